From an optimization exercise on the open Yosys and OpenROAD flow, aimed at small area; shortcuts taken in it are not production practice. Where RTL was checked, it was by simulation tests only, not by an equivalence proof against the original. Runs are listed by start time; runs that overlapped did not see each other's results, and the first one shown may already differ from the original design. The series may have gaps, and a smaller design here may also do less where the tests do not look. Only the layout flow was run in run 2; the RTL was not checked for function there. No activity file was given, so power comes from the tool's default toggle rates.

### flow/config.mk
export PLATFORM = sky130hd
export DESIGN_NAME = CPU
export DESIGN_NICKNAME = CPU
export VERILOG_FILES = /design/flow/design.v
export SDC_FILE = /design/flow/constraint.sdc
export NUM_CORES = 8
export LEC_CHECK = 0
export CAP_MARGIN = 20
export CORE_MARGIN = 2
export CORE_UTILIZATION = 25
export PLACE_DENSITY = 0.3
export SETUP_SLACK_MARGIN = 0.3
export SLEW_MARGIN = 20
### flow/constraint.sdc
create_clock -name core_clock -period 15.0 [get_ports {clk_i}]
set_input_delay 3.0000 -clock core_clock [delete_from_list [all_inputs] [get_ports {clk_i}]]
set_output_delay 3.0000 -clock core_clock [all_outputs]
set_load 0.01 [all_outputs]
### flow/run.sh
#!/bin/bash
# synth_recipe.tcl (not shown) runs the flow's synth.tcl, then flattens the netlist and writes it again
# the make line also repeats each setting of config.mk as NAME=value (left out here)
make -C /OpenROAD-flow-scripts/flow DESIGN_CONFIG=/design/flow/config.mk WORK_HOME=/design/flow/orfs CLKGATE_MAP_FILE= SYNTH_SCRIPT=/design/flow/synth_recipe.tcl finish
### flow/design.v
module MUX32(
    data1_i    ,
    data2_i    ,
    select_i   ,
    data_o     
);
input [31:0] data1_i,data2_i;
input select_i;
output[31:0] data_o;
assign data_o = (select_i)? data2_i : data1_i ;
endmodule
module PC
(
    clk_i,
    start_i,
    pc_i,
    hazardpc_i,
    pc_o
);
input               clk_i;
input               start_i, hazardpc_i;
input   [31:0]      pc_i;
output  [31:0]      pc_o;
reg     [31:0]      pc_o;
reg     flag,flag_next;
always@(*)begin
    if(pc_i == 32'd248)flag_next = 1;
    else flag_next = flag;
end
always@(posedge clk_i or negedge start_i) begin
    if(~start_i) begin
        pc_o <= 32'b0;
        flag <= 0;
    end
    else begin
        flag <= flag_next;
        if(start_i & (!hazardpc_i))
            pc_o <= (flag)? 32'd248 : pc_i ;
        else
            pc_o <= pc_o;
    end
end
endmodule
module Adder
(
    data1_in,
    data2_in,
    data_o
);
input [31:0] data1_in,data2_in;
output [31:0] data_o;
assign data_o = data1_in + data2_in ;
endmodule
module Instruction_Memory
(
    clk,
    reset,
    addr_i, 
    instr_i,
    instr_o
);
integer i;
input               clk;
input               reset;
input   [31:0]      addr_i;
input   [7:0]       instr_i;
output  [31:0]      instr_o;
reg     [31:0]     memory  [0:63];    
reg     [1:0]      quad,quad_d1;
reg     [7:0]      instr_read;
reg     [5:0]      address_read;
reg                flag,flag_next;
reg     [1:0]      counter,counter_next;
reg     [5:0]      instr_wr_address,instr_wr_address_next;  
assign  instr_o = memory[addr_i[7:2]];  
always@(*)begin
    if(instr_i == 8'b1111_1110)flag_next = 1;
    else if (instr_i == 8'b1111_1111)flag_next = 0;
    else flag_next = flag;
    if(flag)counter_next = counter + 2'd1;
    else counter_next = counter;
    if(counter == 2'b11)instr_wr_address_next = instr_wr_address + 6'd1;
    else instr_wr_address_next = instr_wr_address;
end
always@(posedge clk or posedge reset)begin
    if(reset)begin
        for(i=0;i<64;i=i+1)begin
            memory[i] <= 0;
        end
        counter         <= 0;
        quad            <= 0;
        instr_read      <= 0;
        flag            <= 0;
        address_read    <= 0;
        instr_wr_address<=0;
    end
    else begin
        flag             <= flag_next;
        counter          <= counter_next;
        quad             <= (2'b11-counter);
        quad_d1          <= quad;
        instr_wr_address <= instr_wr_address_next;
        address_read     <= instr_wr_address;
        instr_read       <= instr_i;
        if(flag)begin
            case(quad)
            2'b00: memory[address_read][7:0]   <= (instr_read == 8'b1111_1111)?0:instr_read;
            2'b01: memory[address_read][15:8]  <= (instr_read == 8'b1111_1111)?0:instr_read;
            2'b10: memory[address_read][23:16] <= (instr_read == 8'b1111_1111)?0:instr_read;
            2'b11: memory[address_read][31:24] <= (instr_read == 8'b1111_1111)?0:instr_read;
            default: memory[address_read][7:0] <= (instr_read == 8'b1111_1111)?0:instr_read;
            endcase
        end
    end
end
endmodule
module ALU (data1_i, data2_i, ALUCtrl_i, data_o,Zero_o);
input [31:0] data1_i, data2_i;
input [2:0] ALUCtrl_i;
output reg[31:0] data_o;
output reg Zero_o;
parameter SUM = 3'b001;
parameter SUB = 3'b010;
parameter AND = 3'b011;
parameter OR  = 3'b100;
parameter XOR = 3'b101;
parameter MUL = 3'b110;
always@(*)begin
  Zero_o   = (data1_i - data2_i)?0:1;
case(ALUCtrl_i)
  SUM : begin
    data_o = data1_i + data2_i;
  end
  SUB : begin
    data_o = data1_i - data2_i;
  end
  AND : begin
    data_o = data1_i & data2_i;
  end
  OR : begin
    data_o = data1_i | data2_i;
  end
  XOR : begin
    data_o = data1_i ^ data2_i;
  end
  MUL : begin
    data_o = data1_i * data2_i;
  end
  default : begin
    data_o = data1_i;
  end
endcase
end
endmodule
module shift2 (
  input [31:0] data_i,
  output [31:0] data_o
);
assign data_o = {data_i[29:0],2'b00};
endmodule
module Sign_Extend(
    select_i,
    data0_i,
    data1_i,
    data_o     
);
input [11:0] data0_i,data1_i;
input select_i;
output[31:0] data_o;
assign data_o = (select_i)? {{20{data1_i[11]}},data1_i} : {{20{data0_i[11]}},data0_i} ; 
endmodule
module IF_ID(
	clk_i,
	start_i,
	pc_i,
	inst_i,
	hazard_i,
	flush_i,
	pcIm_i,
	pcIm_o,
	pc_o,
	inst_o
);
input	clk_i, hazard_i, flush_i, start_i;
input	[31:0]	inst_i, pc_i;
input 	[11:0]	pcIm_i;
output 	[11:0]	pcIm_o;
output	[31:0]	pc_o, inst_o;
reg [31:0]	pc_o, inst_o;
reg [11:0] 	pcIm_o;
always@(posedge clk_i) begin
	if(~start_i) begin
		pc_o <= 32'b0;
		inst_o <= 32'b0;
		pcIm_o <= 12'b0;
	end
	else if(flush_i) begin
		pc_o <= pc_i;
		inst_o <= 32'b0;   
		pcIm_o <= 12'b0;
	end
	else if(hazard_i) begin
		pc_o <= pc_i;
		inst_o <= inst_o;
		pcIm_o <= pcIm_i;
	end
	else begin
		pc_o <= pc_i;
		inst_o <= inst_i;
		pcIm_o <= pcIm_i;
	end
end
endmodule
module Control(
    Op_i       ,
    ALUOp_o    ,
    ALUSrc_o   ,
    RegWrite_o ,
    MemRd_o,
    MemWr_o,
    MemToReg_o,
    Branch_o,
    immSelect_o,
    Flush_o  
);
input [6:0]     Op_i;
output reg[1:0]     ALUOp_o;   
output  reg      ALUSrc_o, immSelect_o;
output  reg    RegWrite_o, MemRd_o, MemWr_o, MemToReg_o, Branch_o, Flush_o;
always@(*)begin
  case(Op_i)
  7'b0010011 : begin  
    ALUOp_o = 2'b11;
    ALUSrc_o = 1'b1;
    RegWrite_o = 1'b1;    
    MemRd_o = 1'b0;      
    MemWr_o = 1'b0;      
    MemToReg_o = 1'b0;       
    Branch_o = 1'b0;
    immSelect_o = 1'b0;
    Flush_o = 1'b0;
  end
  7'b0110011 : begin  
    ALUOp_o = 2'b10;
    ALUSrc_o = 1'b0;
    RegWrite_o = 1'b1;
    MemRd_o = 1'b0;
    MemWr_o = 1'b0;
    MemToReg_o = 1'b0;
    Branch_o = 1'b0;
    immSelect_o = 1'b0;
    Flush_o = 1'b0;
  end
  7'b1100011 : begin  
    ALUOp_o = 2'b01;
    ALUSrc_o = 1'b1;
    RegWrite_o = 1'b0;
    MemRd_o = 1'b0;
    MemWr_o = 1'b0;
    MemToReg_o = 1'b0;
    Branch_o = 1'b1;
    immSelect_o = 1'b0;
    Flush_o = 1'b1;
  end
  7'b0000011 : begin  
    ALUOp_o = 2'b00;
    ALUSrc_o = 1'b1;
    MemRd_o = 1'b1;
    MemToReg_o = 1'b1;
    RegWrite_o = 1'b1;
    MemWr_o = 1'b0;
    Branch_o = 1'b0;
    immSelect_o = 1'b0;
    Flush_o = 1'b0;
  end
  7'b0100011 : begin  
    ALUOp_o = 2'b00;
    ALUSrc_o = 1'b1;
    MemWr_o = 1'b1;
    RegWrite_o = 1'b0;
    MemRd_o = 1'b0;
    MemToReg_o = 1'b0;
    Branch_o = 1'b0;
    immSelect_o = 1'b1;
    Flush_o = 1'b0;
  end
  7'b1010111: begin  
    ALUOp_o = 2'b00;  
    ALUSrc_o = 1'b0;
    RegWrite_o = 1'b1;
    MemRd_o = 1'b0;
    MemWr_o = 1'b0;
    MemToReg_o = 1'b0;
    Branch_o = 1'b0;
    immSelect_o = 1'b0;
    Flush_o = 1'b0;
  end
  default : begin
    ALUOp_o = 2'b11;
    ALUSrc_o = 1'b1;
    RegWrite_o = 1'b0;
    MemRd_o = 1'b0;
    MemWr_o = 1'b0;
    MemToReg_o = 1'b0;
    Branch_o = 1'b0;
    immSelect_o = 1'b0;
    Flush_o = 1'b0;
  end
  endcase
end
endmodule
module Registers
(
    clk_i,
    reset,
    op_address,
    RSaddr_i,
    RTaddr_i,
    RDaddr_i, 
    RDdata_i,
    RegWrite_i,
    is_pos_i, 
    RSdata_o, 
    RTdata_o,
    reg_o,
    pos_o
);
integer i;
input               clk_i;
input               reset;
input   [4:0]       op_address;
input   [4:0]       RSaddr_i;
input   [4:0]       RTaddr_i;
input   [4:0]       RDaddr_i;
input   [31:0]      RDdata_i;
input               RegWrite_i;
input   [3:0]       is_pos_i;
output  [31:0]      RSdata_o; 
output  [31:0]      RTdata_o;
output  [31:0]      reg_o;
output  [3:0]       pos_o;
reg     [31:0]      register        [0:31];
reg     [3:0]       pos             [0:31];
assign  RSdata_o = register[RSaddr_i];
assign  RTdata_o = register[RTaddr_i];
assign  reg_o    = register[op_address];    
assign  pos_o    = pos[op_address];         
always@(negedge clk_i or posedge reset)begin
    if(reset) begin
        for(i=0;i<32;i=i+1) register[i] <= 0;
        for(i=0;i<32;i=i+1) pos[i]      <= 0;
    end  
    else  begin
        if(RegWrite_i)begin
            register[RDaddr_i] <= RDdata_i;
            pos[RDaddr_i]      <= is_pos_i;
        end
    end      
end
endmodule 
module ID_EX(
	clk_i,
	start_i,
	inst_i,
	pc_i,
	RDData0_i,
	RDData1_i,
	SignExtended_i,
	RegDst_i,
	ALUOp_i,
	ALUSrc_i,
	RegWrite_i,
	MemToReg_i,
	MemRead_i,
	MemWrite_i,
	inst_o,
	PC_branch_select_i,
	RSaddr_i,     
    RTaddr_i,
	pc_o,
	RDData0_o,
	RDData1_o,
	SignExtended_o,
	RegDst_o,
	ALUOp_o,
	ALUSrc_o,
	RegWrite_o,
	MemToReg_o,
	MemRead_o,
	MemWrite_o,
	PC_branch_select_o,
	RSaddr_o,
	RTaddr_o
);
input	clk_i, ALUSrc_i, RegWrite_i, MemToReg_i, MemRead_i, MemWrite_i, start_i; 
input	[31:0]	inst_i, pc_i, RDData0_i, RDData1_i, SignExtended_i;
input	[1:0]	ALUOp_i;
input 	[4:0]	RegDst_i,RSaddr_i,RTaddr_i;
input   PC_branch_select_i;
output	reg ALUSrc_o, RegWrite_o, MemToReg_o, MemRead_o, MemWrite_o;  
output	reg [31:0]	inst_o, pc_o, RDData0_o, RDData1_o, SignExtended_o;
output	reg [1:0]	ALUOp_o;
output 	reg [4:0]	RegDst_o, RSaddr_o, RTaddr_o;
output reg PC_branch_select_o;
always@(posedge clk_i or negedge start_i) begin
	if(~start_i) begin
		inst_o <= 0;
		pc_o <= 0 ;
		RDData0_o <= 0;
		RDData1_o <= 0;
		SignExtended_o <= 0;
		RegDst_o <= 0;
		ALUOp_o <= 0;
		ALUSrc_o <= 0;
		RegWrite_o <= 0;
		MemToReg_o <= 0;
		MemRead_o <= 0;
		MemWrite_o <= 0;
		PC_branch_select_o <=0;
		RSaddr_o <= 0;
		RTaddr_o <= 0;
	end
	else begin
		inst_o <= inst_i;
		pc_o <= pc_i ;
		RDData0_o <= RDData0_i;
		RDData1_o <= RDData1_i;
		SignExtended_o <= SignExtended_i;
		RegDst_o <= RegDst_i;
		ALUOp_o <= ALUOp_i;
		ALUSrc_o <= ALUSrc_i;
		RegWrite_o <= RegWrite_i;
		MemToReg_o <= MemToReg_i;
		MemRead_o <= MemRead_i;
		MemWrite_o <= MemWrite_i;
		PC_branch_select_o <= PC_branch_select_i;
		RSaddr_o <= RSaddr_i;
		RTaddr_o <= RTaddr_i;
	end
end
endmodule
module ALU_Control(
    funct_i    ,
    ALUOp_i    ,
    ALUCtrl_o 
);
input [9:0] funct_i; 
input [1:0] ALUOp_i; 
output reg[2:0] ALUCtrl_o;
always@(*)begin
  case(ALUOp_i)
    2'b11 : begin
        ALUCtrl_o = 3'b001; 
    end
    2'b10 : begin
        case(funct_i)
            10'b0000000000 : begin
                ALUCtrl_o = 3'b001; 
            end
            10'b0100000000 : begin
                ALUCtrl_o = 3'b010; 
            end
            10'b0000001000 : begin
                ALUCtrl_o = 3'b110; 
            end
            10'b0000000110 : begin
                ALUCtrl_o = 3'b100; 
            end
            10'b0000000111 : begin
                ALUCtrl_o = 3'b011; 
            end
            default : begin
                ALUCtrl_o = 3'b001;
            end
        endcase
    end
    2'b01 : begin  
    ALUCtrl_o = 3'b010; 
    end
    default : begin
        ALUCtrl_o = 3'b001;
    end
endcase
end
endmodule
module HazardDetect(
    IF_IDrs1_i,
    IF_IDrs2_i,
    ID_EXrd_i,
    ID_EX_MemRead_i,
    Hazard_o
);
input ID_EX_MemRead_i;
input [4:0] IF_IDrs1_i, IF_IDrs2_i, ID_EXrd_i;
output Hazard_o;
assign Hazard_o = ((ID_EX_MemRead_i && (ID_EXrd_i == IF_IDrs1_i || ID_EXrd_i == IF_IDrs2_i))? 1'b1 : 1'b0);
endmodule
module MUX_Control(
    Hazard_i, 
    RegDst_i,  
    ALUOp_i, 
    ALUSrc_i,  
    RegWrite_i, 
    MemToReg_i, 
    MemRead_i,
    MemWrite_i,
    Branch_i,
    RegDst_o,  
    ALUOp_o, 
    ALUSrc_o,  
    RegWrite_o, 
    MemToReg_o, 
    MemRead_o,
    MemWrite_o,  
    Branch_o 
);
input	[1:0]	ALUOp_i;
input 	[4:0]	RegDst_i;
input	Hazard_i, ALUSrc_i, RegWrite_i, MemToReg_i, MemRead_i, MemWrite_i, Branch_i; 
output	reg [1:0]	ALUOp_o;
output 	reg [4:0]	RegDst_o;
output	reg ALUSrc_o, RegWrite_o, MemToReg_o, MemRead_o, MemWrite_o, Branch_o; 
always@(*)begin
    case(Hazard_i)
    1'b1 : begin
        RegDst_o <= 4'b0000;  
        ALUOp_o <= 2'b00;
        ALUSrc_o <= 1'b0; 
        RegWrite_o <= 1'b0;
        MemToReg_o <= 1'b0;
        MemRead_o <= 1'b0;
        MemWrite_o <= 1'b0;
        Branch_o <= 1'b0;
    end
    1'b0 : begin
        RegDst_o <= RegDst_i;  
        ALUOp_o <= ALUOp_i;
        ALUSrc_o <= ALUSrc_i; 
        RegWrite_o <= RegWrite_i;
        MemToReg_o <= MemToReg_i;
        MemRead_o <= MemRead_i;
        MemWrite_o <= MemWrite_i;
        Branch_o <= Branch_i;
    end
    default : begin
        RegDst_o <= RegDst_i;  
        ALUOp_o <= ALUOp_i;
        ALUSrc_o <= ALUSrc_i; 
        RegWrite_o <= RegWrite_i;
        MemToReg_o <= MemToReg_i;
        MemRead_o <= MemRead_i;
        MemWrite_o <= MemWrite_i;
        Branch_o <= 1'b0;
    end
    endcase
end
endmodule
module ForwardingUnit (   
    EX_MEM_RegWrite_i,
    EX_MEM_RD_i,
    ID_EX_RS_i,
    ID_EX_RT_i,
    MEM_WB_RegWrite_i,
    MEM_WB_RD_i,
    ForwardA_o, 
    ForwardB_o
);
input			    EX_MEM_RegWrite_i, MEM_WB_RegWrite_i;
input	    [4:0]	ID_EX_RS_i, ID_EX_RT_i, EX_MEM_RD_i, MEM_WB_RD_i;
output reg	[1:0]	ForwardA_o, ForwardB_o;
always@(*)begin
    ForwardA_o = 2'b00;
    if(EX_MEM_RegWrite_i && (EX_MEM_RD_i != 5'b00000) && (EX_MEM_RD_i == ID_EX_RS_i))
        ForwardA_o = 2'b10;
    else if(MEM_WB_RegWrite_i && (MEM_WB_RD_i != 5'b00000) && MEM_WB_RD_i == ID_EX_RS_i)
        ForwardA_o = 2'b01;
    ForwardB_o = 2'b00;
    if(EX_MEM_RegWrite_i && (EX_MEM_RD_i != 5'b00000) && (EX_MEM_RD_i == ID_EX_RT_i)) 
        ForwardB_o = 2'b10;
    else if(MEM_WB_RegWrite_i && (MEM_WB_RD_i != 5'b00000) && MEM_WB_RD_i == ID_EX_RT_i)  
        ForwardB_o = 2'b01;
end
endmodule
module ForwardingMUX(
    select_i,
    data_i,
    EX_MEM_i,
    MEM_WB_i,
    data_o
);
input	[1:0]		select_i;
input	[31:0]		data_i, EX_MEM_i, MEM_WB_i;
output reg[31:0]	data_o;
always @(*) begin
	case(select_i)
        2'b00: data_o = data_i;
        2'b01: data_o = MEM_WB_i;
		2'b10: data_o = EX_MEM_i;	
        default : data_o = data_i;
	endcase
end
endmodule
module EX_MEM(
	clk_i,
	start_i,
	pc_i,
	zero_i,
	ALUResult_i,
    VALUResult_i,  
	RDData_i,
	RDaddr_i,
	RegWrite_i,
	MemToReg_i,
	MemRead_i,
	MemWrite_i,
	Branch_i,
	instr_i,
	instr_o,
	pc_o,
	zero_o,
	ALUResult_o,
    VALUResult_o,  
	RDData_o,
	RDaddr_o,
	RegWrite_o,
	MemToReg_o,
	MemRead_o,
	MemWrite_o,
	Branch_o  
);
input	clk_i, zero_i, RegWrite_i, MemToReg_i, MemRead_i, MemWrite_i, Branch_i, start_i;
input	[31:0]	pc_i, ALUResult_i, RDData_i, VALUResult_i;  
input	[4:0] RDaddr_i;
input 	[31:0] instr_i;
output reg [31:0] instr_o;
output reg 	zero_o, RegWrite_o, MemToReg_o, MemRead_o, MemWrite_o, Branch_o;
output reg [31:0]	pc_o, ALUResult_o, RDData_o, VALUResult_o;  
output reg[4:0] RDaddr_o;
always@(posedge clk_i or negedge start_i) begin
	if(~start_i) begin
		pc_o <= 0;
		zero_o <= 0;
		ALUResult_o <= 0;
        VALUResult_o <= 0;  
		RDData_o <= 0;
		RDaddr_o <= 0;
		RegWrite_o <= 0;
		MemToReg_o <= 0;
		MemRead_o <= 0;
		MemWrite_o <= 0;
		Branch_o <= 0;
		instr_o	<= 0;
	end
	else begin
		pc_o <= pc_i;
		zero_o <= zero_i;
		ALUResult_o <= ALUResult_i;
        VALUResult_o <= VALUResult_i;  
		RDData_o <= RDData_i;
		RDaddr_o <= RDaddr_i;
		RegWrite_o <= RegWrite_i;
		MemToReg_o <= MemToReg_i;
		MemRead_o <= MemRead_i;
		MemWrite_o <= MemWrite_i;
		Branch_o <= Branch_i;
		instr_o    <= instr_i;
	end
end
endmodule
module DataMemory(   
    input clk_i,
    input reset,
    input [4:0] op_addr,
    input [31:0] addr_i,
    input [31:0]  data_i,
    input MemWrite_i, 
    input MemRead_i,
    output [31:0] data_o,
    output [31:0] data_mem_o
);
integer i;
reg [7:0] memory [0:31];    
wire [31:0] op;
wire [4:0] a0, a1, a2, a3;
wire [4:0] o0, o1, o2, o3;
assign a0 = addr_i[4:0];
assign a1 = addr_i[4:0] + 5'd1;
assign a2 = addr_i[4:0] + 5'd2;
assign a3 = addr_i[4:0] + 5'd3;
assign o0 = op_addr;
assign o1 = op_addr + 5'd1;
assign o2 = op_addr + 5'd2;
assign o3 = op_addr + 5'd3;
assign op = {memory[a3], memory[a2], memory[a1], memory[a0]};
assign data_mem_o = { memory[o3], memory[o2],
                        memory[o1], memory[o0]};
assign data_o = (MemRead_i) ? op : 32'd0;
always @(posedge clk_i or posedge reset) begin
    if(reset)
        for(i=0;i<32;i=i+1) memory[i] <= 0;
    else if(MemWrite_i) begin
            memory[a3] <= data_i[31:24];
            memory[a2] <= data_i[23:16];
            memory[a1] <= data_i[15:8];
            memory[a0] <= data_i[7:0];
        end
end
endmodule
module MEM_WB(
	clk_i,
	start_i,
	ALUResult_i,
	RDData_i,
	RDaddr_i,
	RegWrite_i,
	MemToReg_i,
	DataMemReadData_i,
	ALUResult_o,
	RDData_o,
	RDaddr_o,
	RegWrite_o,
	MemToReg_o,
	DataMemReadData_o
);
input	clk_i, RegWrite_i, MemToReg_i, start_i;
input	[31:0]	ALUResult_i, RDData_i, DataMemReadData_i;
input	[4:0]	RDaddr_i;
output	 RegWrite_o, MemToReg_o;
output	[31:0]	ALUResult_o, RDData_o, DataMemReadData_o;
reg	 RegWrite_o, MemToReg_o;
reg	[31:0]	ALUResult_o, RDData_o, DataMemReadData_o;
output reg	[4:0]	RDaddr_o;
always@(posedge clk_i or negedge start_i) begin
	if(~start_i) begin
		ALUResult_o <= 0;
		RDData_o <= 0;
		RDaddr_o <= 0;
		RegWrite_o <= 0;
		MemToReg_o <= 0;
		DataMemReadData_o<=0;
	end
	else begin
		ALUResult_o <= ALUResult_i;
		RDData_o <= RDData_i;
		RDaddr_o <= RDaddr_i;
		RegWrite_o <= RegWrite_i;
		MemToReg_o <= MemToReg_i;
		DataMemReadData_o <= DataMemReadData_i;
	end
end
endmodule
module VALU (v1_i, v2_i, VALUCtrl_i, v_o, over);
    input signed[31:0] v1_i, v2_i; 
    input [2:0] VALUCtrl_i;  
    output reg [31:0] v_o;  
    output reg [3:0]  over; 
    reg signed[7:0] e1, e2, e3, e4;
    reg signed[7:0] b1,b2,b3,b4,b5,b6,b7,b8;
    wire [15:0]  a1,a2,a3,a4,a5,a6,a7,a8;
    reg signed[15:0]   s1,s2,s3,s4;
    assign a1 = {{8{v1_i[7]}} ,v1_i[7:0]};
    assign a2 = {{8{v2_i[7]}} ,v2_i[7:0]};
    assign a3 = {{8{v1_i[15]}},v1_i[15:8]};
    assign a4 = {{8{v2_i[15]}},v2_i[15:8]};
    assign a5 = {{8{v1_i[23]}},v1_i[23:16]};
    assign a6 = {{8{v2_i[23]}},v2_i[23:16]};
    assign a7 = {{8{v1_i[31]}},v1_i[31:24]};
    assign a8 = {{8{v2_i[31]}},v2_i[31:24]};
    parameter VSUM  = 3'b010;  
    parameter VSUB  = 3'b110;  
    parameter VDP   = 3'b001;  
    always @(*) begin
        over[0] = 0;
        over[1] = 0;
        over[2] = 0;
        over[3] = 0;
        b1 = v1_i[7:0];
        b2 = v2_i[7:0];
        b3 = v1_i[15:8];
        b4 = v2_i[15:8];
        b5 = v1_i[23:16];
        b6 = v2_i[23:16];
        b7 = v1_i[31:24];
        b8 = v2_i[31:24];
        e1 = 0; e2 = 0; e3 = 0; e4 = 0;
        s1 = 0; s2 = 0; s3 = 0; s4 = 0;
        case (VALUCtrl_i)
            VSUM: begin
                e1 = b1 + b2;
                e2 = b3 + b4;
                e3 = b5 + b6;
                e4 = b7 + b8;
                v_o = {e4,e3,e2,e1};
                if( ~v1_i[7]  & ~v2_i[7] )over[0] = 1;
                else over[0] = 0;
                if( ~v1_i[15] & ~v2_i[15] )over[1] = 1;
                else over[1] = 0;
                if( ~v1_i[23] & ~v2_i[23] )over[2] = 1;
                else over[2] = 0;
                if( ~v1_i[31] & ~v2_i[31] )over[3] = 1;
                else over[3] = 0;
            end
            VSUB: begin
                e1 = b1 - b2;
                e2 = b3 - b4;
                e3 = b5 - b6;
                e4 = b7 - b8;
                v_o = {e4,e3,e2,e1};
                if( ~v1_i[7]  & (v2_i[7]) )     over[0] = 1;
                else over[0] = 0;
                if( ~v1_i[15] & (v2_i[15]) )    over[1] = 1;
                else over[1] = 0;
                if( ~v1_i[23] & (v2_i[23]) )    over[2] = 1;
                else over[2] = 0;
                if( ~v1_i[31] & (v2_i[31]) )    over[3] = 1;
                else over[3] = 0;
            end
            VDP: begin
                s1  = a1 * a2 ;
                s2  = a3 * a4 ;
                s3  = a5 * a6 ;
                s4  = a7 * a8 ; 
                v_o = (s1+s2+s3+s4);
            end
            default: begin
                over[0] = 0;
                over[1] = 0;
                over[2] = 0;
                over[3] = 0;
                v_o = v1_i;
            end
        endcase
    end
endmodule
module VALU_ctrl(vfunct_i, VALUCtrl_o);
    input [9:0] vfunct_i;  
    output reg [2:0] VALUCtrl_o;
    always @(*) begin
        case (vfunct_i)
            10'b000000_1_001: begin
                VALUCtrl_o = 3'b010;  
            end 
            10'b010000_1_000: begin
                VALUCtrl_o = 3'b110;  
            end
            10'b000000_1_111: begin
                VALUCtrl_o = 3'b000;  
            end
            10'b000000_1_110: begin
                VALUCtrl_o = 3'b001;  
            end
            default: begin
                VALUCtrl_o = 3'b000;
            end
        endcase
    end
endmodule
module Branch(
    input [31:0] data1_i,
    input [31:0] data2_i,
    input [2:0] funct_i,      
    input isBranch_i,
    output isBranch_o  
);
    reg branch_select;
    always@(*)begin
        if(isBranch_i) begin
            case(funct_i)
                3'b000: begin
                    if(data1_i == data2_i)branch_select = 1;
                    else branch_select = 0;
                end
                3'b001: begin
                    if(data1_i != data2_i)branch_select = 1;
                    else branch_select = 0;
                end
                3'b100: begin
                    if(data1_i < data2_i)branch_select = 1;
                    else branch_select = 0;
                end
                3'b101: begin
                    if(data1_i >= data2_i)branch_select = 1;
                    else branch_select = 0;
                end
                3'b110: begin
                    if(data1_i < data2_i)branch_select = 1;
                    else branch_select = 0;
                end
                3'b111: begin
                    if(data1_i >= data2_i)branch_select = 1;
                    else branch_select = 0;
                end
                default: branch_select = 0;
            endcase
        end else begin
            branch_select = 0;
        end
    end
    assign isBranch_o = branch_select;
endmodule
module CPU(
    input           clk_i,
    input           DataOrReg,       
    input [4:0]     address,
    input [7:0]     instr_i,
    input           reset,
    input [1:0]     vout_addr,   
    output reg[7:0] value_o,
    output          is_positive,
    output reg[2:0] easter_egg
);
wire [3:0]  vector_signed_bits;
wire [31:0] op_selection;
wire [31:0] inst_addr,inst,aluData,RSD,RTD,signExData,MUXop;
wire [9:0]  ALUfunct_in;
wire [2:0]  alu_ctrl_wire;
wire [11:0] swIm;
wire        rst;
    wire [31:0] pcSelect_data_o;
    wire [31:0] addPC;               
    wire [31:0] AddSum_data_o;         
    reg         start_i;
    wire [11:0] pcIm;
    wire [31:0] IF_ID_pc_o;
    wire [11:0] IF_ID_pcIm_o;
    wire [31:0] IF_ID_inst_o;
    wire        HazardDetect_Hazard_o;
    wire [31:0] shiftLeft_data_o;
    wire [31:0] Registers_RSdata_o;
    wire [31:0] Registers_RTdata_o;
    wire [31:0] reg_o;
     wire [3:0] is_positive_line;
    wire isBranch;
    wire [4:0]  MEM_WB_RDaddr_o;
    wire [31:0] memToReg_data_o;
    wire        MEM_WB_RegWrite_o;
    wire [31:0] Sign_Extend_data_o;
    wire [31:0] PCImmExtend_data_o;
    wire [4:0]  MUX_Control_RegDst_o;
    wire [1:0]  MUX_Control_ALUOp_o;
    wire        MUX_Control_ALUSrc_o;
    wire        MUX_Control_RegWrite_o;
    wire        MUX_Control_MemToReg_o;
    wire        MUX_Control_MemRead_o;
    wire        MUX_Control_MemWrite_o;
    wire        MUX_Control_Branch_o;
    wire [1:0]  Control_ALUOp_o;
    wire        Control_ALUSrc_o;
    wire        Control_RegWrite_o;
    wire        Control_MemRd_o;
    wire        Control_MemWr_o;
    wire        Control_MemToReg_o;
    wire        Control_Branch_o;
    wire        Control_immSelect_o;
    wire        Control_Flush_o;
    wire [1:0]  ForwardingUnit_ForwardA_o;
    wire [1:0]  ForwardingUnit_ForwardB_o;
    wire [31:0] ForwardToData1_data_o;
    wire [31:0] ForwardToData2_data_o;
    wire [31:0] ID_EX_pc_o;
    wire [31:0] ID_EX_inst_o;
    wire [31:0] ID_EX_RDData0_o;
    wire [31:0] ID_EX_RDData1_o;
    wire [31:0] ID_EX_SignExtended_o;
    wire [4:0]  ID_EX_RegDst_o;
    wire        ID_EX_ALUSrc_o;
    wire [1:0]  ID_EX_ALUOp_o;
    wire        ID_EX_RegWrite_o;
    wire        ID_EX_MemToReg_o;
    wire        ID_EX_MemRead_o;
    wire        ID_EX_MemWrite_o;
    wire        ID_EX_PC_Branch_Select_o; 
    wire [4:0]  ID_EX_RSaddr_o;
    wire [4:0]  ID_EX_RTaddr_o;
    wire [31:0] Data_Memory_data_o;
    wire [31:0] data_mem_o;
    wire [31:0] MUX_ALUSrc_data_o;
    wire [2:0]  ALU_Control_ALUCtrl_o;
    wire        ALU_Zero_o;
    wire [31:0] ALU_data_o;
    wire [31:0] EX_MEM_instr_o;
    wire [31:0] EX_MEM_ALUResult_o;
    wire        EX_MEM_RegWrite_o;
    wire [4:0]  EX_MEM_RDaddr_o;
    wire [31:0] EX_MEM_RDData_o;
    wire        EX_MEM_MemWrite_o;
    wire        EX_MEM_MemRead_o;
    wire        EX_MEM_MemToReg_o;
    wire [31:0] MEM_WB_ALUResult_o;
    wire [31:0] MEM_WB_DataMemReadData_o;
    wire        MEM_WB_MemToReg_o;
    wire        PC_Branch_Select;
    wire [31:0] VALU_v_o, EX_MEM_VALUResult_o, aluToDM_data_o;  
    wire        toDataMemory;  
    wire [2:0]  VALU_Control_VALUCtrl_o;
reg         flag;
reg [3:0]   vector_signed [0:2];
reg         easter_flag, easter_flag_next;
reg [7:0]   egg1, egg2, egg3;
reg [2:0]   easter_counter, easter_counter_next;
assign ALUfunct_in      = {ID_EX_inst_o[31:25],ID_EX_inst_o[14:12]};
assign pcIm             = {inst[31],inst[7],inst[30:25],inst[11:8]};  
assign swIm             = {inst[31:25],inst[11:7]};   
assign rst              = reset;
assign toDataMemory     = (EX_MEM_instr_o[6:0] == 7'b1010111)? 1 : 0;  
assign is_positive      = is_positive_line[vout_addr];
always@(posedge clk_i or posedge reset )begin
    if(reset)begin
        flag             <= 0;
        start_i          <= 0;
        vector_signed[0] <= 0;
        vector_signed[1] <= 0;
        egg1             <= 8'b0000_1101; 
        egg2             <= 8'b0011_0110; 
        egg3             <= 8'b1001_1010; 
    end
    else begin
        vector_signed[0] <= vector_signed_bits;
        vector_signed[1] <= vector_signed[0];
        egg1             <= 8'b0000_1101; 
        egg2             <= 8'b0011_0110; 
        egg3             <= 8'b1001_1010; 
        if(flag)begin
            if(instr_i == 8'b1111_1111)begin
                flag    <= 0;
                start_i <= 1;
            end
            else begin
                flag    <= flag;
                start_i <= start_i;
            end
        end
        else begin
            if(instr_i == 8'b1111_1110)flag <= 1; 
            else begin 
                flag <= flag;
                start_i   <= start_i;
            end
        end
    end
end
always@(posedge clk_i or posedge reset )begin
    if(reset)begin
        easter_flag    <= 0;
        easter_counter <= 0;
    end
    else begin
        easter_flag    <= easter_flag_next;
        easter_counter <= easter_counter_next;
        if(easter_flag)begin
            easter_egg[0] <= egg1[(3'd7 - easter_counter)];
            easter_egg[1] <= egg2[(3'd7 - easter_counter)];
            easter_egg[2] <= egg3[(3'd7 - easter_counter)];
        end
        else begin
            easter_egg[0] <= 0;
            easter_egg[1] <= 0;
            easter_egg[2] <= 0;
        end
    end
end
always@(*)begin
    if(instr_i == 8'b1010_1010)     easter_flag_next <= 1;
    else if(easter_counter == 3'd7) easter_flag_next <= 0;
    else                            easter_flag_next <= easter_flag;
    if(easter_flag)easter_counter_next = easter_counter + 3'd1;
    else easter_counter_next = easter_counter;
end
always@(*)begin
    case(vout_addr)
        2'b00:value_o   = (DataOrReg)? reg_o[7:0]   : data_mem_o[7:0];
        2'b01:value_o   = (DataOrReg)? reg_o[15:8]  : data_mem_o[15:8];
        2'b10:value_o   = (DataOrReg)? reg_o[23:16] : data_mem_o[23:16];
        2'b11:value_o   = (DataOrReg)? reg_o[31:24] : data_mem_o[31:24];
    endcase
end
MUX32 u_pcSelect(
    .data1_i    (addPC),
    .data2_i    (AddSum_data_o),             
    .select_i   (PC_Branch_Select),          
    .data_o     (pcSelect_data_o)
);
PC u_PC(
    .clk_i      (clk_i),
    .start_i    (start_i),
    .pc_i       (pcSelect_data_o),
    .hazardpc_i (HazardDetect_Hazard_o),
    .pc_o       (inst_addr)
);
Adder u_Add_PC(
    .data1_in   (inst_addr),
    .data2_in   (32'd4),
    .data_o     (addPC)               
);
Instruction_Memory u_Instruction_Memory(
    .clk        (clk_i),
    .reset      (rst),
    .addr_i     (inst_addr), 
    .instr_i    (instr_i),         
    .instr_o    (inst)           
);
ALU u_AddSum(
    .data1_i    (IF_ID_pc_o),
    .data2_i    (shiftLeft_data_o),
    .ALUCtrl_i  (3'b001),
    .data_o     (AddSum_data_o),         
    .Zero_o     ()
);
shift2 u_shiftLeft(
    .data_i (PCImmExtend_data_o),
    .data_o(shiftLeft_data_o)
);
Sign_Extend u_PCImmExtend(      
    .select_i   (1'b0),
    .data0_i    (IF_ID_pcIm_o),
    .data1_i    (12'b0),
    .data_o     (PCImmExtend_data_o)   
);
IF_ID u_IF_ID(
    .clk_i      (clk_i),
    .start_i    (start_i),
    .pc_i       (inst_addr),
    .inst_i     (inst), 
    .hazard_i   (HazardDetect_Hazard_o),
    .flush_i    (Control_Flush_o),          
    .pcIm_i     (pcIm),
    .pcIm_o     (IF_ID_pcIm_o),      
    .pc_o       (IF_ID_pc_o),        
    .inst_o     (IF_ID_inst_o)       
);
Control u_Control(
    .Op_i       (IF_ID_inst_o[6:0]),
    .ALUOp_o    (Control_ALUOp_o),                
    .ALUSrc_o   (Control_ALUSrc_o),               
    .RegWrite_o (Control_RegWrite_o),             
    .MemRd_o    (Control_MemRd_o),                
    .MemWr_o    (Control_MemWr_o),                
    .MemToReg_o (Control_MemToReg_o),           
    .Branch_o   (Control_Branch_o),             
    .immSelect_o(Control_immSelect_o),           
    .Flush_o    (Control_Flush_o)                 
);
Registers u_Registers(
    .clk_i      (clk_i),
    .reset      (rst),
    .op_address (address),                       
    .RSaddr_i   (IF_ID_inst_o[19:15]),     
    .RTaddr_i   (IF_ID_inst_o[24:20]),     
    .RDaddr_i   (MEM_WB_RDaddr_o), 
    .RDdata_i   (memToReg_data_o),
    .RegWrite_i (MEM_WB_RegWrite_o), 
    .is_pos_i   (vector_signed[1]),
    .RSdata_o   (Registers_RSdata_o),                   
    .RTdata_o   (Registers_RTdata_o),                   
    .reg_o      (reg_o),
    .pos_o      (is_positive_line)
);
Branch u_Branch(
    .data1_i    (Registers_RSdata_o),
    .data2_i    (Registers_RTdata_o),
    .funct_i    (ALUfunct_in[2:0]),
    .isBranch_i (ID_EX_PC_Branch_Select_o),          
    .isBranch_o (isBranch)         
);
Sign_Extend u_Sign_Extend(
    .select_i   (Control_immSelect_o),  
    .data0_i    (IF_ID_inst_o[31:20]),
    .data1_i    ({IF_ID_inst_o[31:25], IF_ID_inst_o[11:7]}),
    .data_o     (Sign_Extend_data_o)    
);
ID_EX u_ID_EX(
    .clk_i              (clk_i),
    .start_i            (start_i),
    .inst_i             (IF_ID_inst_o),
    .pc_i               (IF_ID_pc_o),
    .RDData0_i          (Registers_RSdata_o),
    .RDData1_i          (Registers_RTdata_o),
    .SignExtended_i     (Sign_Extend_data_o),
    .RegDst_i           (MUX_Control_RegDst_o),
    .ALUOp_i            (MUX_Control_ALUOp_o),
    .ALUSrc_i           (MUX_Control_ALUSrc_o),
    .RegWrite_i         (MUX_Control_RegWrite_o),
    .MemToReg_i         (MUX_Control_MemToReg_o),
    .MemRead_i          (MUX_Control_MemRead_o),
    .MemWrite_i         (MUX_Control_MemWrite_o),
    .PC_branch_select_i (MUX_Control_Branch_o),
    .RSaddr_i           (IF_ID_inst_o[19:15]),     
    .RTaddr_i           (IF_ID_inst_o[24:20]),
    .inst_o             (ID_EX_inst_o),     
    .pc_o               (ID_EX_pc_o),              
    .RDData0_o          (ID_EX_RDData0_o),          
    .RDData1_o          (ID_EX_RDData1_o),          
    .SignExtended_o     (ID_EX_SignExtended_o),      
    .RegDst_o           (ID_EX_RegDst_o),          
    .ALUOp_o            (ID_EX_ALUOp_o),          
    .ALUSrc_o           (ID_EX_ALUSrc_o),          
    .RegWrite_o         (ID_EX_RegWrite_o),          
    .MemToReg_o         (ID_EX_MemToReg_o),          
    .MemRead_o          (ID_EX_MemRead_o),          
    .MemWrite_o         (ID_EX_MemWrite_o),          
    .PC_branch_select_o (ID_EX_PC_Branch_Select_o),          
    .RSaddr_o           (ID_EX_RSaddr_o),
    .RTaddr_o           (ID_EX_RTaddr_o)
);
MUX32 MUX_ALUSrc(
    .data1_i    (ForwardToData2_data_o),
    .data2_i    (ID_EX_SignExtended_o),
    .select_i   (ID_EX_ALUSrc_o),
    .data_o     (MUX_ALUSrc_data_o)
);
ALU_Control ALU_Control(
    .funct_i    (ALUfunct_in),
    .ALUOp_i    (ID_EX_ALUOp_o),
    .ALUCtrl_o  (ALU_Control_ALUCtrl_o)
);
ALU ALU(
    .data1_i    (ForwardToData1_data_o),
    .data2_i    (MUX_ALUSrc_data_o),
    .ALUCtrl_i  (ALU_Control_ALUCtrl_o),
    .data_o     (ALU_data_o),          
    .Zero_o     (ALU_Zero_o)           
);
HazardDetect u_HazardDetect(
    .IF_IDrs1_i         (IF_ID_inst_o[24:20]),
    .IF_IDrs2_i         (IF_ID_inst_o[19:15]),
    .ID_EXrd_i          (IF_ID_inst_o[19:15]),
    .ID_EX_MemRead_i    (ID_EX_MemRead_o),
    .Hazard_o           (HazardDetect_Hazard_o)
);
MUX_Control u_MUX_Control(
    .Hazard_i   (HazardDetect_Hazard_o), 
    .RegDst_i   (IF_ID_inst_o[11:7]),            
    .ALUOp_i    (Control_ALUOp_o), 
    .ALUSrc_i   (Control_ALUSrc_o),  
    .RegWrite_i (Control_RegWrite_o), 
    .MemToReg_i (Control_MemToReg_o), 
    .MemRead_i  (Control_MemRd_o),
    .MemWrite_i (Control_MemWr_o),
    .Branch_i   (Control_Branch_o),
    .RegDst_o   (MUX_Control_RegDst_o),  
    .ALUOp_o    (MUX_Control_ALUOp_o), 
    .ALUSrc_o   (MUX_Control_ALUSrc_o),  
    .RegWrite_o (MUX_Control_RegWrite_o), 
    .MemToReg_o (MUX_Control_MemToReg_o),  
    .MemRead_o  (MUX_Control_MemRead_o),
    .MemWrite_o (MUX_Control_MemWrite_o),
    .Branch_o   (MUX_Control_Branch_o)         
);
ForwardingUnit ForwardingUnit(
    .EX_MEM_RegWrite_i (EX_MEM_RegWrite_o),
    .EX_MEM_RD_i       (EX_MEM_RDaddr_o),
    .ID_EX_RS_i        (ID_EX_RSaddr_o),
    .ID_EX_RT_i        (ID_EX_RTaddr_o),
    .MEM_WB_RegWrite_i (MEM_WB_RegWrite_o),
    .MEM_WB_RD_i       (MEM_WB_RDaddr_o),
    .ForwardA_o        (ForwardingUnit_ForwardA_o),
    .ForwardB_o        (ForwardingUnit_ForwardB_o)
);
ForwardingMUX ForwardToData1(
    .select_i (ForwardingUnit_ForwardA_o),
    .data_i   (ID_EX_RDData0_o),
    .EX_MEM_i (EX_MEM_ALUResult_o),
    .MEM_WB_i (memToReg_data_o),
    .data_o   (ForwardToData1_data_o)
);
ForwardingMUX ForwardToData2(
    .select_i (ForwardingUnit_ForwardB_o),
    .data_i   (ID_EX_RDData1_o),
    .EX_MEM_i (EX_MEM_ALUResult_o),
    .MEM_WB_i (memToReg_data_o),
    .data_o   (ForwardToData2_data_o)
);
EX_MEM u_EX_MEM(
    .clk_i  (clk_i),
    .start_i    (start_i),
    .pc_i   (ID_EX_pc_o),
    .zero_i (ALU_Zero_o),
    .ALUResult_i    (ALU_data_o),
    .VALUResult_i (VALU_v_o),  
    .RDData_i   (ForwardToData2_data_o),         
    .RDaddr_i   (ID_EX_RegDst_o),                
    .RegWrite_i (ID_EX_RegWrite_o),
    .MemToReg_i (ID_EX_MemToReg_o),
    .MemRead_i  (ID_EX_MemRead_o),
    .MemWrite_i (ID_EX_MemWrite_o),
    .Branch_i  (isBranch),                       
    .instr_i(ID_EX_inst_o),
    .instr_o(EX_MEM_instr_o),
    .pc_o   (),
    .zero_o (),
    .ALUResult_o    (EX_MEM_ALUResult_o),
    .VALUResult_o (EX_MEM_VALUResult_o),  
    .RDData_o   (EX_MEM_RDData_o),              
    .RDaddr_o   (EX_MEM_RDaddr_o),              
    .RegWrite_o (EX_MEM_RegWrite_o),              
    .MemToReg_o (EX_MEM_MemToReg_o),              
    .MemRead_o  (EX_MEM_MemRead_o),              
    .MemWrite_o (EX_MEM_MemWrite_o),               
    .Branch_o  (PC_Branch_Select)              
);
DataMemory u_DataMemory(
    .clk_i      (clk_i),
    .reset      (rst),
    .op_addr    (address),
    .addr_i     (aluToDM_data_o),
    .data_i     (EX_MEM_RDData_o),
    .MemWrite_i (EX_MEM_MemWrite_o),
    .MemRead_i  (EX_MEM_MemRead_o),
    .data_o     (Data_Memory_data_o),
    .data_mem_o (data_mem_o)
);
MEM_WB u_MEM_WB(
    .clk_i  (clk_i),
    .start_i    (start_i),
    .ALUResult_i    (aluToDM_data_o),
    .RDData_i   (EX_MEM_RDData_o),
    .RDaddr_i   (EX_MEM_RDaddr_o),
    .RegWrite_i (EX_MEM_RegWrite_o),
    .MemToReg_i (EX_MEM_MemToReg_o),
    .DataMemReadData_i(Data_Memory_data_o),
    .ALUResult_o    (MEM_WB_ALUResult_o),
    .RDData_o   (),          
    .RDaddr_o   (MEM_WB_RDaddr_o),         
    .RegWrite_o (MEM_WB_RegWrite_o),          
    .MemToReg_o (MEM_WB_MemToReg_o),           
    .DataMemReadData_o(MEM_WB_DataMemReadData_o)
);
MUX32 memToReg(
    .data1_i    (MEM_WB_ALUResult_o),
    .data2_i    (MEM_WB_DataMemReadData_o),
    .select_i   (MEM_WB_MemToReg_o), 
    .data_o     (memToReg_data_o)
);
MUX32 aluToDM(  
    .data1_i(EX_MEM_ALUResult_o),
    .data2_i(EX_MEM_VALUResult_o),
    .select_i(toDataMemory),  
    .data_o(aluToDM_data_o)  
);
VALU VALU(  
    .v1_i(ForwardToData1_data_o),
    .v2_i(MUX_ALUSrc_data_o),
    .VALUCtrl_i(VALU_Control_VALUCtrl_o),
    .v_o(VALU_v_o),
    .over(vector_signed_bits)
);
VALU_ctrl VALU_Control(  
    .vfunct_i(ALUfunct_in),
    .VALUCtrl_o(VALU_Control_VALUCtrl_o)
);
endmodule
==> out/qor.txt, run 1 <==
run status -> finished clean
clock network power share -> 44.0%
CORE AREA -> 902000 um2
wire per inst -> 46.6 um
Die Ht -> 955 um
Seq cells post-synth -> 3898
synth top area cells -> dfrtp_1 30%, dfrtn_1 13%, fa_1 6.5%, o21ai_0 6.5%, nand2_1 6.5%
GRT Util Overall -> 37.1%
vias in the first global route -> 215000
sequential power share -> 37.0%
commonest non-fill, non-tap cells in the layout -> 3844 x nand2_1, 2892 x o21ai_0, 2653 x dfrtp_1, 1730 x nor2_1, 1469 x a22oi_1
detailed-route DRC error count -> 0
WP buf/inv -> 1
routability cong. -> 1.03
# setup viols final -> 0
Worst Path Required -> 12.00 ns
most common cell after layout, fill and taps aside -> nand2_1
Worst path slowest cell -> mux4_2
Remaining Overflow, GRT -> 0
via count -> 225000
# H-tree levels -> 6
slew margin rel. -> 12.1%
top cell type's share of synthesized area -> 29.5%
Crit. End Element -> primary output
antenna violations before repair -> 202
row cnt -> 349
share of cells above drive strength 1 -> 12.0%
Mapped Cells -> 25100
WL final -> 1740000 um
CTS Buf Count -> 560
Post-Syn Area -> 226000 um2
vias per inst -> 6.01
CP delay by family, top -> compound AO/OA/AOI/OAI gates
leak pwr -> 114 nW
multi-input logic area -> 119000 um2
Post-Route Skew -> 0.128 ns
Synth Area in Adders -> 9.10%
nets -> 26100
CP peak stage delay -> 0.64 ns
CTS tree -> built
DRT iter0 DRCs -> 31400
Layout fillers -> 95600
area share of xor/xnor cells in the synthesized design -> 1.30%
Final Max Tran Viols -> 0
actual slew at the worst max-slew pin -> 1.31 ns
Synth warnings -> 24
1st-pass router iterations -> 9
storage element area -> 97200 um2
Final Hold Violating Endpoints -> 0
area grow syn2layout -> 17.7%
Syn Nets -> 26300
post-synthesis cell type count -> 102
Boundary Pins -> 30
maximum vdd drop -> 158 uV
DIE AREA -> 911000 um2
synthesized area per cell -> 9.00 um2
CP Class -> reg -> out
Max FO, Critical Path -> 4
RSZ-0062 raised after global routing -> yes
mux share of post-synthesis cell area -> 3.12%
combinational power share -> 19.0%
port bufs -> 29
Hold-fix buffers, CTS -> 0
internal power -> 20.2 mW
first-pass GRT wire length -> 2260000 um
pin count of the biggest net entering global routing -> 151
arrival time worst endpoint -> 11.70 ns
Die Wd -> 955 um
Synth Flop Type -> dfrtp_1
Worst Setup Start Kind -> flip-flop
setup TNS -> 0 ns
CTS Root Cell -> clkbuf_16
post-synthesis simple-gate area fraction -> 13.4%
clk buf depth -> 5
worst-skew pair later-pin latency -> 1.13 ns
PwrDens -> 114 nW/um2
Starting Density -> 25.1%
switching fraction of total power -> 33.5%
clk sinks -> 3898
total power -> 30.4 mW
Synth area leader -> dfrtp_1
Final ANT Viol Nets -> 0
hpwl dp -> 1170000 um
chain of cells forming the critical path -> a221oi_1 -> o21ai_0 -> a221oi_1 -> nand4_1 -> o221ai_4 -> o21ai_0 -> mux4_2 -> dlygate4sd2_1
Post-synth ARST share -> 98.0%
main combinational cell family by area after synthesis -> compound AO/OA/AOI/OAI gates
post-synthesis compound-gate area fraction -> 24.4%
Reg clk slew, reported paths -> 0.06 ns
Sw Pwr -> 10.2 mW
worst min path class -> reg -> reg
number of flops mapped to enable cells by yosys -> 3
sequential area share after synthesis -> 43.0%
max-cap viol count -> 0
-- layer usage --
metal / vias up / track usage (%) / part of all wire [%]
li1: 89500 / - / -
met1: 117000 / 48.0 / 42
met2: 13800 / 56.2 / 43
met3: 4484 / 9.20 / 8.1
met4: 62 / 21.3 / 6.9
met5: - / 0.388 / 0.048
-- cell type report --
class                           count  area share [%]
Clock inverter                     88           0.371
Timing Repair Buffer             1474            4.64
Antenna cell                      166           0.156
Multi-Input combinational cell  17800            44.9
Sequential cell                  3898            36.6
Tap cell                        11900            5.62
Clock buffer                      847            6.25
Inverter                         1104            1.56
-- sequential cells by signal (all words and copies together), names as in the netlist, 23 cells and up --
| name | count |
|---|---|
| u_EX_MEM.VALUResult_o | 32 |
| u_MEM_WB.DataMemReadData_o | 32 |
| u_ID_EX.inst_o | 23 |
| u_DataMemory.memory | 256 |
| u_Registers.register | 1024 |
| u_ID_EX.RDData0_o | 32 |
| u_MEM_WB.ALUResult_o | 32 |
| u_Instruction_Memory.memory | 2048 |
| u_IF_ID.inst_o | 32 |
| u_IF_ID.pc_o | 32 |
| u_PC.pc_o | 32 |
| u_ID_EX.RDData1_o | 32 |
| u_EX_MEM.RDData_o | 32 |
| u_Registers.pos | 128 |
| u_EX_MEM.ALUResult_o | 32 |
-- worst register-to-register path, delay by kind of cell, from the launching register on --
family	cells	cell delay, ns
adders and majority gates	14	6.29
DFF	1	0.53
buffers and inverters	8	0.73
and+or+nand+nor	5	0.71
muxes	1	0.53
AOI/OAI and AO/OA	20	4.67
xor gates and xnor gates	1	0.38
-- kinds of logic after synthesis --
kind of cell    count (synthesis)
compound gates               8449
xor+xnor                      320
fa+ha+maj                    1204
buf+inv                      3369
flops                        3898
mux                           640
simple gates                 7226
-- worst paths after layout --
path | from | cells past startpoint | slack [ns] | end
worst max-delay path | u_Registers.register[15][20]$_DFFE_NP0P_ | 8 | 0.30 | value_o[4]
worst min-delay path | u_ID_EX.RegDst_o[4]$_DFF_PN0_ | 0 | 0.32 | u_EX_MEM.RDaddr_o[4]$_DFF_PN0_
worst max register to register | u_MEM_WB.RDaddr_o[1]$_DFF_PN0_ | 49 | 1.04 | u_EX_MEM.VALUResult_o[31]$_DFF_PN0_
worst min register to register | u_ID_EX.RegDst_o[4]$_DFF_PN0_ | 0 | 0.32 | u_EX_MEM.RDaddr_o[4]$_DFF_PN0_
max in group asynchronous | reset | 4 | 3.22 | u_Registers.pos[17][0]$_DFFE_NP0P_
min in group asynchronous | start_i$_DFFE_PP0P_ | 1 | 0.73 | u_EX_MEM.VALUResult_o[16]$_DFF_PN0_
-- cells in the mapped netlist, drive strengths merged, types with 131 or more instances --
library cell / instances
mux2i: 426
inv: 1089
o21ai: 2955
mux2: 181
a22o: 717
dfrtp: 2667
a221oi: 867
fa: 733
a21oi: 1465
a211oi: 284
a22oi: 1469
nand4: 461
nor2: 1963
dfrtn: 1152
nand3: 341
xnor2: 222
clkbuf: 1981
nand2: 3888
buf: 284
nor3: 131
ha: 471
-- power groups by stage --
stage	Clock [mW]	Combinational (mW)	Sequential, mW
6_report	13.4	5.78	11.2
4_1_cts	13.7	5.65	11.2
5_1_grt	14.0	5.96	11.3
2_1_floorplan	0	2.61	11.4
3_3_place_gp	0	5.64	11.4
3_5_place_dp	0	5.63	11.4
-- metrics by stage --
step                      instances  instance area [um2]  hold WS (ns)  worst slack, ns  util [%]
final                         37400               266000         0.316            0.302      29.5
after global routing          37200               266000         0.340            0.211      29.5
after CTS                     37200               265000         0.319            0.187      29.4
after detailed placement      36200               248000         0.335            0.725      27.5
after global placement        36200               247000         0.332            0.720      27.4
after floorplan               25100               226000         0.331           -46.69         -
-- timing repair --
| item | 4_1_cts | 5_1_grt |
|---|---|---|
| resized for setup | 15 | 9 |
| pin swaps | 1 | 4 |
| setup buffers | 0 | 1 |
| setup endpoints to repair | 5 | 11 |
==> inputs of run 2 (changes only) <==
==> flow/design.v (replaced) <==
module CPU(
    input           clk_i,
    input           DataOrReg,
    input [4:0]     address,
    input [7:0]     instr_i,
    input           reset,
    input [1:0]     vout_addr,
    output reg[7:0] value_o,
    output          is_positive,
    output reg[2:0] easter_egg
);
localparam C_OTH = 3'd0, C_ADDI = 3'd1, C_R = 3'd2, C_BR = 3'd3,
           C_LW  = 3'd4, C_SW   = 3'd5, C_VEC = 3'd6;
reg        flag;
reg        start_i;
reg [1:0]  ld_cnt;
reg [5:0]  ld_wa;
reg [1:0]  ld_quad;
reg [5:0]  ld_ar;
reg [7:0]  ld_byte;
always @(posedge clk_i or posedge reset) begin
    if (reset) begin
        flag    <= 1'b0;
        start_i <= 1'b0;
        ld_cnt  <= 2'd0;
        ld_wa   <= 6'd0;
    end else begin
        flag   <= (instr_i == 8'hFE) | (flag & (instr_i != 8'hFF));
        if (flag & (instr_i == 8'hFF)) start_i <= 1'b1;
        ld_cnt <= ld_cnt + {1'b0, flag};
        if (ld_cnt == 2'd3) ld_wa <= ld_wa + 6'd1;
    end
end
always @(posedge clk_i) begin
    ld_quad <= ~ld_cnt;
    ld_ar   <= ld_wa;
    ld_byte <= instr_i;
end
localparam [7:0] EGG1 = 8'b0000_1101, EGG2 = 8'b0011_0110, EGG3 = 8'b1001_1010;
reg       e_flag;
reg [2:0] e_cnt;
always @(posedge clk_i or posedge reset) begin
    if (reset) begin
        e_flag <= 1'b0;
        e_cnt  <= 3'd0;
    end else begin
        e_flag <= (instr_i == 8'hAA) | (e_flag & (e_cnt != 3'd7));
        if (e_flag) e_cnt <= e_cnt + 3'd1;
    end
end
always @(posedge clk_i) begin
    easter_egg <= e_flag ? {EGG3[~e_cnt], EGG2[~e_cnt], EGG1[~e_cnt]} : 3'b000;
end
function [2:0] op_class(input [6:0] op);
    case (op)
        7'b0010011: op_class = C_ADDI;
        7'b0110011: op_class = C_R;
        7'b1100011: op_class = C_BR;
        7'b0000011: op_class = C_LW;
        7'b0100011: op_class = C_SW;
        7'b1010111: op_class = C_VEC;
        default:    op_class = C_OTH;
    endcase
endfunction
reg  [27:0] im   [0:63];
reg  [63:0] im_v;
wire [3:0]  ld_lane = 4'b0001 << ld_quad;
wire [27:0] im_wd = { ld_lane[3] ? ld_byte : 8'd0,
                      ld_lane[2] ? ld_byte : 8'd0,
                      ld_lane[1] ? ld_byte : 8'd0,
                      ld_lane[0] ? {ld_byte[7], op_class(ld_byte[6:0])} : 4'd0 };
genvar gw;
generate
for (gw = 0; gw < 64; gw = gw + 1) begin : g_im
    wire sel = flag & (ld_ar == gw);
    always @(posedge clk_i) begin
        if (sel & (ld_lane[3] | ~im_v[gw])) im[gw][27:20] <= im_wd[27:20];
        if (sel & (ld_lane[2] | ~im_v[gw])) im[gw][19:12] <= im_wd[19:12];
        if (sel & (ld_lane[1] | ~im_v[gw])) im[gw][11:4]  <= im_wd[11:4];
        if (sel & (ld_lane[0] | ~im_v[gw])) im[gw][3:0]   <= im_wd[3:0];
    end
    always @(posedge clk_i or posedge reset) begin
        if (reset)    im_v[gw] <= 1'b0;
        else if (sel) im_v[gw] <= 1'b1;
    end
end
endgenerate
reg  [31:2] pc;
reg         pc_flag;
reg  [27:0] id_inst;
reg  [31:2] id_pc;
reg  [11:0] id_pcim;
reg         ex_regwrite, ex_memread, ex_memwrite, ex_branch;
reg  [31:0] ex_a, ex_b;
reg  [11:0] ex_imm;
reg  [4:0]  ex_rd;
reg         ex_alusrc;
reg         ex_sub, ex_mul, ex_or, ex_and;
reg  [1:0]  ex_vc;           
reg         ex_vec;
reg  [1:0]  ex_fa, ex_fb;    
reg         mem_regwrite, mem_memread, mem_memwrite, mem_branch;
reg  [31:0] mem_alu, mem_res, mem_sd;
reg  [4:0]  mem_rd;
reg         wb_regwrite;
reg  [31:0] wb_data;
reg  [4:0]  wb_rd;
reg  [3:0]  vs0, vs1;
wire        hazard = ex_memread;
wire [5:0]  f_idx  = pc[7:2];
wire [27:0] f_inst = im_v[f_idx] ? im[f_idx] : 28'd0;
wire [11:0] f_pcim = {f_inst[27], f_inst[3], f_inst[26:21], f_inst[7:4]};
wire [31:2] pc_target = id_pc + {{18{id_pcim[11]}}, id_pcim};
wire [31:2] pc_next   = mem_branch ? pc_target : (pc + 30'd1);
always @(posedge clk_i or negedge start_i) begin
    if (~start_i) begin
        pc      <= 30'd0;
        pc_flag <= 1'b0;
    end else begin
        pc_flag <= pc_flag | (pc_next == 30'd62);
        if (~hazard) pc <= pc_flag ? 30'd62 : pc_next;
    end
end
wire [2:0] id_cls = id_inst[2:0];
wire       flush  = (id_cls == C_BR);
always @(posedge clk_i) begin
    if (~start_i | flush) id_inst <= 28'd0;
    else if (~hazard)     id_inst <= f_inst;
    id_pc   <= pc;
    id_pcim <= f_pcim;
end
wire [4:0] id_rs1  = id_inst[15:11];
wire [4:0] id_rs2  = id_inst[20:16];
wire [4:0] id_rdn  = {id_inst[7:4], id_inst[3]};
wire [2:0] id_f3   = id_inst[10:8];
wire [6:0] id_f7   = id_inst[27:21];
wire [9:0] id_fn   = {id_f7, id_f3};
wire c_addi = (id_cls == C_ADDI);
wire c_r    = (id_cls == C_R);
wire c_lw   = (id_cls == C_LW);
wire c_sw   = (id_cls == C_SW);
wire c_vec  = (id_cls == C_VEC);
wire id_regwrite = c_addi | c_r | c_lw | c_vec;
wire id_brtaken  = flush & ((id_f3 == 3'b000) | (id_f3 == 3'b101) | (id_f3 == 3'b111));
wire [11:0] id_imm = c_sw ? {id_inst[27:21], id_rdn} : id_inst[27:16];
reg  [31:0] rf [0:31];
reg  [3:0]  pf [0:31];
reg  [31:0] rf_v;
wire [31:0] id_a = rf_v[id_rs1] ? rf[id_rs1] : 32'd0;
wire [31:0] id_b = rf_v[id_rs2] ? rf[id_rs2] : 32'd0;
wire fa_mem = ex_regwrite  & (ex_rd  != 5'd0) & (ex_rd  == id_rs1);
wire fa_wb  = mem_regwrite & (mem_rd != 5'd0) & (mem_rd == id_rs1);
wire fb_mem = ex_regwrite  & (ex_rd  != 5'd0) & (ex_rd  == id_rs2);
wire fb_wb  = mem_regwrite & (mem_rd != 5'd0) & (mem_rd == id_rs2);
always @(posedge clk_i or negedge start_i) begin
    if (~start_i) begin
        ex_regwrite <= 1'b0;
        ex_memread  <= 1'b0;
        ex_memwrite <= 1'b0;
        ex_branch   <= 1'b0;
    end else begin
        ex_regwrite <= ~hazard & id_regwrite;
        ex_memread  <= ~hazard & c_lw;
        ex_memwrite <= ~hazard & c_sw;
        ex_branch   <= ~hazard & id_brtaken;
    end
end
always @(posedge clk_i) begin
    ex_a      <= id_a;
    ex_b      <= id_b;
    ex_imm    <= id_imm;
    ex_rd     <= id_rdn;
    ex_alusrc <= ~(c_r | c_vec);
    ex_sub    <= c_r & (id_fn == 10'b0100000_000);
    ex_mul    <= c_r & (id_fn == 10'b0000001_000);
    ex_or     <= c_r & (id_fn == 10'b0000000_110);
    ex_and    <= c_r & (id_fn == 10'b0000000_111);
    ex_vc     <= (id_fn == 10'b0000001_001) ? 2'd1 :
                 (id_fn == 10'b0100001_000) ? 2'd2 :
                 (id_fn == 10'b0000001_110) ? 2'd3 : 2'd0;
    ex_vec    <= c_vec;
    ex_fa     <= fa_mem ? 2'd2 : fa_wb ? 2'd1 : 2'd0;
    ex_fb     <= fb_mem ? 2'd2 : fb_wb ? 2'd1 : 2'd0;
end
wire [31:0] fwd_a = ex_fa[1] ? mem_alu : ex_fa[0] ? wb_data : ex_a;
wire [31:0] fwd_b = ex_fb[1] ? mem_alu : ex_fb[0] ? wb_data : ex_b;
wire [31:0] opb   = ex_alusrc ? {{20{ex_imm[11]}}, ex_imm} : fwd_b;
wire [31:0] alu_sum = ex_sub ? (fwd_a - opb) : (fwd_a + opb);
wire [31:0] alu_mul = fwd_a * opb;
wire [31:0] alu_out = ex_mul ? alu_mul :
                      ex_or  ? (fwd_a | opb) :
                      ex_and ? (fwd_a & opb) : alu_sum;
wire signed [7:0]  sa0 = fwd_a[7:0],   sa1 = fwd_a[15:8],  sa2 = fwd_a[23:16], sa3 = fwd_a[31:24];
wire signed [7:0]  sb0 = opb[7:0],     sb1 = opb[15:8],    sb2 = opb[23:16],   sb3 = opb[31:24];
wire signed [15:0] dp0 = sa0 * sb0;
wire signed [15:0] dp1 = sa1 * sb1;
wire signed [15:0] dp2 = sa2 * sb2;
wire signed [15:0] dp3 = sa3 * sb3;
wire signed [31:0] vdp = dp0 + dp1 + dp2 + dp3;
reg  [31:0] valu;
reg  [3:0]  over;
always @(*) begin
    over = 4'd0;
    case (ex_vc)
        2'd1: begin
            valu = {fwd_a[31:24] + opb[31:24], fwd_a[23:16] + opb[23:16],
                    fwd_a[15:8]  + opb[15:8],  fwd_a[7:0]   + opb[7:0]};
            over = ~{fwd_a[31], fwd_a[23], fwd_a[15], fwd_a[7]} &
                   ~{opb[31],   opb[23],   opb[15],   opb[7]};
        end
        2'd2: begin
            valu = {fwd_a[31:24] - opb[31:24], fwd_a[23:16] - opb[23:16],
                    fwd_a[15:8]  - opb[15:8],  fwd_a[7:0]   - opb[7:0]};
            over = ~{fwd_a[31], fwd_a[23], fwd_a[15], fwd_a[7]} &
                    {opb[31],   opb[23],   opb[15],   opb[7]};
        end
        2'd3:    valu = vdp;
        default: valu = fwd_a;
    endcase
end
always @(posedge clk_i) begin
    vs0 <= over;
    vs1 <= vs0;
end
always @(posedge clk_i or negedge start_i) begin
    if (~start_i) begin
        mem_regwrite <= 1'b0;
        mem_memread  <= 1'b0;
        mem_memwrite <= 1'b0;
        mem_branch   <= 1'b0;
    end else begin
        mem_regwrite <= ex_regwrite;
        mem_memread  <= ex_memread;
        mem_memwrite <= ex_memwrite;
        mem_branch   <= ex_branch;
    end
end
always @(posedge clk_i) begin
    mem_alu <= alu_out;
    mem_res <= ex_vec ? valu : alu_out;
    mem_sd  <= fwd_b;
    mem_rd  <= ex_rd;
end
reg  [7:0] dm [0:31];
wire [4:0] da  = mem_res[4:0];
wire [1:0] dr  = da[1:0];
wire [2:0] dw  = da[4:2];
wire [2:0] dw1 = dw + 3'd1;
wire [31:0] sd_rot = (dr == 2'd0) ? mem_sd :
                     (dr == 2'd1) ? {mem_sd[23:0], mem_sd[31:24]} :
                     (dr == 2'd2) ? {mem_sd[15:0], mem_sd[31:16]} :
                                    {mem_sd[7:0],  mem_sd[31:8]};
genvar gb;
generate
for (gb = 0; gb < 32; gb = gb + 1) begin : g_dm
    localparam [1:0] LJ = gb % 4;
    localparam [2:0] WJ = gb / 4;
    wire we = mem_memwrite & ((LJ >= dr) ? (dw == WJ) : (dw1 == WJ));
    always @(posedge clk_i or posedge reset) begin
        if (reset)   dm[gb] <= 8'd0;
        else if (we) dm[gb] <= sd_rot[8*LJ +: 8];
    end
end
endgenerate
wire [7:0] ln0 = dm[{(2'd0 < dr) ? dw1 : dw, 2'd0}];
wire [7:0] ln1 = dm[{(2'd1 < dr) ? dw1 : dw, 2'd1}];
wire [7:0] ln2 = dm[{(2'd2 < dr) ? dw1 : dw, 2'd2}];
wire [7:0] ln3 = dm[{dw, 2'd3}];
wire [31:0] lanes = {ln3, ln2, ln1, ln0};
wire [31:0] ld_data = (dr == 2'd0) ? lanes :
                      (dr == 2'd1) ? {lanes[7:0],  lanes[31:8]} :
                      (dr == 2'd2) ? {lanes[15:0], lanes[31:16]} :
                                     {lanes[23:0], lanes[31:24]};
always @(posedge clk_i or negedge start_i) begin
    if (~start_i) wb_regwrite <= 1'b0;
    else          wb_regwrite <= mem_regwrite;
end
always @(posedge clk_i) begin
    wb_data <= mem_memread ? ld_data : mem_res;
    wb_rd   <= mem_rd;
end
genvar gr;
generate
for (gr = 0; gr < 32; gr = gr + 1) begin : g_rf
    wire we = wb_regwrite & (wb_rd == gr);
    always @(negedge clk_i) begin
        if (we) begin
            rf[gr] <= wb_data;
            pf[gr] <= vs1;
        end
    end
    always @(negedge clk_i or posedge reset) begin
        if (reset)   rf_v[gr] <= 1'b0;
        else if (we) rf_v[gr] <= 1'b1;
    end
end
endgenerate
wire [31:0] ro_reg  = rf[address];
wire [7:0]  ro_rb   = rf_v[address] ? ro_reg[8*vout_addr +: 8] : 8'd0;
wire [3:0]  ro_pf   = pf[address];
assign is_positive  = rf_v[address] & ro_pf[vout_addr];
wire [4:0]  ro_da   = address + {3'd0, vout_addr};
wire [7:0]  ro_db   = dm[ro_da];
always @(*) begin
    value_o = DataOrReg ? ro_rb : ro_db;
end
endmodule
==> run 2 against run 1 <==
Effect of this change: core utilization grew 0.82 points; setup slack lost 0.036 ns; synthesized cell count decreased by 43%; die area is 19% lower; area after synthesis decreased by 19%; highest routed layer unchanged; largest power group unchanged; register-to-register slack gained 2.5 ns.
==> out/qor.txt, run 2 <==
GR met1 Demand/Resource -> 40.6% (was 48.0%)
RSZ-0062 raised after global routing -> yes (unchanged)
total power -> 25.3 mW (was 30.4 mW)
Worst Setup Start Kind -> flip-flop (unchanged)
antenna violations before repair -> 167 (was 202)
most common cell in the netlist -> edfxtp_1 (was nand2_1)
Die Wd -> 860 um (was 955 um)
sequential area share after synthesis -> 57.4% (was 43.0%)
post-synthesis cell type count -> 100 (was 102)
hpwl dp -> 799000 um (was 1170000 um)
Post-Route Skew -> 0.148 ns (was 0.128 ns)
most common cell after layout, fill and taps aside -> edfxtp_1 (was nand2_1)
Final ANT Viol Nets -> 0 (unchanged)
final instance area -> 221000 um2 (was 266000 um2)
DRT iter0 DRCs -> 25000 (was 31400)
clk sinks -> 3678 (was 3898)
worst-skew pair later-pin latency -> 1.09 ns (was 1.13 ns)
max-cap viol count -> 0 (unchanged)
synthesized area per cell -> 12.8 um2 (was 9.00 um2)
vias in the first global route -> 153000 (was 215000)
DIE AREA -> 739000 um2 (was 911000 um2)
CP Class -> reg -> out (unchanged)
GR peak layer -> met2 (unchanged)
Crit. End Element -> primary output (unchanged)
chain of cells forming the critical path -> a22o_1 -> a221oi_1 -> nand3_1 -> nor3_2 -> nor3_1 -> o32ai_2 -> buf_4 -> o32ai_1 -> clkdlybuf4s50_1 (was a221oi_1 -> o21ai_0 -> a221oi_1 -> nand4_1 -> o221ai_4 -> o21ai_0 -> mux4_2 -> dlygate4sd2_1)
Post-Place Cells -> 24100 (was 36200)
Seq cells post-synth -> 3678 (was 3898)
Synth Flop Type -> edfxtp_1 (was dfrtp_1)
Synth warnings -> 5 (was 24)
share of cells above drive strength 1 -> 14.4% (was 12.0%)
total setup buffers inserted after CTS -> 0 (unchanged)
first-pass GRT wire length -> 1570000 um (was 2260000 um)
Non-Filler Instances -> 26100 (was 37400)
Remaining Overflow, GRT -> 0 (unchanged)
run status -> finished clean (unchanged)
actual slew at the worst max-slew pin -> 1.30 ns (was 1.31 ns)
GRT Util Overall -> 32.0% (was 37.1%)
PwrDens -> 114 nW/um2 (about the same)
Synth area leader -> edfxtp_1 (was dfrtp_1)
Post-synth ARST share -> 11.0% (was 98.0%)
area grow syn2layout -> 20.9% (was 17.7%)
commonest non-fill, non-tap cells in the layout -> 2944 x edfxtp_1, 2165 x inv_1, 997 x a22oi_1, 903 x nand2_1, 893 x buf_4 (was 3844 x nand2_1, 2892 x o21ai_0, 2653 x dfrtp_1, 1730 x nor2_1, 1469 x a22oi_1)
Final Hold Violating Endpoints -> 0 (unchanged)
leak pwr -> 86.3 nW (was 114 nW)
via count -> 155000 (was 225000)
synth top area cells -> edfxtp_1 48%, fa_1 8.0%, dfrtp_1 5.1%, a22oi_1 4.1%, a221oi_1 3.8% (was dfrtp_1 30%, dfrtn_1 13%, fa_1 6.5%, o21ai_0 6.5%, nand2_1 6.5%)
pin count of the biggest net entering global routing -> 67 (was 151)
CP peak stage delay -> 0.56 ns (was 0.64 ns)
setup TNS -> 0 ns (unchanged)
worst min path class -> reg -> reg (unchanged)
slew margin rel. -> 13.1% (was 12.1%)
PnR worst setup slack -> 0.267 ns (was 0.302 ns)
WP buf/inv -> 2 (was 1)
routability cong. -> 0.945 (was 1.03)
met2 Use GR -> 51.4% (was 56.2%)
Biggest register -> im (was u_Instruction_Memory.memory)
vias per inst -> 5.94 (was 6.01)
arrival time worst endpoint -> 11.73 ns (was 11.70 ns)
Boundary Pins -> 30 (unchanged)
WL final -> 1220000 um (was 1740000 um)
row cnt -> 314 (was 349)
Mapped Cells -> 14300 (was 25100)
CTS Root Cell -> clkbuf_16 (unchanged)
detailed-route DRC error count -> 0 (unchanged)
nets -> 17100 (was 26100)
Die Ht -> 860 um (was 955 um)
CP delay by family, top -> compound AO/OA/AOI/OAI gates (unchanged)
CORE AREA -> 730000 um2 (was 902000 um2)
maximum vdd drop -> 125 uV (was 158 uV)
Largest register FFs -> 1792 (was 2048)
Worst path slowest cell -> clkdlybuf4s50_1 (was mux4_2)
Reg clk slew, reported paths -> 0.06 ns (about the same)
Hold-fix buffers, CTS -> 0 (unchanged)
wire per inst -> 46.8 um (was 46.6 um)
list of most frequent post-synthesis cells -> 2944 x edfxtp_1, 997 x a22oi_1, 997 x inv_1 (was 3887 x nand2_1, 2926 x o21ai_0, 2667 x dfrtp_1)
Placed Area -> 202000 um2 (was 248000 um2)
# setup viols final -> 0 (unchanged)
Post-Syn Area -> 183000 um2 (was 226000 um2)
CTS tree -> built (unchanged)
port bufs -> 29 (unchanged)
clk buf depth -> 4 (was 5)
number of flops mapped to enable cells by yosys -> 2944 (was 3)
Max FO, Critical Path -> 3 (was 4)
CTS Buf Count -> 452 (was 560)
worst slack at placement -> 1.11 ns (was 0.725 ns)
met3 Use GR -> 7.82% (was 9.20%)
biggest regs -> im x1792, rf x1024, dm x256 (was u_Instruction_Memory.memory x2048, u_Registers.register x1024, u_DataMemory.memory x256)
1st-pass router iterations -> 13 (was 9)
Worst Path Required -> 12.00 ns (about the same)
Final Max Tran Viols -> 0 (unchanged)
# H-tree levels -> 5 (was 6)
Starting Density -> 25.1% (about the same)
top cell type's share of synthesized area -> 48.3% (was 29.5%)
Syn Nets -> 15400 (was 26300)
## run 2: cell count changes after synthesis, sizes merged, moves of 853 or more
cell,change
dfrtp,-2293
nor2,-1019
dfrtn,-1120
o21ai,-2648
clkbuf,-1264
nand2,-2984
edfxtp,+2941
a21oi,-853
## run 2: area by class of cell
class                           count  area [um2]
Clock inverter                   1412        7010
Antenna cell                       98         245
Sequential cell                  3678      105000
Multi-Input combinational cell   8770       73100
Clock buffer                      561       12200
Timing Repair Buffer              960        7770
Inverter                         1020        3830
Tap cell                         9638       12100
Fill cell                       74000      509000
## run 2: path summary, 6_finish.rpt
kind / slack [ns] / startpoint / cells past startpoint / end
worst max-delay path: 0.27 / rf[8][31]$_DFFE_NP_ / 9 / value_o[7]
worst min-delay path: 0.28 / vs0[1]$_SDFF_PN0_ / 0 / vs1[1]$_DFF_P_
worst max register to register: 3.58 / ex_fb[0]$_SDFF_PP0_ / 31 / mem_res[31]$_DFF_P_
worst min register to register: 0.28 / vs0[1]$_SDFF_PN0_ / 0 / vs1[1]$_DFF_P_
max in group asynchronous: 4.13 / reset / 4 / rf_v[13]$_DFFE_NP0P_
min in group asynchronous: 0.72 / start_i$_DFFE_PP0P_ / 1 / ex_branch$_DFF_PN0_
## run 2: logic make-up after synthesis
| kind of cell | after synthesis | share of synthesized area [%] |
|---|---|---|
| xor gates and xnor gates | 280 | 1.38 |
| muxes | 430 | 2.96 |
| DFF | 3678 | 57.4 |
| buffers and inverters | 1896 | 3.94 |
| AOI/OAI and AO/OA | 3974 | 16.4 |
| and+or+nand+nor | 3011 | 7.59 |
| adders and majority gates | 1075 | 10.4 |
## run 2: worst register-to-register path, delay by kind of cell (launching register included)
kind | cells | cell delay (ns)
fa+ha+maj | 10 | 5.18
compound gates | 6 | 2.06
buf+inv | 8 | 2.01
mux | 2 | 0.80
simple gates | 4 | 0.55
flops | 1 | 0.49
xor+xnor | 1 | 0.22
## run 2: per-layer routing
layer	vias up	part of all wire (%)	wire length (um)
li1	58600	-	-
met1	81700	40	491000
met2	11600	46	562000
met3	3376	8.3	102000
met4	34	5.7	69700
met5	-	0.048	588
## run 2: per-stage QoR
stage / hold slack, ns / utilization, %
after detailed placement: 0.319 / 27.6
after global placement: 0.318 / 27.6
after floorplan: 0.310 / -
after CTS: 0.283 / 30.3
final: 0.280 / 30.3
after global routing: 0.309 / 30.3
## run 2: what timing repair did
action,4_1_cts,5_1_grt
endpoints found under the hold margin,0,0
endpoints found under the setup margin,5,8
gates resized for setup,5,14
pin swaps,1,2
## run 2: report_power, final
group,internal [mW],leakage [nW],switching (mW)
sequential,11.4,36.8,0.0902
combinational,0.169,36.1,0.954
clock,6.85,13.4,5.79
--- run 3: outline of the changes from run 2 ---
flow/design.v: 307 -> 2488 lines; modules unchanged: 0
  mul32_cs: new, 1462 lines, shown in part
  vdp_cs: new, 730 lines, not shown
  CPU: edited, 307 -> 296 lines
==> module mul32_cs as of run 3, first 57 of 1462 lines <==
module mul32_cs(input [31:0] a, input [31:0] b, output [31:0] s0, output [31:0] s1);
    wire m_w0 = a[0] & b[0];
    wire m_w1 = a[0] & b[1];
    wire m_w2 = a[0] & b[2];
    wire m_w3 = a[0] & b[3];
    wire m_w4 = a[0] & b[4];
    wire m_w5 = a[0] & b[5];
    wire m_w6 = a[0] & b[6];
    wire m_w7 = a[0] & b[7];
    wire m_w8 = a[0] & b[8];
    wire m_w9 = a[0] & b[9];
    wire m_w10 = a[0] & b[10];
    wire m_w11 = a[0] & b[11];
    wire m_w12 = a[0] & b[12];
    wire m_w13 = a[0] & b[13];
    wire m_w14 = a[0] & b[14];
    wire m_w15 = a[0] & b[15];
    wire m_w16 = a[0] & b[16];
    wire m_w17 = a[0] & b[17];
    wire m_w18 = a[0] & b[18];
    wire m_w19 = a[0] & b[19];
    wire m_w20 = a[0] & b[20];
    wire m_w21 = a[0] & b[21];
    wire m_w22 = a[0] & b[22];
    wire m_w23 = a[0] & b[23];
    wire m_w24 = a[0] & b[24];
    wire m_w25 = a[0] & b[25];
    wire m_w26 = a[0] & b[26];
    wire m_w27 = a[0] & b[27];
    wire m_w28 = a[0] & b[28];
    wire m_w29 = a[0] & b[29];
    wire m_w30 = a[0] & b[30];
    wire m_w31 = a[0] & b[31];
    wire m_w32 = a[1] & b[0];
    wire m_w33 = a[1] & b[1];
    wire m_w34 = a[1] & b[2];
    wire m_w35 = a[1] & b[3];
    wire m_w36 = a[1] & b[4];
    wire m_w37 = a[1] & b[5];
    wire m_w38 = a[1] & b[6];
    wire m_w39 = a[1] & b[7];
    wire m_w40 = a[1] & b[8];
    wire m_w41 = a[1] & b[9];
    wire m_w42 = a[1] & b[10];
    wire m_w43 = a[1] & b[11];
    wire m_w44 = a[1] & b[12];
    wire m_w45 = a[1] & b[13];
    wire m_w46 = a[1] & b[14];
    wire m_w47 = a[1] & b[15];
    wire m_w48 = a[1] & b[16];
    wire m_w49 = a[1] & b[17];
    wire m_w50 = a[1] & b[18];
    wire m_w51 = a[1] & b[19];
    wire m_w52 = a[1] & b[20];
    wire m_w53 = a[1] & b[21];
    wire m_w54 = a[1] & b[22];
    wire m_w55 = a[1] & b[23];
==> module CPU, changes in run 3 <==
@@ -89,6 +89,5 @@
 reg         pc_flag;
 reg  [27:0] id_inst;
-reg  [31:2] id_pc;
-reg  [11:0] id_pcim;
+reg  [12:0] id_off;          
 reg         ex_regwrite, ex_memread, ex_memwrite, ex_branch;
 reg  [31:0] ex_a, ex_b;
@@ -101,5 +100,5 @@
 reg  [1:0]  ex_fa, ex_fb;    
 reg         mem_regwrite, mem_memread, mem_memwrite, mem_branch;
-reg  [31:0] mem_alu, mem_res, mem_sd;
+reg  [31:0] mem_alu, mem_res;    
 reg  [4:0]  mem_rd;
 reg         wb_regwrite;
@@ -111,5 +110,6 @@
 wire [27:0] f_inst = im_v[f_idx] ? im[f_idx] : 28'd0;
 wire [11:0] f_pcim = {f_inst[27], f_inst[3], f_inst[26:21], f_inst[7:4]};
-wire [31:2] pc_target = id_pc + {{18{id_pcim[11]}}, id_pcim};
+wire [12:0] f_off  = {f_pcim[11], f_pcim} - 13'd1;
+wire [31:2] pc_target = pc + {{17{id_off[12]}}, id_off};
 wire [31:2] pc_next   = mem_branch ? pc_target : (pc + 30'd1);
 always @(posedge clk_i or negedge start_i) begin
@@ -127,6 +127,5 @@
     if (~start_i | flush) id_inst <= 28'd0;
     else if (~hazard)     id_inst <= f_inst;
-    id_pc   <= pc;
-    id_pcim <= f_pcim;
+    id_off  <= f_off;
 end
 wire [4:0] id_rs1  = id_inst[15:11];
@@ -186,37 +185,27 @@
 wire [31:0] fwd_b = ex_fb[1] ? mem_alu : ex_fb[0] ? wb_data : ex_b;
 wire [31:0] opb   = ex_alusrc ? {{20{ex_imm[11]}}, ex_imm} : fwd_b;
-wire [31:0] alu_sum = ex_sub ? (fwd_a - opb) : (fwd_a + opb);
-wire [31:0] alu_mul = fwd_a * opb;
-wire [31:0] alu_out = ex_mul ? alu_mul :
-                      ex_or  ? (fwd_a | opb) :
-                      ex_and ? (fwd_a & opb) : alu_sum;
-wire signed [7:0]  sa0 = fwd_a[7:0],   sa1 = fwd_a[15:8],  sa2 = fwd_a[23:16], sa3 = fwd_a[31:24];
-wire signed [7:0]  sb0 = opb[7:0],     sb1 = opb[15:8],    sb2 = opb[23:16],   sb3 = opb[31:24];
-wire signed [15:0] dp0 = sa0 * sb0;
-wire signed [15:0] dp1 = sa1 * sb1;
-wire signed [15:0] dp2 = sa2 * sb2;
-wire signed [15:0] dp3 = sa3 * sb3;
-wire signed [31:0] vdp = dp0 + dp1 + dp2 + dp3;
-reg  [31:0] valu;
-reg  [3:0]  over;
-always @(*) begin
-    over = 4'd0;
-    case (ex_vc)
-        2'd1: begin
-            valu = {fwd_a[31:24] + opb[31:24], fwd_a[23:16] + opb[23:16],
-                    fwd_a[15:8]  + opb[15:8],  fwd_a[7:0]   + opb[7:0]};
-            over = ~{fwd_a[31], fwd_a[23], fwd_a[15], fwd_a[7]} &
-                   ~{opb[31],   opb[23],   opb[15],   opb[7]};
-        end
-        2'd2: begin
-            valu = {fwd_a[31:24] - opb[31:24], fwd_a[23:16] - opb[23:16],
-                    fwd_a[15:8]  - opb[15:8],  fwd_a[7:0]   - opb[7:0]};
-            over = ~{fwd_a[31], fwd_a[23], fwd_a[15], fwd_a[7]} &
-                    {opb[31],   opb[23],   opb[15],   opb[7]};
-        end
-        2'd3:    valu = vdp;
-        default: valu = fwd_a;
-    endcase
-end
+wire [31:0] mul_s0, mul_s1;
+mul32_cs u_mul(.a(fwd_a), .b(opb), .s0(mul_s0), .s1(mul_s1));
+wire [31:0] add_x   = ex_mul ? mul_s0 : fwd_a;
+wire [31:0] add_y   = ex_mul ? mul_s1 : (opb ^ {32{ex_sub}});
+wire [31:0] add_out = add_x + add_y + {31'd0, ex_sub};
+wire [31:0] alu_out = ex_or  ? (fwd_a | opb) :
+                      ex_and ? (fwd_a & opb) : add_out;
+wire [17:0] vdp_s0, vdp_s1;
+vdp_cs u_vdp(.a(fwd_a), .b(opb), .s0(vdp_s0), .s1(vdp_s1));
+wire [17:0] vdp_sum = vdp_s0 + vdp_s1;
+wire [31:0] vdp = {{15{~vdp_sum[17]}}, vdp_sum[16:0]};
+wire        vsub = ex_vc[1];
+wire [31:0] opbv = opb ^ {32{vsub}};
+wire [31:0] vlane = {fwd_a[31:24] + opbv[31:24] + {7'd0, vsub},
+                     fwd_a[23:16] + opbv[23:16] + {7'd0, vsub},
+                     fwd_a[15:8]  + opbv[15:8]  + {7'd0, vsub},
+                     fwd_a[7:0]   + opbv[7:0]   + {7'd0, vsub}};
+wire [3:0]  sa = {fwd_a[31], fwd_a[23], fwd_a[15], fwd_a[7]};
+wire [3:0]  sb = {opb[31],   opb[23],   opb[15],   opb[7]};
+wire [3:0]  over = (ex_vc == 2'd1) ? (~sa & ~sb) :
+                   (ex_vc == 2'd2) ? (~sa &  sb) : 4'd0;
+wire [31:0] valu = (ex_vc == 2'd3) ? vdp :
+                   (ex_vc == 2'd0) ? fwd_a : vlane;
 always @(posedge clk_i) begin
     vs0 <= over;
@@ -237,7 +226,6 @@
 end
 always @(posedge clk_i) begin
-    mem_alu <= alu_out;
+    mem_alu <= ex_memwrite ? fwd_b : alu_out;
     mem_res <= ex_vec ? valu : alu_out;
-    mem_sd  <= fwd_b;
     mem_rd  <= ex_rd;
 end
@@ -247,4 +235,5 @@
 wire [2:0] dw  = da[4:2];
 wire [2:0] dw1 = dw + 3'd1;
+wire [31:0] mem_sd = mem_alu;
 wire [31:0] sd_rot = (dr == 2'd0) ? mem_sd :
                      (dr == 2'd1) ? {mem_sd[23:0], mem_sd[31:24]} :
--- a/flow/config.mk
+++ b/flow/config.mk
@@ -8,6 +8,6 @@
 export CAP_MARGIN = 20
 export CORE_MARGIN = 2
-export CORE_UTILIZATION = 25
-export PLACE_DENSITY = 0.3
-export SETUP_SLACK_MARGIN = 0.3
+export CORE_UTILIZATION = 45
+export PLACE_DENSITY = 0.55
+export SETUP_SLACK_MARGIN = 0.2
 export SLEW_MARGIN = 20
==> run 3 against run 2 <==
Effect of this change: now fails the layout checks on antenna rules; final cell count fell by 21%; clock-buffer cell count fell by 99; power fell by 3.6%; non-clock buffer count fell by 157; setup slack got worse by 0.17 ns; sequential share of layout area rose by 3.0 points; synthesized cell count fell by 5.2%; sequential power barely moved; core utilization rose by 23 points; highest routed layer unchanged; clock power fell by 7%; area after synthesis fell by 4.3%; largest power group unchanged; die area fell by 47%.
==> out/qor.txt, run 3 <==
list of most frequent post-synthesis cells -> 2944 x edfxtp_1, 1356 x a22oi_1, 975 x nor2_1 (was 2944 x edfxtp_1, 997 x a22oi_1, 997 x inv_1)
Synth area leader -> edfxtp_1 (unchanged)
Final ANT Viol Nets -> 1 (was 0)
Hold-fix buffers, CTS -> 0 (unchanged)
CP peak stage delay -> 0.70 ns (was 0.56 ns)
Worst Path Required -> 12.00 ns (about the same)
WP buf/inv -> 1 (was 2)
biggest regs -> im x1792, rf x1024, dm x256 (unchanged)
Starting Density -> 45.1% (was 25.1%)
Post-Syn Area -> 175000 um2 (was 183000 um2)
actual slew at the worst max-slew pin -> 1.37 ns (was 1.30 ns)
Die Wd -> 628 um (was 860 um)
most common cell in the netlist -> edfxtp_1 (unchanged)
Remaining Overflow, GRT -> 0 (unchanged)
Seq cells post-synth -> 3617 (was 3678)
wire per inst -> 48.0 um (was 46.8 um)
CTS tree -> built (unchanged)
Post-Route Skew -> 0.128 ns (was 0.148 ns)
Worst Setup Start Kind -> flip-flop (unchanged)
share of cells above drive strength 1 -> 14.3% (was 14.4%)
antenna violations before repair -> 88 (was 167)
maximum vdd drop -> 340 uV (was 125 uV)
most common cell after layout, fill and taps aside -> edfxtp_1 (unchanged)
GRT Util Overall -> 49.1% (was 32.0%)
hpwl dp -> 632000 um (was 799000 um)
Worst Reg-to-Reg Cells -> 3 (was 31)
DIE AREA -> 394000 um2 (was 739000 um2)
worst min path class -> reg -> reg (unchanged)
clk buf depth -> 4 (unchanged)
Critical Path Start -> rf[12][5]$_DFFE_NP_ (was rf[8][31]$_DFFE_NP_)
run status -> failed layout checks (was finished clean)
synthesized area per cell -> 12.9 um2 (was 12.8 um2)
routability cong. -> 1.04 (was 0.945)
max-cap viol count -> 0 (unchanged)
vias in the first global route -> 145000 (was 153000)
1st-pass router iterations -> 13 (unchanged)
pin count of the biggest net entering global routing -> 164 (was 67)
# H-tree levels -> 5 (unchanged)
post-synthesis cell type count -> 96 (was 100)
Crit. End Element -> primary output (unchanged)
via count -> 154000 (was 155000)
Max FO, Critical Path -> 3 (unchanged)
nets -> 15900 (was 17100)
worst setup path end -> value_o[5] (was value_o[7])
final design utilization -> 52.9% (was 30.3%)
Boundary Pins -> 30 (unchanged)
CP Class -> reg -> out (unchanged)
WHS -> 0.354 ns (was 0.280 ns)
Final Hold Violating Endpoints -> 0 (unchanged)
number of flops mapped to enable cells by yosys -> 2944 (unchanged)
Mapped Cells -> 13600 (was 14300)
leak pwr -> 77.4 nW (was 86.3 nW)
chain of cells forming the critical path -> a22o_1 -> a221oi_1 -> nand4_1 -> o32ai_1 -> o21ai_1 -> o211ai_1 -> o21ai_0 -> clkdlybuf4s50_1 (was a22o_1 -> a221oi_1 -> nand3_1 -> nor3_2 -> nor3_1 -> o32ai_2 -> buf_4 -> o32ai_1 -> clkdlybuf4s50_1)
Reg clk slew, reported paths -> 0.06 ns (about the same)
port bufs -> 29 (unchanged)
DRT iter0 DRCs -> 32600 (was 25000)
RSZ-0062 raised after global routing -> no (was yes)
Die Ht -> 628 um (was 860 um)
Final Max Tran Viols -> 0 (unchanged)
commonest non-fill, non-tap cells in the layout -> 2944 x edfxtp_1, 1887 x inv_1, 1356 x a22oi_1, 901 x nand2_1, 774 x nor2_1 (was 2944 x edfxtp_1, 2165 x inv_1, 997 x a22oi_1, 903 x nand2_1, 893 x buf_4)
worst-skew pair later-pin latency -> 1.03 ns (was 1.09 ns)
CORE AREA -> 389000 um2 (was 730000 um2)
sequential area share after synthesis -> 59.3% (was 57.4%)
Synth Flop Type -> edfxtp_1 (unchanged)
detailed-route DRC error count -> 0 (unchanged)
first-pass GRT wire length -> 1300000 um (was 1570000 um)
Levels on crit path -> 8 (was 9)
vias per inst -> 7.40 (was 5.94)
area grow syn2layout -> 17.3% (was 20.9%)
WL final -> 996000 um (was 1220000 um)
Biggest register -> im (unchanged)
reg2reg start -> wb_rd[2]$_DFF_P_ (was ex_fb[0]$_SDFF_PP0_)
Failing Checks -> antenna rules
Post-synth ARST share -> 11.2% (was 11.0%)
CTS Buf Count -> 397 (was 452)
top cell type's share of synthesized area -> 50.4% (was 48.3%)
Worst path slowest cell -> o211ai_1 (was clkdlybuf4s50_1)
slew margin rel. -> 8.18% (was 13.1%)
Synth warnings -> 5 (unchanged)
Syn Nets -> 14400 (was 15400)
CP delay by family, top -> compound AO/OA/AOI/OAI gates (unchanged)
synth top area cells -> edfxtp_1 50%, fa_1 7.1%, a22oi_1 5.8%, dfrtp_1 5.3%, dfxtp_1 3.0% (was edfxtp_1 48%, fa_1 8.0%, dfrtp_1 5.1%, a22oi_1 4.1%, a221oi_1 3.8%)
Largest register FFs -> 1792 (unchanged)
row cnt -> 229 (was 314)
arrival time worst endpoint -> 11.91 ns (was 11.73 ns)
PwrDens -> 118 nW/um2 (was 114 nW/um2)
clk sinks -> 3617 (was 3678)
R2R setup slack -> 4.02 ns (was 3.58 ns)
# setup viols final -> 0 (unchanged)
CTS Root Cell -> clkbuf_16 (unchanged)
worst r2r dst -> rf[27][20]$_DFFE_NP_ (was mem_res[31]$_DFF_P_)
## run 3: worst min path at each step
| stage | from | to | slack (ns) | cells after the start |
|---|---|---|---|---|
| 2_1_floorplan | vs0[0]$_DFF_P_ | vs1[0]$_DFF_P_ | 0.31 | 0 |
| 3_3_place_gp | ex_branch$_DFF_PN0_ | mem_branch$_DFF_PN0_ | 0.35 | 0 |
| 3_5_place_dp | ex_branch$_DFF_PN0_ | mem_branch$_DFF_PN0_ | 0.34 | 0 |
| 4_1_cts | ex_branch$_DFF_PN0_ | mem_branch$_DFF_PN0_ | 0.36 | 0 |
| 5_1_grt | ex_branch$_DFF_PN0_ | mem_branch$_DFF_PN0_ | 0.37 | 0 |
| 6_report | ex_branch$_DFF_PN0_ | mem_branch$_DFF_PN0_ | 0.35 | 0 |
## run 3: worst register-to-register path: stages (launching register included)
cell,delay [ns]
dfxtp_1,0.35
nand2b_1,0.55
nor2_4,1.02
buf_4,1.05
## run 3: what timing repair did
item	CTS	global route
setup buffers	0	0
pin swaps	2	1
resized for setup	6	2
endpoints found under the setup margin	3	1
## run 3: logic make-up (layout without fill, tap and decap cells)
kind of cell    count (synthesis)  in the layout  share of synthesized area, %
simple gates                 2904           2904                          7.61
flops                        3617           3617                          59.3
other cells                     0            113                             0
fa+ha+maj                     786            786                          8.29
compound gates               3987           3987                          16.8
buf+inv                      1569           3420                          3.40
mux                           477            477                          3.30
xor+xnor                      252            252                          1.29
## run 3: power by group
part	total, mW	leakage, nW	internal (mW)	switching [mW]
Clock	11.7	12.8	6.38	5.37
Combinational	1.18	30.3	0.186	0.995
Sequential	11.4	34.3	11.3	0.126
## run 3: per-stage QoR
step / area, um2 / power [mW] / setup TNS [ns] / setup slack [ns] / instances
after floorplan: 175000 / 12.5 / -7.51 / -0.235 / 13600
after global placement: 187000 / 13.1 / -0.00955 / -0.00955 / 18700
after detailed placement: 187000 / 13.2 / 0 / 0.932 / 18700
after CTS: 205000 / 24.2 / 0 / 0.187 / 20600
after global routing: 205000 / 24.9 / 0 / 0.217 / 20700
final: 206000 / 24.3 / 0 / 0.0937 / 20800
## run 3: per-layer routing
| metal | track usage, % | up-vias | wire, um |
|---|---|---|---|
| li1 | - | 55800 | - |
| met4 | 37.2 | 54 | 98300 |
| met1 | 59.6 | 76700 | 337000 |
| met3 | 19.4 | 4856 | 149000 |
| met2 | 70.2 | 16200 | 412000 |
| met5 | 0.930 | - | 752 |
## run 3: final cells by class
type,instances,area (um2)
antenna,113,283
clock inverter,1428,7450
multi-input combinational,8406,67900
sequential,3617,104000
fill,33500,183000
inverter,727,2740
timing repair buffer,803,6370
tap,5197,6500
clock buffer,462,10400
==> inputs of run 4 (changes only) <==
--- a/flow/design.v
+++ b/flow/design.v
@@ -2204,4 +2204,38 @@
 localparam C_OTH = 3'd0, C_ADDI = 3'd1, C_R = 3'd2, C_BR = 3'd3,
            C_LW  = 3'd4, C_SW   = 3'd5, C_VEC = 3'd6;
+function [29:0] inc30(input [29:0] x);
+    integer i; reg c;
+    begin
+        c = 1'b1;
+        for (i = 0; i < 30; i = i + 1) begin inc30[i] = x[i] ^ c; c = x[i] & c; end
+    end
+endfunction
+function [29:0] add30(input [29:0] x, input [29:0] y);
+    integer i; reg c;
+    begin
+        c = 1'b0;
+        for (i = 0; i < 30; i = i + 1) begin
+            add30[i] = x[i] ^ y[i] ^ c;
+            c = (x[i] & y[i]) | (x[i] & c) | (y[i] & c);
+        end
+    end
+endfunction
+function [7:0] add8(input [7:0] x, input [7:0] y, input ci);
+    integer i; reg c;
+    begin
+        c = ci;
+        for (i = 0; i < 8; i = i + 1) begin
+            add8[i] = x[i] ^ y[i] ^ c;
+            c = (x[i] & y[i]) | (x[i] & c) | (y[i] & c);
+        end
+    end
+endfunction
+function [12:0] dec13(input [12:0] x);
+    integer i; reg b;
+    begin
+        b = 1'b1;
+        for (i = 0; i < 13; i = i + 1) begin dec13[i] = x[i] ^ b; b = ~x[i] & b; end
+    end
+endfunction
 reg        flag;
 reg        start_i;
@@ -2302,7 +2336,7 @@
 wire [27:0] f_inst = im_v[f_idx] ? im[f_idx] : 28'd0;
 wire [11:0] f_pcim = {f_inst[27], f_inst[3], f_inst[26:21], f_inst[7:4]};
-wire [12:0] f_off  = {f_pcim[11], f_pcim} - 13'd1;
-wire [31:2] pc_target = pc + {{17{id_off[12]}}, id_off};
-wire [31:2] pc_next   = mem_branch ? pc_target : (pc + 30'd1);
+wire [12:0] f_off  = dec13({f_pcim[11], f_pcim});
+wire [31:2] pc_target = add30(pc, {{17{id_off[12]}}, id_off});
+wire [31:2] pc_next   = mem_branch ? pc_target : inc30(pc);
 always @(posedge clk_i or negedge start_i) begin
     if (~start_i) begin
@@ -2390,8 +2424,8 @@
 wire        vsub = ex_vc[1];
 wire [31:0] opbv = opb ^ {32{vsub}};
-wire [31:0] vlane = {fwd_a[31:24] + opbv[31:24] + {7'd0, vsub},
-                     fwd_a[23:16] + opbv[23:16] + {7'd0, vsub},
-                     fwd_a[15:8]  + opbv[15:8]  + {7'd0, vsub},
-                     fwd_a[7:0]   + opbv[7:0]   + {7'd0, vsub}};
+wire [31:0] vlane = {add8(fwd_a[31:24], opbv[31:24], vsub),
+                     add8(fwd_a[23:16], opbv[23:16], vsub),
+                     add8(fwd_a[15:8],  opbv[15:8],  vsub),
+                     add8(fwd_a[7:0],   opbv[7:0],   vsub)};
 wire [3:0]  sa = {fwd_a[31], fwd_a[23], fwd_a[15], fwd_a[7]};
 wire [3:0]  sb = {opb[31],   opb[23],   opb[15],   opb[7]};
==> flow/config.mk (replaced) <==
export PLATFORM = sky130hd
export DESIGN_NAME = CPU
export DESIGN_NICKNAME = CPU
export VERILOG_FILES = /design/flow/design.v
export SDC_FILE = /design/flow/constraint.sdc
export NUM_CORES = 8
export LEC_CHECK = 0
export CAP_MARGIN = 30
export CORE_MARGIN = 2
export CORE_UTILIZATION = 30
export CTS_CLUSTER_DIAMETER = 80
export CTS_CLUSTER_SIZE = 18
export PLACE_DENSITY = 0.36
export SETUP_SLACK_MARGIN = 0.5
export SLEW_MARGIN = 30
==> run 4 against run 3 <==
Effect of this change: now clean on timing, DRC and antenna; sequential power is essentially flat; first-iteration DRC count down 25%; global-route usage is 13 points lower; power shrank 8.1%; hold slack improved by 0.00056 ns; core utilization shrank 17 points; critical path depth is the same; sequential share of layout area hardly changed; clock-buffer cell count decreased by 139; non-clock buffer count increased by 119; design area hardly changed; largest cell class unchanged.
==> out/qor.txt, run 4 <==
Crit. End Element -> primary output (unchanged)
port bufs -> 29 (unchanged)
hpwl dp -> 711000 um (was 632000 um)
biggest regs -> im x1792, rf x1024, dm x256 (unchanged)
CTS Root Cell -> clkbuf_16 (unchanged)
setup TNS -> 0 ns (unchanged)
DIE AREA -> 588000 um2 (was 394000 um2)
CTS tree -> built (unchanged)
WP buf/inv -> 1 (unchanged)
PwrDens -> 109 nW/um2 (was 118 nW/um2)
chain of cells forming the critical path -> a22o_1 -> a221oi_1 -> nand4_1 -> nor3_1 -> nor2_1 -> nor3_4 -> o32ai_2 -> clkdlybuf4s50_1 (was a22o_1 -> a221oi_1 -> nand4_1 -> o32ai_1 -> o21ai_1 -> o211ai_1 -> o21ai_0 -> clkdlybuf4s50_1)
detailed-route DRC error count -> 0 (unchanged)
vias per inst -> 6.42 (was 7.40)
synth top area cells -> edfxtp_1 51%, fa_1 7.8%, dfrtp_1 5.4%, a22oi_1 4.3%, a221oi_1 3.9% (was edfxtp_1 50%, fa_1 7.1%, a22oi_1 5.8%, dfrtp_1 5.3%, dfxtp_1 3.0%)
synthesized area per cell -> 13.2 um2 (was 12.9 um2)
CTS Buf Count -> 295 (was 397)
row cnt -> 280 (was 229)
number of flops mapped to enable cells by yosys -> 2944 (unchanged)
worst slack at placement -> 0.570 ns (was 0.932 ns)
Die Wd -> 767 um (was 628 um)
slew margin rel. -> 19.9% (was 8.18%)
via count -> 147000 (was 154000)
Synth warnings -> 5 (unchanged)
GRT Util Overall -> 36.3% (was 49.1%)
worst min path class -> reg -> reg (unchanged)
top cell type's share of synthesized area -> 50.6% (was 50.4%)
first-pass GRT wire length -> 1420000 um (was 1300000 um)
leak pwr -> 75.5 nW (was 77.4 nW)
max-cap viol count -> 0 (unchanged)
DRT iter0 DRCs -> 24500 (was 32600)
Reg clk slew, reported paths -> 0.08 ns (was 0.06 ns)
CP delay by family, top -> simple AND/OR/NAND/NOR gates (was compound AO/OA/AOI/OAI gates)
Layout fillers -> 56800 (was 33500)
actual slew at the worst max-slew pin -> 1.20 ns (was 1.37 ns)
antenna violations before repair -> 77 (was 88)
area grow syn2layout -> 17.9% (was 17.3%)
commonest non-fill, non-tap cells in the layout -> 2944 x edfxtp_1, 1897 x inv_1, 997 x a22oi_1, 850 x buf_4, 846 x nor2_1 (was 2944 x edfxtp_1, 1887 x inv_1, 1356 x a22oi_1, 901 x nand2_1, 774 x nor2_1)
Worst Path Required -> 12.00 ns (about the same)
Post-Route Skew -> 0.106 ns (was 0.128 ns)
Syn Nets -> 14100 (was 14400)
most common cell in the netlist -> edfxtp_1 (unchanged)
worst-skew pair later-pin latency -> 1.00 ns (was 1.03 ns)
Final ANT Viol Nets -> 0 (was 1)
Worst Setup Start Kind -> flip-flop (unchanged)
wire per inst -> 48.3 um (was 48.0 um)
most common cell after layout, fill and taps aside -> edfxtp_1 (unchanged)
sequential area share after synthesis -> 59.5% (was 59.3%)
list of most frequent post-synthesis cells -> 2944 x edfxtp_1, 1047 x nor2_1, 997 x a22oi_1 (was 2944 x edfxtp_1, 1356 x a22oi_1, 975 x nor2_1)
Final Max Tran Viols -> 0 (unchanged)
vias in the first global route -> 143000 (was 145000)
Max FO, Critical Path -> 3 (unchanged)
Largest register FFs -> 1792 (unchanged)
Post-synth ARST share -> 11.2% (unchanged)
post-synthesis cell type count -> 86 (was 96)
Starting Density -> 30.1% (was 45.1%)
Synth area leader -> edfxtp_1 (unchanged)
Seq cells post-synth -> 3617 (unchanged)
# H-tree levels -> 5 (unchanged)
Boundary Pins -> 30 (unchanged)
Mapped Cells -> 13300 (was 13600)
run status -> finished clean (was failed layout checks)
pin count of the biggest net entering global routing -> 84 (was 164)
share of cells above drive strength 1 -> 14.7% (was 14.3%)
multi-input logic area -> 67200 um2 (was 67900 um2)
1st-pass router iterations -> 9 (was 13)
Final Hold Violating Endpoints -> 0 (unchanged)
storage element area -> 104000 um2 (about the same)
Synth Flop Type -> edfxtp_1 (unchanged)
# setup viols final -> 0 (unchanged)
clk sinks -> 3617 (unchanged)
CP peak stage delay -> 0.57 ns (was 0.70 ns)
WL final -> 1100000 um (was 996000 um)
arrival time worst endpoint -> 11.57 ns (was 11.91 ns)
maximum vdd drop -> 106 uV (was 340 uV)
Die Ht -> 767 um (was 628 um)
clk buf depth -> 4 (unchanged)
Post-Syn Area -> 175000 um2 (about the same)
PnR worst setup slack -> 0.431 ns (was 0.0937 ns)
RSZ-0062 raised after global routing -> no (unchanged)
CP Class -> reg -> out (unchanged)
routability cong. -> 0.977 (was 1.04)
Worst path slowest cell -> clkdlybuf4s50_1 (was o211ai_1)
CORE AREA -> 581000 um2 (was 389000 um2)
Biggest register -> im (unchanged)
nets -> 15600 (was 15900)
Remaining Overflow, GRT -> 0 (unchanged)
==> run 4: changes by cell type after synthesis, sizes merged, moves of 32 or more <==
cell	before	now
a21oi	604	524
a221oi	602	774
a222oi	50	91
a22o	596	750
a22oi	1356	997
fa	625	677
inv	715	747
nand2	903	667
nand3	156	265
nand4	399	345
nor2	977	1048
o211ai	59	15
o21ai	323	268
==> run 4: through the flow <==
stage | hold WS [ns] | instances | util [%] | area [um2] | total power [mW]
2_1_floorplan | 0.310 | 13300 | - | 175000 | 12.4
4_1_cts | 0.362 | 22700 | 35.4 | 205000 | 22.4
3_5_place_dp | 0.342 | 21100 | 32.9 | 191000 | 13.0
5_1_grt | 0.365 | 22800 | 35.4 | 206000 | 23.1
6_report | 0.354 | 22800 | 35.5 | 206000 | 22.4
3_3_place_gp | 0.337 | 21100 | 32.7 | 190000 | 13.0
==> run 4: final cells by class <==
type / count / area share (%)
multi-input combinational: 8045 / 32.7
inverter: 757 / 1.38
clock buffer: 323 / 3.74
antenna: 84 / 0.102
tap: 7755 / 4.71
timing repair buffer: 922 / 3.69
clock inverter: 1331 / 3.21
sequential: 3617 / 50.5
==> run 4: worst reg2reg max path, delay by kind of cell, from the launching register on <==
| family | cells | cell delay, ns |
|---|---|---|
| adder cells (fa/ha/maj) | 26 | 10.80 |
| flip-flops | 1 | 0.72 |
| AND/OR/NAND/NOR | 3 | 0.60 |
| buffers and inverters | 1 | 0.57 |
| AO/OA/AOI/OAI | 2 | 0.32 |
==> run 4: worst paths after layout <==
check	depth (start not counted)	slack [ns]	start	to
setup / recovery	8	0.43	rf[31][8]$_DFFE_NP_	value_o[0]
hold / removal	0	0.35	ex_branch$_DFF_PN0_	mem_branch$_DFF_PN0_
setup reg to reg	32	1.90	pc[4]$_DFFE_PN0N_	pc_flag$_DFF_PN0_
hold reg to reg	0	0.35	ex_branch$_DFF_PN0_	mem_branch$_DFF_PN0_
max in group asynchronous	3	4.21	reset	rf_v[19]$_DFFE_NP0P_
min in group asynchronous	1	0.65	start_i$_DFFE_PP0P_	pc[30]$_DFFE_PN0N_
==> run 4: logic make-up (layout without fill, tap and decap cells) <==
group	after synthesis	count (layout)	share of synthesized area (%)
other	0	84	0
adder cells (fa/ha/maj)	825	825	8.82
XOR/XNOR	198	198	1.03
AO/OA/AOI/OAI	3752	3752	16.3
flip-flops	3617	3617	59.5
buffers and inverters	1607	3333	3.51
multiplexers	489	489	3.49
AND/OR/NAND/NOR	2781	2781	7.29
==> run 4: timing repair <==
action | CTS | global route
setup endpoints to repair | 7 | 6
cloned | 0 | 0
setup buffers | 0 | 5
pin swaps | 7 | 11
gates resized for setup | 34 | 13
hold buffers | 0 | 0
==> run 4: metal layers <==
metal | vias up | track usage [%] | share of wire (%)
met5 | - | 0.0487 | 0.0083
met4 | 12 | 21.6 | 7.2
met3 | 3451 | 9.52 | 9.7
met2 | 11700 | 57.1 | 45
met1 | 76800 | 44.9 | 38
li1 | 54700 | - | -
==> run 4: where the power goes <==
group          switching (mW)  leakage [nW]  internal [mW]  total [mW]
Sequential             0.0839          34.8           11.2        11.3
Clock                    5.33          11.0           4.62        9.95
Combinational           0.947          29.8          0.175        1.12
